This is an optimization exercise on Yosys and OpenROAD, whose aim is small area, a short achievable clock period and few clock cycles per item, not a production implementation. The RTL was checked by simulation tests, not by an equivalence proof against the original design. The runs stand in the order in which they began. Some may have run side by side, so a run need not build on the results above it, and the first need not be the original design. Not every run is shown, and edits may drop behaviour that the tests do not exercise.

==> design.v <==
module karatsuba_multiply_32
(
    input               clk     ,
    input       [31:0]  x       , 
    input       [31:0]  y       ,   
    output reg  [63:0]  product
);
    wire [15:0] a,b,c,d;
    reg [31:0] ac,bd, ac_d1,ac_d2,ac_d3, bd_d1,bd_d2,bd_d3;
    reg [16:0] a_add_b, c_add_d;
    reg [33:0] ab_cd, ab_cd_d1; 
    reg [63:0] temp0,temp1,temp2;
      assign a = x[31:16];    
      assign b = x[15:0];     
      assign c = y[31:16];    
      assign d = y[15:0];     
      always@(posedge clk) begin
        {ac_d1,ac_d2,ac_d3}<={ac,ac_d1,ac_d2};
        {bd_d1,bd_d2,bd_d3}<={bd,bd_d1,bd_d2};
        ab_cd_d1 <= ab_cd;
      end
      always@(posedge clk ) begin
        ac <= a * c;
      end 
      always@(posedge clk ) begin 
        bd <= b * d;
      end
      always@(posedge clk ) begin
        a_add_b <= (a + b) ;
        c_add_d <= (c + d) ;
        ab_cd <= a_add_b * c_add_d;
      end
      always @(posedge clk ) begin
        temp0 <= {$signed({1'b0,ab_cd}) - $signed({1'b0,ac_d1}) - $signed({1'b0,bd_d1}), 16'b0};
        temp1 <= temp0 + bd_d2;
        product <= temp1 + {ac_d3, 32'b0};
      end
endmodule
`timescale 1ns / 1ps
module karatsuba_multiply_62
(
    input                      clk,
    input       [61:0]           x, 
    input       [61:0]           y, 
    output reg [123:0]     product
);
    wire [31:0] a,b,c,d;
    wire [32:0] ab,cd;
    wire [63:0] ac,bd, ab_cd;
    reg  [63:0] ac_d1, ac_d2, bd_d1;
    reg [123:0] temp0,temp1,temp2;
      assign a = {1'b0,x[61:31]};    
      assign b = {1'b0,x[30:0]};     
      assign c = {1'b0,y[61:31]};    
      assign d = {1'b0,y[30:0]};     
      karatsuba_multiply_32 u_karatsuba_multiply_32_0
      (
          .clk      (clk    ),
          .x        ( a     ),
          .y        ( c     ),
          .product  ( ac    )
      );
      karatsuba_multiply_32 u_karatsuba_multiply_32_1
      (
          .clk      (clk    ),
          .x        ( b     ),
          .y        ( d     ),
          .product  ( bd    )
      );
        assign ab = (a + b);
        assign cd = (c + d);
      karatsuba_multiply_32 u_karatsuba_multiply_32_2
      (
          .clk      (clk       ),
          .x        ( ab[31:0] ),
          .y        ( cd[31:0] ),
          .product  ( ab_cd    )
      );
      always@(posedge clk ) begin
        bd_d1 <= bd;
        {ac_d1,ac_d2}<={ac,ac_d1};
        temp0 <= {$signed({1'b0,ab_cd}) - $signed({1'b0,ac}) - $signed({1'b0,bd}), 31'b0};
        temp1 <= temp0 + bd_d1;
        product <= temp1 + {ac_d2[61:0], 62'b0} ;
      end
endmodule
`timescale 1ns / 1ps
module barret_sp
#(
    parameter MAX_BW = 62
)
(
    input                             clk     ,
    input                             rst_n   ,
    input                             i_valid ,
    input                             i_mode  ,
    input       [2*MAX_BW-1:0]        i_xy    ,
    input       [MAX_BW-1:0]          i_q     , 
    input       [MAX_BW:0]            i_t     ,
    output                            o_valid,
    output      [2*MAX_BW-1:0]        o_res  
);
wire                             i_hamming_sign0       ;
wire       [4:0]                 i_hamming_index0      ;
wire                             i_hamming_sign1       ;
wire       [4:0]                 i_hamming_index1      ;
wire                             i_hamming_sign0_T     ;
wire       [4:0]                 i_hamming_index0_T    ;
wire                             i_hamming_sign1_T     ;
wire       [4:0]                 i_hamming_index1_T    ;
wire                             i_hamming_sign2_T     ;
wire       [4:0]                 i_hamming_index2_T    ;
wire                             i_hamming_sign3_T     ;
wire       [4:0]                 i_hamming_index3_T    ;
assign {i_hamming_sign0    ,
        i_hamming_index0   ,
        i_hamming_sign1    ,
        i_hamming_index1   ,
        i_hamming_sign0_T  ,
        i_hamming_index0_T ,
        i_hamming_sign1_T  ,
        i_hamming_index1_T ,
        i_hamming_sign2_T  ,
        i_hamming_index2_T ,
        i_hamming_sign3_T  ,
        i_hamming_index3_T } = i_t[35:0];
assign o_res = {xy_d9[2*MAX_BW-1:MAX_BW],res} ; 
assign o_valid = valid[3];
reg [15:0] valid;
always@(posedge clk or negedge rst_n)
begin
    if(!rst_n)
        valid<=0;
    else
        valid<={valid[14:0],i_valid};
end
reg [2*MAX_BW-1:0] 
xy_d1, xy_d2, xy_d3, xy_d4, xy_d5, xy_d6, xy_d7, xy_d8, xy_d9, xy_d10; 
always@(posedge clk or negedge rst_n) 
begin
    if(!rst_n)
        {
            xy_d1, xy_d2, xy_d3, xy_d4, xy_d5, xy_d6, xy_d7, xy_d8, xy_d9, xy_d10
        }
        <=0;
    else
        {
            xy_d1, xy_d2, xy_d3, xy_d4, xy_d5, xy_d6, xy_d7, xy_d8, xy_d9, xy_d10
        }
        <=
        {
            i_xy, xy_d1, xy_d2, xy_d3, xy_d4, xy_d5, xy_d6, xy_d7, xy_d8, xy_d9
        };
end
wire    [MAX_BW:0]  ah; 
assign ah = i_mode ? 0:(i_xy[2*MAX_BW-1:MAX_BW-1]);  
reg     [MAX_BW:0]              ah_d1,   ah_d2, ah_d3, ah_d4                ;      
reg     [2*(MAX_BW+1)-1:0]      temp0,  temp1,  temp2, temp3,  temp4        ;
always@(posedge clk or negedge rst_n)
begin
    if(!rst_n)
        {ah_d1,ah_d2,ah_d3,ah_d4}<=0;
    else
        {ah_d1,ah_d2,ah_d3,ah_d4}<={ah,ah_d1,ah_d2,ah_d3};
end
always@(*)
begin
    if(!rst_n)
        temp0=0;
    else    
        temp0=( ah << (MAX_BW+1) );
end
always@(*) 
begin
    if(i_hamming_sign0_T)
        temp1=temp0-( ah << i_hamming_index0_T );       
    else
        temp1=temp0+( ah << i_hamming_index0_T );
end
always@(*) 
begin
    if(i_hamming_sign1_T)
        temp2=temp1-( ah << i_hamming_index1_T );    
    else
        temp2=temp1+( ah << i_hamming_index1_T );
end
always@(*) 
begin
    if(i_hamming_sign2_T)
        temp3=temp2-( ah << i_hamming_index2_T );       
    else
        temp3=temp2+( ah << i_hamming_index2_T );
end
always@(posedge clk or negedge rst_n) 
begin
    if(!rst_n)
        temp4<=0;
    else if(i_hamming_sign3_T)
        temp4<=temp3-( ah << i_hamming_index3_T );    
    else
        temp4<=temp3+( ah << i_hamming_index3_T );
end
wire    [MAX_BW:0]  uh_out_high ;  
assign uh_out_high = temp4[2*MAX_BW+2-1:MAX_BW+1];  
wire    [MAX_BW:0]  al; 
assign al = uh_out_high;
wire    [MAX_BW:0]      lh_out_low;  
reg     [MAX_BW:0]              al_d1,   al_d2                ;  
reg     [2*(MAX_BW+1)-1:0]      temp5,  temp6,  temp7         ;
always@(posedge clk or negedge rst_n)
begin
    if(!rst_n)
        {al_d1,al_d2}<=0;
    else
        {al_d1,al_d2}<={al,al_d1};
end
always@(*)
begin   
        temp5=al+( al << (MAX_BW-1) );
end
always@(*) 
begin
    if(i_hamming_sign0)
        temp6=temp5-( al << i_hamming_index0 );       
    else
        temp6=temp5+( al << i_hamming_index0 );
end
always@(posedge clk or negedge rst_n) 
begin
    if(!rst_n)
        temp7 <= 0;
    else if(i_hamming_sign1)
        temp7<=temp6-( al << i_hamming_index1 );    
    else
        temp7<=temp6+( al << i_hamming_index1 );
end
assign lh_out_low = temp7[MAX_BW:0];
reg    [MAX_BW:0]   sub1    ;
reg    [MAX_BW:0]   sub1_d1 ; 
always@(posedge clk or negedge rst_n)
begin
    if(!rst_n)  
        sub1<=0;
    else
        sub1<=xy_d2[MAX_BW:0]-lh_out_low; 
end
reg  signed  [MAX_BW+1:0]   sub2    ; 
always@(*)
begin
     sub2=$signed({1'b0,sub1})-$signed({2'b0,i_q});
end
reg     [MAX_BW-1:0]      res;
always@(posedge clk or negedge rst_n)
begin
    if(!rst_n)
        res<=0;
    else if(sub2[MAX_BW+1] || i_mode)  
        res<=sub1;
    else
        res<=sub2;
end
endmodule
module tfg_modmul
(
    input                 clk     ,
    input                 rst_n   ,
    input                 i_valid ,
    input       [61:0]    i_a     ,
    input       [61:0]    i_b     ,
    input       [61:0]    i_q     ,
    input       [62:0]    i_t     ,
    output                o_valid ,
    output      [61:0]    o_res
);
localparam MUL_CC = 8;
reg  [MUL_CC-1:0] mul_valid;
wire [123:0]      mul_p;
wire [123:0]      barret_res;
always@(posedge clk or negedge rst_n)
begin
    if(!rst_n)
        mul_valid <= 0;
    else
        mul_valid <= {mul_valid[MUL_CC-2:0], i_valid};
end
karatsuba_multiply_62 u_mul
(
    .clk        ( clk      ),
    .x          ( i_a      ),
    .y          ( i_b      ),
    .product    ( mul_p    )
);
barret_sp#(
    .MAX_BW     ( 62       )
)u_barret_sp(
    .clk        ( clk                  ),
    .rst_n      ( rst_n                ),
    .i_valid    ( mul_valid[MUL_CC-1]  ),
    .i_mode     ( 1'b0                 ),
    .i_xy       ( mul_p                ),
    .i_q        ( i_q                  ),
    .i_t        ( i_t                  ),
    .o_valid    ( o_valid              ),
    .o_res      ( barret_res           )
);
assign o_res = barret_res[61:0];
endmodule
==> run.sh <==
#!/bin/bash
# synth_recipe.tcl (not shown) runs the flow's synth.tcl, then flattens the netlist and writes it again
# the make line also repeats each setting of config.mk as NAME=value (left out here)
make -C /OpenROAD-flow-scripts/flow DESIGN_CONFIG=/design/flow/config.mk WORK_HOME=/design/flow/orfs CLKGATE_MAP_FILE= SYNTH_SCRIPT=/design/flow/synth_recipe.tcl finish
==> config.mk <==
export PLATFORM = sky130hd
export DESIGN_NAME = tfg_modmul
export DESIGN_NICKNAME = tfg_modmul
export VERILOG_FILES = /design/flow/design.v
export SDC_FILE = /design/flow/constraint.sdc
export NUM_CORES = 4
export LEC_CHECK = 0
export CAP_MARGIN = 20
export CORE_MARGIN = 2
export CORE_UTILIZATION = 40
export SLEW_MARGIN = 20
==> constraint.sdc <==
create_clock -name core_clock -period 18.0 [get_ports {clk}]
set_input_delay 3.6000 -clock core_clock [delete_from_list [all_inputs] [get_ports {clk}]]
set_output_delay 3.6000 -clock core_clock [all_outputs]
set_load 0.01 [all_outputs]
==> results by group, run 1 <==
Run status
  • Status: timing/DRC/antenna clean

Detailed routing
  • DR WL/cell: 20.7 µm
  • Via count: 179k
  • First-pass DRT Iterations: 10
  • Final antenna-violating net count: 0
  • Via/cell ratio: 5.34
  • # DRC: 0
  • Initial DRC count: 13.9k
  • Drt total wl: 694 mm

GRT
  • Met3 Use GR: 3.91%
  • Antenna violations before repair: 83
  • Global route total overflow: 0
  • Pin count of the biggest net entering global routing: 174
  • First-pass GRT wire length: 1050 mm
  • Met1 Use GR: 33.4%
  • Global Route Usage Sum: 24.5%
  • Busiest grt layer: met2
  • Met2 Usage GRT: 38.9%
  • Vias in the first global route: 178k

STA
  • Slew headroom: 18.0%
  • Setup TNS: 0 ns
  • Minimum hold slack: 0.211 ns
  • Tmin final: 17.23 ns
  • Slew @ Worst Pin: 1.23 ns
  • Post-route clock period utilization: 95.7%
  • Max-slew violation count: 0
  • Final Hold Fails: 0
  • Setup violators final: 0
  • Clock Skew: 0.164 ns
  • Fmax: 58.0 MHz

Cells and area
  • Share of layout cells above drive strength 1: 10.3%
  • Reg area: 45,500 µm²
  • Most common cell after layout, fill and taps aside: inv_1
  • Final Util: 45.3%
  • Layout area overhead: 12.7%
  • Multi-input logic area: 158,000 µm²
  • Filler Cells Inserted: 53.3k
  • Most frequent cells in the layout: inv_1, nand2_1, ha_1
  • Nets: 30.4k

CTS
  • CTS Root Cell: clkbuf_16
  • Clk sinks: 2,173
  • Num CTS Buffers: 218
  • Skew-Pair Late Insertion Delay: 0.99 ns
  • Post-CTS Hold Buffers: 0
  • CTS tree: yes
  • Htree depth: 4
  • Clock tree buffer depth: 4
  • CTS clk-pin slew, worst paths: 0.07 ns

Die
  • Die width: 744 µm
  • Cell Rows: 271
  • Core area: 545,000 µm²
  • Total die area: 553,000 µm²
  • Die Ht: 744 µm
  • Starting Density: 40.2%
  • I/O pins: 315

Critical path
  • Crit path max-delay cell type: mux4_2
  • WP buf/inv: 4
  • Crit path DAT: 17.95 ns
  • Slowest stage delay, CP: 0.57 ns
  • Endpoint required time on the critical path: 18.72 ns
  • Crit Path Max Fanout: 17
  • CP top delay family: compound AO/OA/AOI/OAI gates
  • CP dominant cell by count: a21o_1
  • Crit Path Category: primary input to flop
  • Startpoint types: primary input
  • Crit. End Element: flop

Placement
  • Placer Congestion: 0.962
  • Hpwl dp: 561 mm
  • IO Port Bufs: 287

Worst hold path
  • HP Class: flop to flop

Yosys
  • Netlist Area Pre-Place: 219,000 µm²
  • Async S/R FF share, synth: 17.9%
  • Simple-gate area share of the yosys netlist: 15.8%
  • Synthesized instance count: 25.1k
  • Synth unique cells: 124
  • Synth Area in Compound Gates: 12.8%
  • Mux cell area share after synthesis: 6.17%
  • Combinational family with the most area after synthesis: adder cells
  • Adder-Cell Fraction of Synth Area: 30.1%
  • Synthesized flop and latch total: 2,173
  • Dominant synthesized flop cell: dfxtp_1
  • Avg Cell Area, Syn: 8.73 µm²
  • Register area share after synthesis: 20.8%
  • Synth warnings: 4
  • EDFF count, synth: 0
  • Synth Area in XOR/XNOR: 7.23%

Flow run
  • Number of max-cap violations: 0
per-layer routing:
| metal | vias to the layer above | routed length, µm |
|---|---|---|
| met1 | 87000 | 308000 |
| li1 | 84900 | - |
| met3 | 1400 | 50000 |
| met4 | 30 | 30800 |
| met5 | - | 196 |
| met2 | 5999 | 305000 |
kinds of logic after synthesis:
family | Yosys count
flip-flops | 2173
multiplexers | 921
XOR/XNOR | 1804
adder cells (fa/ha/maj) | 4083
AO/OA/AOI/OAI | 4467
AND/OR/NAND/NOR | 7480
buffers and inverters | 4128
registers in the layout, summed over array words and instances (netlist names), 63 cells and up:
register                                 count
u_mul.u_karatsuba_multiply_32_0.product     63
u_mul.product                              124
u_mul.u_karatsuba_multiply_32_1.product     63
u_mul.bd_d1                                 63
u_barret_sp.xy_d1                           63
u_mul.temp0                                 65
u_barret_sp.temp7                           63
u_barret_sp.xy_d2                           63
u_mul.temp1                                 97
u_barret_sp.temp4                           63
u_mul.u_karatsuba_multiply_32_2.product     64
u_barret_sp.sub1                            63
layout make-up:
class	instances	share of cell area, %
Tap cell	7234	3.67
Clock inverter	130	0.713
Inverter	3143	4.78
Timing Repair Buffer	1823	5.86
Clock buffer	275	2.45
Multi-Input combinational cell	18800	64.1
Sequential cell	2173	18.4
Antenna cell	23	0.0233
synthesized netlist by cell type (all sizes together), types with 50 or more instances:
library cell | number | area [µm²]
o211ai | 56 | 420
clkbuf | 798 | 3000
nor2 | 1676 | 6300
nand4 | 121 | 757
o31ai | 50 | 389
o21ai | 917 | 4590
a31oi | 226 | 1410
or3 | 84 | 526
nand3 | 313 | 1580
fa | 1959 | 39200
and2 | 940 | 5880
a21o | 492 | 3690
ha | 2124 | 26600
nor3 | 276 | 1390
nor2b | 248 | 1550
nand2 | 3087 | 11600
nor4 | 54 | 393
buf | 187 | 845
xor2 | 667 | 5840
xnor2 | 1136 | 9960
nand2b | 198 | 1240
and3 | 247 | 1550
inv | 3132 | 11800
a21boi | 116 | 875
o21a | 161 | 1210
mux2 | 192 | 2170
a21oi | 1508 | 7550
or2 | 81 | 507
o21bai | 325 | 2440
a41oi | 51 | 447
mux4 | 323 | 7270
mux2i | 406 | 4070
a211oi | 94 | 726
dfrtp | 389 | 9730
dfxtp | 1784 | 35700
worst register-to-register path, delay by kind of cell (launching register included):
family	cells	cell delay (ns)
AOI/OAI and AO/OA	47	8.55
xor gates and xnor gates	6	0.88
adders and majority gates	3	0.80
buffers and inverters	4	0.79
DFF	1	0.52
muxes	2	1.09
and+or+nand+nor	13	2.29
through the flow:
stage | cell area, µm² | worst slack, ns | std cells
after floorplan | 219000 | 0.0515 | 25100
after global placement | 238000 | -0.935 | 33100
after detailed placement | 238000 | -0.836 | 33100
after CTS | 246000 | 0.0623 | 33500
after global routing | 247000 | -0.109 | 33500
final | 247000 | 0.768 | 33600
path summary, 6_finish.rpt:
check / start / endpoint / slack (ns) / cells after the start
max in group asynchronous: rst_n / u_barret_sp.xy_d1[42]$_DFF_PN0_ / 12.13 / 5
hold / removal: u_mul.u_karatsuba_multiply_32_2.ac_d2[7]$_DFF_P_ / u_mul.u_karatsuba_multiply_32_2.ac_d3[7]$_DFF_P_ / 0.21 / 0
min in group asynchronous: rst_n / u_barret_sp.temp4[80]$_DFF_PN0_ / 2.65 / 1
setup / recovery: i_t[18] / u_barret_sp.temp4[125]$_DFF_PN0_ / 0.77 / 75
hold reg to reg: u_mul.u_karatsuba_multiply_32_2.ac_d2[7]$_DFF_P_ / u_mul.u_karatsuba_multiply_32_2.ac_d3[7]$_DFF_P_ / 0.21 / 0
setup reg to reg: u_mul.product[76]$_DFF_P_ / u_barret_sp.temp4[125]$_DFF_PN0_ / 2.78 / 75
timing repair:
action / in CTS / in global routing
cloned: 0 / 1
setup endpoints to repair: 1 / 13
pin swaps: 0 / 13
gates resized for setup: 1 / 62
setup buffers: 0 / 5
Testbench counts, summed over its fixed seeds: cycles 12,096, items 12,000.
Power of run 1 is left out: the tool's default activity adds up to more than one toggle a clock period on the data nets, which glitch-free logic cannot reach.
## Run 2: large edit since run 1, in outline
design.v: 307 -> 9151 lines; modules unchanged: 0
  tfg_fa: new, 4 lines
  tfg_ha: new, 4 lines
  tfg_bpp: new, 3 lines
  tfg_mul_pp: new, 7724 lines, shown in part
  tfg_mul_fin: new, 252 lines
  tfg_red_t: new, 690 lines, not shown
  tfg_red_l: new, 405 lines, not shown
  tfg_red_f: new, 10 lines
  tfg_modmul: edited, 45 -> 59 lines
  removed: karatsuba_multiply_32, karatsuba_multiply_62, barret_sp
  code outside the modules changed too, not shown
==> module tfg_fa as of run 2 <==
module tfg_fa (input a, input b, input c, output s, output co);
assign s = a ^ b ^ c;
assign co = (a & b) | (a & c) | (b & c);
endmodule
==> module tfg_ha as of run 2 <==
module tfg_ha (input a, input b, output s, output co);
assign s = a ^ b;
assign co = a & b;
endmodule
==> module tfg_bpp as of run 2 <==
module tfg_bpp (input a1, input a0, input one, input two, input neg, output pp);
assign pp = ((one & a1) | (two & a0)) ^ neg;
endmodule
==> module tfg_mul_pp as of run 2, first 42 of 7724 lines <==
module tfg_mul_pp (
    input [61:0] a,
    input [61:0] b,
    output [367:0] cut
);
wire one0 = b[0] ^ 1'b0;
wire two0 = (b[1] & ~b[0] & ~1'b0) | (~b[1] & b[0] & 1'b0);
wire neg0 = b[1];
wire n1 = (a[0] & one0) ^ neg0;
wire n2;
tfg_bpp u_n2 (.a1(a[1]), .a0(a[0]), .one(one0), .two(two0), .neg(neg0), .pp(n2));
wire n3;
tfg_bpp u_n3 (.a1(a[2]), .a0(a[1]), .one(one0), .two(two0), .neg(neg0), .pp(n3));
wire n4;
tfg_bpp u_n4 (.a1(a[3]), .a0(a[2]), .one(one0), .two(two0), .neg(neg0), .pp(n4));
wire n5;
tfg_bpp u_n5 (.a1(a[4]), .a0(a[3]), .one(one0), .two(two0), .neg(neg0), .pp(n5));
wire n6;
tfg_bpp u_n6 (.a1(a[5]), .a0(a[4]), .one(one0), .two(two0), .neg(neg0), .pp(n6));
wire n7;
tfg_bpp u_n7 (.a1(a[6]), .a0(a[5]), .one(one0), .two(two0), .neg(neg0), .pp(n7));
wire n8;
tfg_bpp u_n8 (.a1(a[7]), .a0(a[6]), .one(one0), .two(two0), .neg(neg0), .pp(n8));
wire n9;
tfg_bpp u_n9 (.a1(a[8]), .a0(a[7]), .one(one0), .two(two0), .neg(neg0), .pp(n9));
wire n10;
tfg_bpp u_n10 (.a1(a[9]), .a0(a[8]), .one(one0), .two(two0), .neg(neg0), .pp(n10));
wire n11;
tfg_bpp u_n11 (.a1(a[10]), .a0(a[9]), .one(one0), .two(two0), .neg(neg0), .pp(n11));
wire n12;
tfg_bpp u_n12 (.a1(a[11]), .a0(a[10]), .one(one0), .two(two0), .neg(neg0), .pp(n12));
wire n13;
tfg_bpp u_n13 (.a1(a[12]), .a0(a[11]), .one(one0), .two(two0), .neg(neg0), .pp(n13));
wire n14;
tfg_bpp u_n14 (.a1(a[13]), .a0(a[12]), .one(one0), .two(two0), .neg(neg0), .pp(n14));
wire n15;
tfg_bpp u_n15 (.a1(a[14]), .a0(a[13]), .one(one0), .two(two0), .neg(neg0), .pp(n15));
wire n16;
tfg_bpp u_n16 (.a1(a[15]), .a0(a[14]), .one(one0), .two(two0), .neg(neg0), .pp(n16));
wire n17;
tfg_bpp u_n17 (.a1(a[16]), .a0(a[15]), .one(one0), .two(two0), .neg(neg0), .pp(n17));
wire n18;
==> module tfg_mul_fin as of run 2 <==
module tfg_mul_fin (
    input [367:0] cut,
    output [123:0] p
);
wire n1, n2;
tfg_ha u_n1 (.a(cut[3]), .b(cut[4]), .s(n1), .co(n2));
wire n3, n4;
tfg_ha u_n3 (.a(cut[6]), .b(cut[7]), .s(n3), .co(n4));
wire n5, n6;
tfg_fa u_n5 (.a(cut[8]), .b(cut[9]), .c(cut[10]), .s(n5), .co(n6));
wire n7, n8;
tfg_fa u_n7 (.a(cut[11]), .b(cut[12]), .c(cut[13]), .s(n7), .co(n8));
wire n9, n10;
tfg_fa u_n9 (.a(cut[14]), .b(cut[15]), .c(cut[16]), .s(n9), .co(n10));
wire n11, n12;
tfg_fa u_n11 (.a(cut[17]), .b(cut[18]), .c(cut[19]), .s(n11), .co(n12));
wire n13, n14;
tfg_fa u_n13 (.a(cut[20]), .b(cut[21]), .c(cut[22]), .s(n13), .co(n14));
wire n15, n16;
tfg_fa u_n15 (.a(cut[23]), .b(cut[24]), .c(cut[25]), .s(n15), .co(n16));
wire n17, n18;
tfg_fa u_n17 (.a(cut[26]), .b(cut[27]), .c(cut[28]), .s(n17), .co(n18));
wire n19, n20;
tfg_fa u_n19 (.a(cut[29]), .b(cut[30]), .c(cut[31]), .s(n19), .co(n20));
wire n21, n22;
tfg_fa u_n21 (.a(cut[32]), .b(cut[33]), .c(cut[34]), .s(n21), .co(n22));
wire n23, n24;
tfg_fa u_n23 (.a(cut[35]), .b(cut[36]), .c(cut[37]), .s(n23), .co(n24));
wire n25, n26;
tfg_fa u_n25 (.a(cut[38]), .b(cut[39]), .c(cut[40]), .s(n25), .co(n26));
wire n27, n28;
tfg_fa u_n27 (.a(cut[41]), .b(cut[42]), .c(cut[43]), .s(n27), .co(n28));
wire n29, n30;
tfg_fa u_n29 (.a(cut[44]), .b(cut[45]), .c(cut[46]), .s(n29), .co(n30));
wire n31, n32;
tfg_fa u_n31 (.a(cut[47]), .b(cut[48]), .c(cut[49]), .s(n31), .co(n32));
wire n33, n34;
tfg_fa u_n33 (.a(cut[50]), .b(cut[51]), .c(cut[52]), .s(n33), .co(n34));
wire n35, n36;
tfg_fa u_n35 (.a(cut[53]), .b(cut[54]), .c(cut[55]), .s(n35), .co(n36));
wire n37, n38;
tfg_fa u_n37 (.a(cut[56]), .b(cut[57]), .c(cut[58]), .s(n37), .co(n38));
wire n39, n40;
tfg_fa u_n39 (.a(cut[59]), .b(cut[60]), .c(cut[61]), .s(n39), .co(n40));
wire n41, n42;
tfg_fa u_n41 (.a(cut[62]), .b(cut[63]), .c(cut[64]), .s(n41), .co(n42));
wire n43, n44;
tfg_fa u_n43 (.a(cut[65]), .b(cut[66]), .c(cut[67]), .s(n43), .co(n44));
wire n45, n46;
tfg_fa u_n45 (.a(cut[68]), .b(cut[69]), .c(cut[70]), .s(n45), .co(n46));
wire n47, n48;
tfg_fa u_n47 (.a(cut[71]), .b(cut[72]), .c(cut[73]), .s(n47), .co(n48));
wire n49, n50;
tfg_fa u_n49 (.a(cut[74]), .b(cut[75]), .c(cut[76]), .s(n49), .co(n50));
wire n51, n52;
tfg_fa u_n51 (.a(cut[77]), .b(cut[78]), .c(cut[79]), .s(n51), .co(n52));
wire n53, n54;
tfg_fa u_n53 (.a(cut[80]), .b(cut[81]), .c(cut[82]), .s(n53), .co(n54));
wire n55, n56;
tfg_fa u_n55 (.a(cut[83]), .b(cut[84]), .c(cut[85]), .s(n55), .co(n56));
wire n57, n58;
tfg_fa u_n57 (.a(cut[86]), .b(cut[87]), .c(cut[88]), .s(n57), .co(n58));
wire n59, n60;
tfg_fa u_n59 (.a(cut[89]), .b(cut[90]), .c(cut[91]), .s(n59), .co(n60));
wire n61, n62;
tfg_fa u_n61 (.a(cut[92]), .b(cut[93]), .c(cut[94]), .s(n61), .co(n62));
wire n63, n64;
tfg_fa u_n63 (.a(cut[95]), .b(cut[96]), .c(cut[97]), .s(n63), .co(n64));
wire n65, n66;
tfg_fa u_n65 (.a(cut[98]), .b(cut[99]), .c(cut[100]), .s(n65), .co(n66));
wire n67, n68;
tfg_fa u_n67 (.a(cut[101]), .b(cut[102]), .c(cut[103]), .s(n67), .co(n68));
wire n69, n70;
tfg_fa u_n69 (.a(cut[104]), .b(cut[105]), .c(cut[106]), .s(n69), .co(n70));
wire n71, n72;
tfg_fa u_n71 (.a(cut[107]), .b(cut[108]), .c(cut[109]), .s(n71), .co(n72));
wire n73, n74;
tfg_fa u_n73 (.a(cut[110]), .b(cut[111]), .c(cut[112]), .s(n73), .co(n74));
wire n75, n76;
tfg_fa u_n75 (.a(cut[113]), .b(cut[114]), .c(cut[115]), .s(n75), .co(n76));
wire n77, n78;
tfg_fa u_n77 (.a(cut[116]), .b(cut[117]), .c(cut[118]), .s(n77), .co(n78));
wire n79, n80;
tfg_fa u_n79 (.a(cut[119]), .b(cut[120]), .c(cut[121]), .s(n79), .co(n80));
wire n81, n82;
tfg_fa u_n81 (.a(cut[122]), .b(cut[123]), .c(cut[124]), .s(n81), .co(n82));
wire n83, n84;
tfg_fa u_n83 (.a(cut[125]), .b(cut[126]), .c(cut[127]), .s(n83), .co(n84));
wire n85, n86;
tfg_fa u_n85 (.a(cut[128]), .b(cut[129]), .c(cut[130]), .s(n85), .co(n86));
wire n87, n88;
tfg_fa u_n87 (.a(cut[131]), .b(cut[132]), .c(cut[133]), .s(n87), .co(n88));
wire n89, n90;
tfg_fa u_n89 (.a(cut[134]), .b(cut[135]), .c(cut[136]), .s(n89), .co(n90));
wire n91, n92;
tfg_fa u_n91 (.a(cut[137]), .b(cut[138]), .c(cut[139]), .s(n91), .co(n92));
wire n93, n94;
tfg_fa u_n93 (.a(cut[140]), .b(cut[141]), .c(cut[142]), .s(n93), .co(n94));
wire n95, n96;
tfg_fa u_n95 (.a(cut[143]), .b(cut[144]), .c(cut[145]), .s(n95), .co(n96));
wire n97, n98;
tfg_fa u_n97 (.a(cut[146]), .b(cut[147]), .c(cut[148]), .s(n97), .co(n98));
wire n99, n100;
tfg_fa u_n99 (.a(cut[149]), .b(cut[150]), .c(cut[151]), .s(n99), .co(n100));
wire n101, n102;
tfg_fa u_n101 (.a(cut[152]), .b(cut[153]), .c(cut[154]), .s(n101), .co(n102));
wire n103, n104;
tfg_fa u_n103 (.a(cut[155]), .b(cut[156]), .c(cut[157]), .s(n103), .co(n104));
wire n105, n106;
tfg_fa u_n105 (.a(cut[158]), .b(cut[159]), .c(cut[160]), .s(n105), .co(n106));
wire n107, n108;
tfg_fa u_n107 (.a(cut[161]), .b(cut[162]), .c(cut[163]), .s(n107), .co(n108));
wire n109, n110;
tfg_fa u_n109 (.a(cut[164]), .b(cut[165]), .c(cut[166]), .s(n109), .co(n110));
wire n111, n112;
tfg_fa u_n111 (.a(cut[167]), .b(cut[168]), .c(cut[169]), .s(n111), .co(n112));
wire n113, n114;
tfg_fa u_n113 (.a(cut[170]), .b(cut[171]), .c(cut[172]), .s(n113), .co(n114));
wire n115, n116;
tfg_fa u_n115 (.a(cut[173]), .b(cut[174]), .c(cut[175]), .s(n115), .co(n116));
wire n117, n118;
tfg_fa u_n117 (.a(cut[176]), .b(cut[177]), .c(cut[178]), .s(n117), .co(n118));
wire n119, n120;
tfg_fa u_n119 (.a(cut[179]), .b(cut[180]), .c(cut[181]), .s(n119), .co(n120));
wire n121, n122;
tfg_fa u_n121 (.a(cut[182]), .b(cut[183]), .c(cut[184]), .s(n121), .co(n122));
wire n123, n124;
tfg_fa u_n123 (.a(cut[185]), .b(cut[186]), .c(cut[187]), .s(n123), .co(n124));
wire n125, n126;
tfg_fa u_n125 (.a(cut[188]), .b(cut[189]), .c(cut[190]), .s(n125), .co(n126));
wire n127, n128;
tfg_fa u_n127 (.a(cut[191]), .b(cut[192]), .c(cut[193]), .s(n127), .co(n128));
wire n129, n130;
tfg_fa u_n129 (.a(cut[194]), .b(cut[195]), .c(cut[196]), .s(n129), .co(n130));
wire n131, n132;
tfg_fa u_n131 (.a(cut[197]), .b(cut[198]), .c(cut[199]), .s(n131), .co(n132));
wire n133, n134;
tfg_fa u_n133 (.a(cut[200]), .b(cut[201]), .c(cut[202]), .s(n133), .co(n134));
wire n135, n136;
tfg_fa u_n135 (.a(cut[203]), .b(cut[204]), .c(cut[205]), .s(n135), .co(n136));
wire n137, n138;
tfg_fa u_n137 (.a(cut[206]), .b(cut[207]), .c(cut[208]), .s(n137), .co(n138));
wire n139, n140;
tfg_fa u_n139 (.a(cut[209]), .b(cut[210]), .c(cut[211]), .s(n139), .co(n140));
wire n141, n142;
tfg_fa u_n141 (.a(cut[212]), .b(cut[213]), .c(cut[214]), .s(n141), .co(n142));
wire n143, n144;
tfg_fa u_n143 (.a(cut[215]), .b(cut[216]), .c(cut[217]), .s(n143), .co(n144));
wire n145, n146;
tfg_fa u_n145 (.a(cut[218]), .b(cut[219]), .c(cut[220]), .s(n145), .co(n146));
wire n147, n148;
tfg_fa u_n147 (.a(cut[221]), .b(cut[222]), .c(cut[223]), .s(n147), .co(n148));
wire n149, n150;
tfg_fa u_n149 (.a(cut[224]), .b(cut[225]), .c(cut[226]), .s(n149), .co(n150));
wire n151, n152;
tfg_fa u_n151 (.a(cut[227]), .b(cut[228]), .c(cut[229]), .s(n151), .co(n152));
wire n153, n154;
tfg_fa u_n153 (.a(cut[230]), .b(cut[231]), .c(cut[232]), .s(n153), .co(n154));
wire n155, n156;
tfg_fa u_n155 (.a(cut[233]), .b(cut[234]), .c(cut[235]), .s(n155), .co(n156));
wire n157, n158;
tfg_fa u_n157 (.a(cut[236]), .b(cut[237]), .c(cut[238]), .s(n157), .co(n158));
wire n159, n160;
tfg_fa u_n159 (.a(cut[239]), .b(cut[240]), .c(cut[241]), .s(n159), .co(n160));
wire n161, n162;
tfg_fa u_n161 (.a(cut[242]), .b(cut[243]), .c(cut[244]), .s(n161), .co(n162));
wire n163, n164;
tfg_fa u_n163 (.a(cut[245]), .b(cut[246]), .c(cut[247]), .s(n163), .co(n164));
wire n165, n166;
tfg_fa u_n165 (.a(cut[248]), .b(cut[249]), .c(cut[250]), .s(n165), .co(n166));
wire n167, n168;
tfg_fa u_n167 (.a(cut[251]), .b(cut[252]), .c(cut[253]), .s(n167), .co(n168));
wire n169, n170;
tfg_fa u_n169 (.a(cut[254]), .b(cut[255]), .c(cut[256]), .s(n169), .co(n170));
wire n171, n172;
tfg_fa u_n171 (.a(cut[257]), .b(cut[258]), .c(cut[259]), .s(n171), .co(n172));
wire n173, n174;
tfg_fa u_n173 (.a(cut[260]), .b(cut[261]), .c(cut[262]), .s(n173), .co(n174));
wire n175, n176;
tfg_fa u_n175 (.a(cut[263]), .b(cut[264]), .c(cut[265]), .s(n175), .co(n176));
wire n177, n178;
tfg_fa u_n177 (.a(cut[266]), .b(cut[267]), .c(cut[268]), .s(n177), .co(n178));
wire n179, n180;
tfg_fa u_n179 (.a(cut[269]), .b(cut[270]), .c(cut[271]), .s(n179), .co(n180));
wire n181, n182;
tfg_fa u_n181 (.a(cut[272]), .b(cut[273]), .c(cut[274]), .s(n181), .co(n182));
wire n183, n184;
tfg_fa u_n183 (.a(cut[275]), .b(cut[276]), .c(cut[277]), .s(n183), .co(n184));
wire n185, n186;
tfg_fa u_n185 (.a(cut[278]), .b(cut[279]), .c(cut[280]), .s(n185), .co(n186));
wire n187, n188;
tfg_fa u_n187 (.a(cut[281]), .b(cut[282]), .c(cut[283]), .s(n187), .co(n188));
wire n189, n190;
tfg_fa u_n189 (.a(cut[284]), .b(cut[285]), .c(cut[286]), .s(n189), .co(n190));
wire n191, n192;
tfg_fa u_n191 (.a(cut[287]), .b(cut[288]), .c(cut[289]), .s(n191), .co(n192));
wire n193, n194;
tfg_fa u_n193 (.a(cut[290]), .b(cut[291]), .c(cut[292]), .s(n193), .co(n194));
wire n195, n196;
tfg_fa u_n195 (.a(cut[293]), .b(cut[294]), .c(cut[295]), .s(n195), .co(n196));
wire n197, n198;
tfg_fa u_n197 (.a(cut[296]), .b(cut[297]), .c(cut[298]), .s(n197), .co(n198));
wire n199, n200;
tfg_fa u_n199 (.a(cut[299]), .b(cut[300]), .c(cut[301]), .s(n199), .co(n200));
wire n201, n202;
tfg_fa u_n201 (.a(cut[302]), .b(cut[303]), .c(cut[304]), .s(n201), .co(n202));
wire n203, n204;
tfg_fa u_n203 (.a(cut[305]), .b(cut[306]), .c(cut[307]), .s(n203), .co(n204));
wire n205, n206;
tfg_fa u_n205 (.a(cut[308]), .b(cut[309]), .c(cut[310]), .s(n205), .co(n206));
wire n207, n208;
tfg_fa u_n207 (.a(cut[311]), .b(cut[312]), .c(cut[313]), .s(n207), .co(n208));
wire n209, n210;
tfg_fa u_n209 (.a(cut[314]), .b(cut[315]), .c(cut[316]), .s(n209), .co(n210));
wire n211, n212;
tfg_fa u_n211 (.a(cut[317]), .b(cut[318]), .c(cut[319]), .s(n211), .co(n212));
wire n213, n214;
tfg_fa u_n213 (.a(cut[320]), .b(cut[321]), .c(cut[322]), .s(n213), .co(n214));
wire n215, n216;
tfg_fa u_n215 (.a(cut[323]), .b(cut[324]), .c(cut[325]), .s(n215), .co(n216));
wire n217, n218;
tfg_fa u_n217 (.a(cut[326]), .b(cut[327]), .c(cut[328]), .s(n217), .co(n218));
wire n219, n220;
tfg_fa u_n219 (.a(cut[329]), .b(cut[330]), .c(cut[331]), .s(n219), .co(n220));
wire n221, n222;
tfg_fa u_n221 (.a(cut[332]), .b(cut[333]), .c(cut[334]), .s(n221), .co(n222));
wire n223, n224;
tfg_fa u_n223 (.a(cut[335]), .b(cut[336]), .c(cut[337]), .s(n223), .co(n224));
wire n225, n226;
tfg_fa u_n225 (.a(cut[338]), .b(cut[339]), .c(cut[340]), .s(n225), .co(n226));
wire n227, n228;
tfg_fa u_n227 (.a(cut[341]), .b(cut[342]), .c(cut[343]), .s(n227), .co(n228));
wire n229, n230;
tfg_fa u_n229 (.a(cut[344]), .b(cut[345]), .c(cut[346]), .s(n229), .co(n230));
wire n231, n232;
tfg_fa u_n231 (.a(cut[347]), .b(cut[348]), .c(cut[349]), .s(n231), .co(n232));
wire n233, n234;
tfg_fa u_n233 (.a(cut[350]), .b(cut[351]), .c(cut[352]), .s(n233), .co(n234));
wire n235, n236;
tfg_fa u_n235 (.a(cut[353]), .b(cut[354]), .c(cut[355]), .s(n235), .co(n236));
wire n237, n238;
tfg_fa u_n237 (.a(cut[356]), .b(cut[357]), .c(cut[358]), .s(n237), .co(n238));
wire n239, n240;
tfg_fa u_n239 (.a(cut[359]), .b(cut[360]), .c(cut[361]), .s(n239), .co(n240));
wire n241, n242;
tfg_fa u_n241 (.a(cut[362]), .b(cut[363]), .c(cut[364]), .s(n241), .co(n242));
wire n243, n244;
tfg_fa u_n243 (.a(cut[365]), .b(cut[366]), .c(cut[367]), .s(n243), .co(n244));
wire [123:0] r0 = {n242, n240, n238, n236, n234, n232, n230, n228, n226, n224, n222, n220, n218, n216, n214, n212, n210, n208, n206, n204, n202, n200, n198, n196, n194, n192, n190, n188, n186, n184, n182, n180, n178, n176, n174, n172, n170, n168, n166, n164, n162, n160, n158, n156, n154, n152, n150, n148, n146, n144, n142, n140, n138, n136, n134, n132, n130, n128, n126, n124, n122, n120, n118, n116, n114, n112, n110, n108, n106, n104, n102, n100, n98, n96, n94, n92, n90, n88, n86, n84, n82, n80, n78, n76, n74, n72, n70, n68, n66, n64, n62, n60, n58, n56, n54, n52, n50, n48, n46, n44, n42, n40, n38, n36, n34, n32, n30, n28, n26, n24, n22, n20, n18, n16, n14, n12, n10, n8, n6, n4, n2, n1, cut[2], cut[0]};
wire [123:0] r1 = {n243, n241, n239, n237, n235, n233, n231, n229, n227, n225, n223, n221, n219, n217, n215, n213, n211, n209, n207, n205, n203, n201, n199, n197, n195, n193, n191, n189, n187, n185, n183, n181, n179, n177, n175, n173, n171, n169, n167, n165, n163, n161, n159, n157, n155, n153, n151, n149, n147, n145, n143, n141, n139, n137, n135, n133, n131, n129, n127, n125, n123, n121, n119, n117, n115, n113, n111, n109, n107, n105, n103, n101, n99, n97, n95, n93, n91, n89, n87, n85, n83, n81, n79, n77, n75, n73, n71, n69, n67, n65, n63, n61, n59, n57, n55, n53, n51, n49, n47, n45, n43, n41, n39, n37, n35, n33, n31, n29, n27, n25, n23, n21, n19, n17, n15, n13, n11, n9, n7, n5, n3, cut[5], 1'b0, cut[1]};
assign p = r0 + r1;
endmodule
==> module tfg_red_f as of run 2 <==
module tfg_red_f (
    input [62:0] s0,
    input [62:0] s1,
    input [61:0] q,
    output [61:0] res
);
wire [62:0] s = s0 + s1;
wire [63:0] d = {1'b0, s} - {2'b0, q};
assign res = d[63] ? s[61:0] : d[61:0];
endmodule
==> module tfg_modmul as of run 2 <==
module tfg_modmul
(
    input                 clk     ,
    input                 rst_n   ,
    input                 i_valid ,
    input       [61:0]    i_a     ,
    input       [61:0]    i_b     ,
    input       [61:0]    i_q     ,
    input       [62:0]    i_t     ,
    output                o_valid ,
    output      [61:0]    o_res
);
localparam LAT = 6;
reg  [LAT-1:0]  vld;
always @(posedge clk or negedge rst_n)
begin
    if (!rst_n)
        vld <= 0;
    else
        vld <= {vld[LAT-2:0], i_valid};
end
assign o_valid = vld[LAT-1];
reg  [61:0]     cfg_q;
reg  [35:0]     cfg_t;
reg  [61:0]     r_a, r_b;
reg  [368-1:0] r_cut;
reg  [123:0]    r_p;
reg  [62:0]     r_h0, r_h1, r_plo;
reg             r_c;
reg  [62:0]     r_s0, r_s1;
reg  [61:0]     r_res;
wire [368-1:0] cut;
wire [123:0]    p;
wire [62:0]     h0, h1, s0, s1;
wire            c;
wire [61:0]     res;
tfg_mul_pp u_pp  (.a(r_a), .b(r_b), .cut(cut));
tfg_mul_fin u_fin (.cut(r_cut), .p(p));
tfg_red_t  u_t   (.ah(r_p[123:61]), .cfg(cfg_t[23:0]), .h0(h0), .h1(h1), .c(c));
tfg_red_l  u_l   (.h0(r_h0), .h1(r_h1), .c(r_c), .plo(r_plo), .cfg(cfg_t[35:24]), .s0(s0), .s1(s1));
tfg_red_f  u_f   (.s0(r_s0), .s1(r_s1), .q(cfg_q), .res(res));
always @(posedge clk)
begin
    cfg_q <= i_q;
    cfg_t <= i_t[35:0];
    r_a   <= i_a;
    r_b   <= i_b;
    r_cut <= cut;
    r_p   <= p;
    r_h0  <= h0;
    r_h1  <= h1;
    r_c   <= c;
    r_plo <= r_p[62:0];
    r_s0  <= s0;
    r_s1  <= s1;
    r_res <= res;
end
assign o_res = r_res;
endmodule
--- a/config.mk
+++ b/config.mk
@@ -8,4 +8,5 @@
 export CAP_MARGIN = 20
 export CORE_MARGIN = 2
-export CORE_UTILIZATION = 40
+export CORE_UTILIZATION = 50
 export SLEW_MARGIN = 20
+export SYNTH_HIERARCHICAL = 1
==> results by group, run 2 <==
Critical path
  • Crit path max-delay cell type: o211ai_1 (was mux4_2)
  • Crit Path Max Fanout: 42 (was 17)
  • Slowest stage delay, CP: 0.63 ns (was 0.57 ns)
  • Crit. End Element: flop (unchanged)
  • CP top delay family: compound AO/OA/AOI/OAI gates (unchanged)
  • Crit path DAT: 8.36 ns (was 17.95 ns)
  • WP buf/inv: 3 (was 4)
  • Endpoint required time on the critical path: 18.78 ns (was 18.72 ns)
  • CP cell instances: ha_1 > inv_1 > fa_1 > nor2b_1 > o211ai_1 > a21oi_1 > o21ai_0 > o211ai_1 > a21boi_0 > o31a_1 > o2111a_1 > or3_2 > ha_1 > nand2_1 > inv_1 > a221o_1 > a41oi_1 > a211oi_1 > a211oi_1 > o21a_1 > o21ai_2 > or3_4 > buf_4 > mux2_4
  • Startpoint types: flop (was primary input)
  • Crit Path Category: flop to flop (was primary input to flop)

Die
  • Cell Rows: 212 (was 271)
  • Starting Density: 50.2% (was 40.2%)
  • Core area: 333,000 µm² (was 545,000 µm²)
  • Die width: 582 µm (was 744 µm)
  • Total die area: 339,000 µm² (was 553,000 µm²)
  • Die Ht: 582 µm (was 744 µm)
  • I/O pins: 315 (unchanged)

Yosys
  • Async S/R FF share, synth: 0.546% (was 17.9%)
  • Synthesized instance count: 15.7k (was 25.1k)
  • Synth unique cells: 142 (was 124)
  • Netlist Area Pre-Place: 167,000 µm² (was 219,000 µm²)
  • EDFF count, synth: 0 (unchanged)
  • Synthesized flop and latch total: 1,098 (was 2,173)
  • Share of the synthesized area in the top cell type: 26.2% (was 17.9%)
  • Commonest cells in the netlist: xnor2_1, fa_1, a22oi_2 (was inv_1, nand2_1, ha_1)
  • Dominant synthesized flop cell: dfxtp_1 (unchanged)
  • Most frequent cell after synthesis: xnor2_1 (was inv_1)
  • Register area share after synthesis: 13.2% (was 20.8%)
  • Area contributors post-synth: fa_1, a22oi_2, xnor2_1, dfxtp_1, ha_1 (was fa_1, dfxtp_1, ha_1, inv_1, nand2_1)
  • Synth warnings: 7 (was 4)
  • Avg Cell Area, Syn: 10.7 µm² (was 8.73 µm²)
  • Yosys top cell by area: fa_1 (unchanged)

GRT
  • Busiest grt layer: met2 (unchanged)
  • Global Route Usage Sum: 39.6% (was 24.5%)
  • First-pass GRT wire length: 978 mm (was 1050 mm)
  • Global route total overflow: 0 (unchanged)
  • Pin count of the biggest net entering global routing: 89 (was 174)
  • Antenna violations before repair: 25 (was 83)
  • Met1 Use GR: 50.3% (was 33.4%)
  • Met2 Usage GRT: 58.7% (was 38.9%)
  • Vias in the first global route: 138k (was 178k)
  • Met3 Use GR: 14.4% (was 3.91%)

Detailed routing
  • # DRC: 0 (unchanged)
  • DR WL/cell: 35.0 µm (was 20.7 µm)
  • First-pass DRT Iterations: 8 (was 10)
  • Drt total wl: 690 mm (was 694 mm)
  • Final antenna-violating net count: 0 (unchanged)
  • Via/cell ratio: 6.87 (was 5.34)
  • Via count: 136k (was 179k)
  • Initial DRC count: 17.0k (was 13.9k)

Run status
  • Status: timing/DRC/antenna clean (unchanged)

Cells and area
  • Largest reg by FF count: r_cut (was u_mul.product)
  • Share of layout cells above drive strength 1: 20.9% (was 10.3%)
  • Most frequent cells in the layout: xnor2_1, fa_1, a22oi_2 (was inv_1, nand2_1, ha_1)
  • Layout area overhead: 6.01% (was 12.7%)
  • Max reg flops: 368 (was 124)
  • Top flop regs: r_cut: 368 flops, r_p: 124 flops (was u_mul.product: 124 flops, u_mul.temp1: 97 flops, u_mul.temp0: 65 flops)
  • Filler Cells Inserted: 30.1k (was 53.3k)
  • Most common cell after layout, fill and taps aside: xnor2_1 (was inv_1)
  • Nets: 18.3k (was 30.4k)

CTS
  • Clock tree buffer depth: 4 (unchanged)
  • Clk sinks: 1,098 (was 2,173)
  • Post-CTS Hold Buffers: 0 (unchanged)
  • Num CTS Buffers: 145 (was 218)
  • Htree depth: 4 (unchanged)
  • CTS tree: yes (unchanged)
  • # Post-CTS Setup Buffers: 0 (unchanged)
  • CTS Root Cell: clkbuf_16 (unchanged)
  • Skew-Pair Late Insertion Delay: 0.94 ns (was 0.99 ns)
  • PostCTS Resize Cnt: 0 (was 1)
  • CTS clk-pin slew, worst paths: 0.07 ns (about the same)

Worst hold path
  • HP Class: flop to flop (unchanged)

Flow run
  • Number of max-cap violations: 0 (unchanged)

STA
  • Setup violators final: 0 (unchanged)
  • RSZ-0062 raised after global routing: no
  • Max-slew violation count: 0 (unchanged)
  • Clock Skew: 0.0997 ns (was 0.164 ns)
  • Post-route clock period utilization: 42.1% (was 95.7%)
  • Slew headroom: 12.1% (was 18.0%)
  • Tmin final: 7.58 ns (was 17.23 ns)
  • Final Hold Fails: 0 (unchanged)
  • Setup TNS: 0 ns (unchanged)
  • Fmax: 132 MHz (was 58.0 MHz)
  • Slew @ Worst Pin: 1.30 ns (was 1.23 ns)

Placement
  • Placer Congestion: 1.03 (was 0.962)
  • Hpwl dp: 494 mm (was 561 mm)
  • IO Port Bufs: 287 (unchanged)
[run 2: cell types whose count changed after synthesis, sizes merged, moves of 692 or more]
| cell | delta |
|---|---|
| a22oi | +1903 |
| buf | +716 |
| and2 | -839 |
| inv | -2725 |
| nand2 | -2417 |
| a21oi | -904 |
| ha | -1510 |
| dfxtp | -692 |
| xnor2 | +1456 |
| nor2 | -1023 |
[run 2: final cells by class]
cell class / instances / area (µm²) / area share, %
antenna: 11 / 27.5 / 0.0155
clock inverter: 78 / 1020 / 0.573
sequential: 1098 / 22400 / 12.6
timing repair buffer: 679 / 6030 / 3.40
multi-input combinational: 12900 / 137000 / 77.2
inverter: 412 / 1560 / 0.877
tap: 4387 / 5490 / 3.09
clock buffer: 175 / 3960 / 2.23
[run 2: metrics by stage]
step,std cells,area (µm²),util (%),hold WS [ns],setup WS [ns]
detailed placement,19500,172000,51.7,0.312,10.63
global route,19700,177000,53.2,0.294,10.04
CTS,19700,177000,53.2,0.291,10.56
finish,19700,177000,53.2,0.294,10.42
global placement,19500,172000,51.7,0.311,10.64
floorplan,15700,167000,-,0.310,5.50
[run 2: logic make-up after synthesis]
logic type	Yosys count	share of synthesized area (%)
DFF	1098	13.2
other	2	0.00449
and+or+nand+nor	2162	6.01
AOI/OAI and AO/OA	4228	23.2
muxes	973	6.98
buffers and inverters	1666	5.59
xor gates and xnor gates	2730	14.3
adders and majority gates	2802	30.8
[run 2: path summary, 6_finish.rpt]
path | start | endpoint | slack (ns) | depth (start not counted)
setup / recovery | r_s0[0]$_DFF_P_ | r_res[24]$_DFF_P_ | 10.42 | 24
min in group asynchronous | rst_n | vld[5]$_DFF_PN0_ | 2.95 | 1
setup reg to reg | r_s0[0]$_DFF_P_ | r_res[24]$_DFF_P_ | 10.42 | 24
hold / removal | r_p[53]$_DFF_P_ | r_plo[53]$_DFF_P_ | 0.29 | 0
hold reg to reg | r_p[53]$_DFF_P_ | r_plo[53]$_DFF_P_ | 0.29 | 0
max in group asynchronous | rst_n | vld[1]$_DFF_PN0_ | 14.84 | 1
[run 2: per-module statistics from Yosys, one instance, submodules excluded]
module | cells inside | cell area, µm² | flip-flops and latches | times used
tfg_bpp | 2 | 21.3 | 0 | 1891
tfg_ha | 1 | 12.5 | 0 | 216
tfg_red_t | 2736 | 20700 | 0 | 1
tfg_fa | 1 | 20.0 | 0 | 2184
tfg_red_f | 1263 | 9050 | 0 | 1
tfg_red_l | 2205 | 14800 | 0 | 1
tfg_mul_fin | 1263 | 8210 | 0 | 1
tfg_modmul | 1098 | 22000 | 1098 | 1
tfg_mul_pp | 914 | 5940 | 0 | 1
[run 2: layer usage]
| metal | part of all wire [%] | vias to the layer above |
|---|---|---|
| met4 | 6.1 | 38 |
| li1 | - | 54800 |
| met2 | 42 | 9804 |
| met5 | 0.13 | - |
| met1 | 38 | 68500 |
| met3 | 13 | 2414 |
[run 2: worst reg2reg max path: stages (launching register included)]
cell and delay [ns]:
dfxtp_1 0.31, ha_1 0.16, inv_1 0.06, fa_1 0.40, nor2b_1 0.17, o211ai_1 0.13
a21oi_1 0.21, o21ai_0 0.14, o211ai_1 0.63, a21boi_0 0.42, o31a_1 0.44, o2111a_1 0.25
or3_2 0.52, ha_1 0.38, nand2_1 0.17, inv_1 0.06, a221o_1 0.35, a41oi_1 0.36
a211oi_1 0.15, a211oi_1 0.23, o21a_1 0.35, o21ai_2 0.12, or3_4 0.52, buf_4 0.43
mux2_4 0.48
Testbench counts for the RTL of run 2, summed over its fixed seeds: cycles 12,048, items 12,000.
Power of run 2 is left out for the same reason.
## Run 3: large edit since run 2, in outline
design.v: 9151 -> 9505 lines; modules unchanged: 2
  tfg_bpp2: new, 4 lines
  tfg_add124_sk: new, 977 lines, not shown
  tfg_add63_sk: new, 440 lines
  tfg_add63_skc: new, 441 lines, not shown
  tfg_add64_sk: new, 453 lines, not shown
  tfg_mul_pp: edited, 7724 -> 5742 lines, shown in part
  tfg_mul_fin: edited, 252 -> 253 lines
  tfg_red_t: edited, 690 -> 690 lines
  tfg_red_l: edited, 405 -> 407 lines
  tfg_red_f: edited, 10 -> 17 lines
  tfg_modmul: edited, 59 -> 73 lines
  removed: tfg_bpp
==> module tfg_bpp2 as of run 3 <==
module tfg_bpp2 (input a2, input a1, input a0, input one, input two, input neg, output pp1, output pp0);
assign pp1 = ((one & a2) | (two & a1)) ^ neg;
assign pp0 = ((one & a1) | (two & a0)) ^ neg;
endmodule
==> module tfg_add63_sk as of run 3 <==
module tfg_add63_sk (input [62:0] a, input [62:0] b, output [62:0] s, output co);
wire [62:0] p0 = a ^ b;
wire [62:0] g0 = a & b;
wire g1 = g0[1] | (p0[1] & g0[0]);
wire p1 = p0[1] & p0[0];
wire g2 = g0[3] | (p0[3] & g0[2]);
wire p2 = p0[3] & p0[2];
wire g3 = g0[5] | (p0[5] & g0[4]);
wire p3 = p0[5] & p0[4];
wire g4 = g0[7] | (p0[7] & g0[6]);
wire p4 = p0[7] & p0[6];
wire g5 = g0[9] | (p0[9] & g0[8]);
wire p5 = p0[9] & p0[8];
wire g6 = g0[11] | (p0[11] & g0[10]);
wire p6 = p0[11] & p0[10];
wire g7 = g0[13] | (p0[13] & g0[12]);
wire p7 = p0[13] & p0[12];
wire g8 = g0[15] | (p0[15] & g0[14]);
wire p8 = p0[15] & p0[14];
wire g9 = g0[17] | (p0[17] & g0[16]);
wire p9 = p0[17] & p0[16];
wire g10 = g0[19] | (p0[19] & g0[18]);
wire p10 = p0[19] & p0[18];
wire g11 = g0[21] | (p0[21] & g0[20]);
wire p11 = p0[21] & p0[20];
wire g12 = g0[23] | (p0[23] & g0[22]);
wire p12 = p0[23] & p0[22];
wire g13 = g0[25] | (p0[25] & g0[24]);
wire p13 = p0[25] & p0[24];
wire g14 = g0[27] | (p0[27] & g0[26]);
wire p14 = p0[27] & p0[26];
wire g15 = g0[29] | (p0[29] & g0[28]);
wire p15 = p0[29] & p0[28];
wire g16 = g0[31] | (p0[31] & g0[30]);
wire p16 = p0[31] & p0[30];
wire g17 = g0[33] | (p0[33] & g0[32]);
wire p17 = p0[33] & p0[32];
wire g18 = g0[35] | (p0[35] & g0[34]);
wire p18 = p0[35] & p0[34];
wire g19 = g0[37] | (p0[37] & g0[36]);
wire p19 = p0[37] & p0[36];
wire g20 = g0[39] | (p0[39] & g0[38]);
wire p20 = p0[39] & p0[38];
wire g21 = g0[41] | (p0[41] & g0[40]);
wire p21 = p0[41] & p0[40];
wire g22 = g0[43] | (p0[43] & g0[42]);
wire p22 = p0[43] & p0[42];
wire g23 = g0[45] | (p0[45] & g0[44]);
wire p23 = p0[45] & p0[44];
wire g24 = g0[47] | (p0[47] & g0[46]);
wire p24 = p0[47] & p0[46];
wire g25 = g0[49] | (p0[49] & g0[48]);
wire p25 = p0[49] & p0[48];
wire g26 = g0[51] | (p0[51] & g0[50]);
wire p26 = p0[51] & p0[50];
wire g27 = g0[53] | (p0[53] & g0[52]);
wire p27 = p0[53] & p0[52];
wire g28 = g0[55] | (p0[55] & g0[54]);
wire p28 = p0[55] & p0[54];
wire g29 = g0[57] | (p0[57] & g0[56]);
wire p29 = p0[57] & p0[56];
wire g30 = g0[59] | (p0[59] & g0[58]);
wire p30 = p0[59] & p0[58];
wire g31 = g0[61] | (p0[61] & g0[60]);
wire p31 = p0[61] & p0[60];
wire g32 = g0[2] | (p0[2] & g1);
wire p32 = p0[2] & p1;
wire g33 = g2 | (p2 & g1);
wire p33 = p2 & p1;
wire g34 = g0[6] | (p0[6] & g3);
wire p34 = p0[6] & p3;
wire g35 = g4 | (p4 & g3);
wire p35 = p4 & p3;
wire g36 = g0[10] | (p0[10] & g5);
wire p36 = p0[10] & p5;
wire g37 = g6 | (p6 & g5);
wire p37 = p6 & p5;
wire g38 = g0[14] | (p0[14] & g7);
wire p38 = p0[14] & p7;
wire g39 = g8 | (p8 & g7);
wire p39 = p8 & p7;
wire g40 = g0[18] | (p0[18] & g9);
wire p40 = p0[18] & p9;
wire g41 = g10 | (p10 & g9);
wire p41 = p10 & p9;
wire g42 = g0[22] | (p0[22] & g11);
wire p42 = p0[22] & p11;
wire g43 = g12 | (p12 & g11);
wire p43 = p12 & p11;
wire g44 = g0[26] | (p0[26] & g13);
wire p44 = p0[26] & p13;
wire g45 = g14 | (p14 & g13);
wire p45 = p14 & p13;
wire g46 = g0[30] | (p0[30] & g15);
wire p46 = p0[30] & p15;
wire g47 = g16 | (p16 & g15);
wire p47 = p16 & p15;
wire g48 = g0[34] | (p0[34] & g17);
wire p48 = p0[34] & p17;
wire g49 = g18 | (p18 & g17);
wire p49 = p18 & p17;
wire g50 = g0[38] | (p0[38] & g19);
wire p50 = p0[38] & p19;
wire g51 = g20 | (p20 & g19);
wire p51 = p20 & p19;
wire g52 = g0[42] | (p0[42] & g21);
wire p52 = p0[42] & p21;
wire g53 = g22 | (p22 & g21);
wire p53 = p22 & p21;
wire g54 = g0[46] | (p0[46] & g23);
wire p54 = p0[46] & p23;
wire g55 = g24 | (p24 & g23);
wire p55 = p24 & p23;
wire g56 = g0[50] | (p0[50] & g25);
wire p56 = p0[50] & p25;
wire g57 = g26 | (p26 & g25);
wire p57 = p26 & p25;
wire g58 = g0[54] | (p0[54] & g27);
wire p58 = p0[54] & p27;
wire g59 = g28 | (p28 & g27);
wire p59 = p28 & p27;
wire g60 = g0[58] | (p0[58] & g29);
wire p60 = p0[58] & p29;
wire g61 = g30 | (p30 & g29);
wire p61 = p30 & p29;
wire g62 = g0[62] | (p0[62] & g31);
wire p62 = p0[62] & p31;
wire g63 = g0[4] | (p0[4] & g33);
wire p63 = p0[4] & p33;
wire g64 = g3 | (p3 & g33);
wire p64 = p3 & p33;
wire g65 = g34 | (p34 & g33);
wire p65 = p34 & p33;
wire g66 = g35 | (p35 & g33);
wire p66 = p35 & p33;
wire g67 = g0[12] | (p0[12] & g37);
wire p67 = p0[12] & p37;
wire g68 = g7 | (p7 & g37);
wire p68 = p7 & p37;
wire g69 = g38 | (p38 & g37);
wire p69 = p38 & p37;
wire g70 = g39 | (p39 & g37);
wire p70 = p39 & p37;
wire g71 = g0[20] | (p0[20] & g41);
wire p71 = p0[20] & p41;
wire g72 = g11 | (p11 & g41);
wire p72 = p11 & p41;
wire g73 = g42 | (p42 & g41);
wire p73 = p42 & p41;
wire g74 = g43 | (p43 & g41);
wire p74 = p43 & p41;
wire g75 = g0[28] | (p0[28] & g45);
wire p75 = p0[28] & p45;
wire g76 = g15 | (p15 & g45);
wire p76 = p15 & p45;
wire g77 = g46 | (p46 & g45);
wire p77 = p46 & p45;
wire g78 = g47 | (p47 & g45);
wire p78 = p47 & p45;
wire g79 = g0[36] | (p0[36] & g49);
wire p79 = p0[36] & p49;
wire g80 = g19 | (p19 & g49);
wire p80 = p19 & p49;
wire g81 = g50 | (p50 & g49);
wire p81 = p50 & p49;
wire g82 = g51 | (p51 & g49);
wire p82 = p51 & p49;
wire g83 = g0[44] | (p0[44] & g53);
wire p83 = p0[44] & p53;
wire g84 = g23 | (p23 & g53);
wire p84 = p23 & p53;
wire g85 = g54 | (p54 & g53);
wire p85 = p54 & p53;
wire g86 = g55 | (p55 & g53);
wire p86 = p55 & p53;
wire g87 = g0[52] | (p0[52] & g57);
wire p87 = p0[52] & p57;
wire g88 = g27 | (p27 & g57);
wire p88 = p27 & p57;
wire g89 = g58 | (p58 & g57);
wire p89 = p58 & p57;
wire g90 = g59 | (p59 & g57);
wire p90 = p59 & p57;
wire g91 = g0[60] | (p0[60] & g61);
wire p91 = p0[60] & p61;
wire g92 = g31 | (p31 & g61);
wire p92 = p31 & p61;
wire g93 = g62 | (p62 & g61);
wire p93 = p62 & p61;
wire g94 = g0[8] | (p0[8] & g66);
wire p94 = p0[8] & p66;
wire g95 = g5 | (p5 & g66);
wire p95 = p5 & p66;
wire g96 = g36 | (p36 & g66);
wire p96 = p36 & p66;
wire g97 = g37 | (p37 & g66);
wire p97 = p37 & p66;
wire g98 = g67 | (p67 & g66);
wire p98 = p67 & p66;
wire g99 = g68 | (p68 & g66);
wire p99 = p68 & p66;
wire g100 = g69 | (p69 & g66);
wire p100 = p69 & p66;
wire g101 = g70 | (p70 & g66);
wire p101 = p70 & p66;
wire g102 = g0[24] | (p0[24] & g74);
wire p102 = p0[24] & p74;
wire g103 = g13 | (p13 & g74);
wire p103 = p13 & p74;
wire g104 = g44 | (p44 & g74);
wire p104 = p44 & p74;
wire g105 = g45 | (p45 & g74);
wire p105 = p45 & p74;
wire g106 = g75 | (p75 & g74);
wire p106 = p75 & p74;
wire g107 = g76 | (p76 & g74);
wire p107 = p76 & p74;
wire g108 = g77 | (p77 & g74);
wire p108 = p77 & p74;
wire g109 = g78 | (p78 & g74);
wire p109 = p78 & p74;
wire g110 = g0[40] | (p0[40] & g82);
wire p110 = p0[40] & p82;
wire g111 = g21 | (p21 & g82);
wire p111 = p21 & p82;
wire g112 = g52 | (p52 & g82);
wire p112 = p52 & p82;
wire g113 = g53 | (p53 & g82);
wire p113 = p53 & p82;
wire g114 = g83 | (p83 & g82);
wire p114 = p83 & p82;
wire g115 = g84 | (p84 & g82);
wire p115 = p84 & p82;
wire g116 = g85 | (p85 & g82);
wire p116 = p85 & p82;
wire g117 = g86 | (p86 & g82);
wire p117 = p86 & p82;
wire g118 = g0[56] | (p0[56] & g90);
wire p118 = p0[56] & p90;
wire g119 = g29 | (p29 & g90);
wire p119 = p29 & p90;
wire g120 = g60 | (p60 & g90);
wire p120 = p60 & p90;
wire g121 = g61 | (p61 & g90);
wire p121 = p61 & p90;
wire g122 = g91 | (p91 & g90);
wire p122 = p91 & p90;
wire g123 = g92 | (p92 & g90);
wire p123 = p92 & p90;
wire g124 = g93 | (p93 & g90);
wire p124 = p93 & p90;
wire g125 = g0[16] | (p0[16] & g101);
wire p125 = p0[16] & p101;
wire g126 = g9 | (p9 & g101);
wire p126 = p9 & p101;
wire g127 = g40 | (p40 & g101);
wire p127 = p40 & p101;
wire g128 = g41 | (p41 & g101);
wire p128 = p41 & p101;
wire g129 = g71 | (p71 & g101);
wire p129 = p71 & p101;
wire g130 = g72 | (p72 & g101);
wire p130 = p72 & p101;
wire g131 = g73 | (p73 & g101);
wire p131 = p73 & p101;
wire g132 = g74 | (p74 & g101);
wire p132 = p74 & p101;
wire g133 = g102 | (p102 & g101);
wire p133 = p102 & p101;
wire g134 = g103 | (p103 & g101);
wire p134 = p103 & p101;
wire g135 = g104 | (p104 & g101);
wire p135 = p104 & p101;
wire g136 = g105 | (p105 & g101);
wire p136 = p105 & p101;
wire g137 = g106 | (p106 & g101);
wire p137 = p106 & p101;
wire g138 = g107 | (p107 & g101);
wire p138 = p107 & p101;
wire g139 = g108 | (p108 & g101);
wire p139 = p108 & p101;
wire g140 = g109 | (p109 & g101);
wire p140 = p109 & p101;
wire g141 = g0[48] | (p0[48] & g117);
wire p141 = p0[48] & p117;
wire g142 = g25 | (p25 & g117);
wire p142 = p25 & p117;
wire g143 = g56 | (p56 & g117);
wire p143 = p56 & p117;
wire g144 = g57 | (p57 & g117);
wire p144 = p57 & p117;
wire g145 = g87 | (p87 & g117);
wire p145 = p87 & p117;
wire g146 = g88 | (p88 & g117);
wire p146 = p88 & p117;
wire g147 = g89 | (p89 & g117);
wire p147 = p89 & p117;
wire g148 = g90 | (p90 & g117);
wire p148 = p90 & p117;
wire g149 = g118 | (p118 & g117);
wire p149 = p118 & p117;
wire g150 = g119 | (p119 & g117);
wire p150 = p119 & p117;
wire g151 = g120 | (p120 & g117);
wire p151 = p120 & p117;
wire g152 = g121 | (p121 & g117);
wire p152 = p121 & p117;
wire g153 = g122 | (p122 & g117);
wire p153 = p122 & p117;
wire g154 = g123 | (p123 & g117);
wire p154 = p123 & p117;
wire g155 = g124 | (p124 & g117);
wire p155 = p124 & p117;
wire g156 = g0[32] | (p0[32] & g140);
wire p156 = p0[32] & p140;
wire g157 = g17 | (p17 & g140);
wire p157 = p17 & p140;
wire g158 = g48 | (p48 & g140);
wire p158 = p48 & p140;
wire g159 = g49 | (p49 & g140);
wire p159 = p49 & p140;
wire g160 = g79 | (p79 & g140);
wire p160 = p79 & p140;
wire g161 = g80 | (p80 & g140);
wire p161 = p80 & p140;
wire g162 = g81 | (p81 & g140);
wire p162 = p81 & p140;
wire g163 = g82 | (p82 & g140);
wire p163 = p82 & p140;
wire g164 = g110 | (p110 & g140);
wire p164 = p110 & p140;
wire g165 = g111 | (p111 & g140);
wire p165 = p111 & p140;
wire g166 = g112 | (p112 & g140);
wire p166 = p112 & p140;
wire g167 = g113 | (p113 & g140);
wire p167 = p113 & p140;
wire g168 = g114 | (p114 & g140);
wire p168 = p114 & p140;
wire g169 = g115 | (p115 & g140);
wire p169 = p115 & p140;
wire g170 = g116 | (p116 & g140);
wire p170 = p116 & p140;
wire g171 = g117 | (p117 & g140);
wire p171 = p117 & p140;
wire g172 = g141 | (p141 & g140);
wire p172 = p141 & p140;
wire g173 = g142 | (p142 & g140);
wire p173 = p142 & p140;
wire g174 = g143 | (p143 & g140);
wire p174 = p143 & p140;
wire g175 = g144 | (p144 & g140);
wire p175 = p144 & p140;
wire g176 = g145 | (p145 & g140);
wire p176 = p145 & p140;
wire g177 = g146 | (p146 & g140);
wire p177 = p146 & p140;
wire g178 = g147 | (p147 & g140);
wire p178 = p147 & p140;
wire g179 = g148 | (p148 & g140);
wire p179 = p148 & p140;
wire g180 = g149 | (p149 & g140);
wire p180 = p149 & p140;
wire g181 = g150 | (p150 & g140);
wire p181 = p150 & p140;
wire g182 = g151 | (p151 & g140);
wire p182 = p151 & p140;
wire g183 = g152 | (p152 & g140);
wire p183 = p152 & p140;
wire g184 = g153 | (p153 & g140);
wire p184 = p153 & p140;
wire g185 = g154 | (p154 & g140);
wire p185 = p154 & p140;
wire g186 = g155 | (p155 & g140);
wire p186 = p155 & p140;
assign s[0] = p0[0] ^ 1'b0;
assign s[1] = p0[1] ^ g0[0];
assign s[2] = p0[2] ^ g1;
assign s[3] = p0[3] ^ g32;
assign s[4] = p0[4] ^ g33;
assign s[5] = p0[5] ^ g63;
assign s[6] = p0[6] ^ g64;
assign s[7] = p0[7] ^ g65;
assign s[8] = p0[8] ^ g66;
assign s[9] = p0[9] ^ g94;
assign s[10] = p0[10] ^ g95;
assign s[11] = p0[11] ^ g96;
assign s[12] = p0[12] ^ g97;
assign s[13] = p0[13] ^ g98;
assign s[14] = p0[14] ^ g99;
assign s[15] = p0[15] ^ g100;
assign s[16] = p0[16] ^ g101;
assign s[17] = p0[17] ^ g125;
assign s[18] = p0[18] ^ g126;
assign s[19] = p0[19] ^ g127;
assign s[20] = p0[20] ^ g128;
assign s[21] = p0[21] ^ g129;
assign s[22] = p0[22] ^ g130;
assign s[23] = p0[23] ^ g131;
assign s[24] = p0[24] ^ g132;
assign s[25] = p0[25] ^ g133;
assign s[26] = p0[26] ^ g134;
assign s[27] = p0[27] ^ g135;
assign s[28] = p0[28] ^ g136;
assign s[29] = p0[29] ^ g137;
assign s[30] = p0[30] ^ g138;
assign s[31] = p0[31] ^ g139;
assign s[32] = p0[32] ^ g140;
assign s[33] = p0[33] ^ g156;
assign s[34] = p0[34] ^ g157;
assign s[35] = p0[35] ^ g158;
assign s[36] = p0[36] ^ g159;
assign s[37] = p0[37] ^ g160;
assign s[38] = p0[38] ^ g161;
assign s[39] = p0[39] ^ g162;
assign s[40] = p0[40] ^ g163;
assign s[41] = p0[41] ^ g164;
assign s[42] = p0[42] ^ g165;
assign s[43] = p0[43] ^ g166;
assign s[44] = p0[44] ^ g167;
assign s[45] = p0[45] ^ g168;
assign s[46] = p0[46] ^ g169;
assign s[47] = p0[47] ^ g170;
assign s[48] = p0[48] ^ g171;
assign s[49] = p0[49] ^ g172;
assign s[50] = p0[50] ^ g173;
assign s[51] = p0[51] ^ g174;
assign s[52] = p0[52] ^ g175;
assign s[53] = p0[53] ^ g176;
assign s[54] = p0[54] ^ g177;
assign s[55] = p0[55] ^ g178;
assign s[56] = p0[56] ^ g179;
assign s[57] = p0[57] ^ g180;
assign s[58] = p0[58] ^ g181;
assign s[59] = p0[59] ^ g182;
assign s[60] = p0[60] ^ g183;
assign s[61] = p0[61] ^ g184;
assign s[62] = p0[62] ^ g185;
assign co = g186;
endmodule
==> module tfg_mul_pp as of run 3, first 33 of 5742 lines <==
module tfg_mul_pp (
    input [61:0] a_in,
    input [92:0] enc,
    input b61,
    output [367:0] cut
);
wire [62:0] a = {1'b0, a_in};
wire n1 = (a[0] & enc[0]) ^ enc[2];
wire n2, n3;
tfg_bpp2 u_n2 (.a2(a[2]), .a1(a[1]), .a0(a[0]), .one(enc[0]), .two(enc[1]), .neg(enc[2]), .pp1(n3), .pp0(n2));
wire n4, n5;
tfg_bpp2 u_n4 (.a2(a[4]), .a1(a[3]), .a0(a[2]), .one(enc[0]), .two(enc[1]), .neg(enc[2]), .pp1(n5), .pp0(n4));
wire n6, n7;
tfg_bpp2 u_n6 (.a2(a[6]), .a1(a[5]), .a0(a[4]), .one(enc[0]), .two(enc[1]), .neg(enc[2]), .pp1(n7), .pp0(n6));
wire n8, n9;
tfg_bpp2 u_n8 (.a2(a[8]), .a1(a[7]), .a0(a[6]), .one(enc[0]), .two(enc[1]), .neg(enc[2]), .pp1(n9), .pp0(n8));
wire n10, n11;
tfg_bpp2 u_n10 (.a2(a[10]), .a1(a[9]), .a0(a[8]), .one(enc[0]), .two(enc[1]), .neg(enc[2]), .pp1(n11), .pp0(n10));
wire n12, n13;
tfg_bpp2 u_n12 (.a2(a[12]), .a1(a[11]), .a0(a[10]), .one(enc[0]), .two(enc[1]), .neg(enc[2]), .pp1(n13), .pp0(n12));
wire n14, n15;
tfg_bpp2 u_n14 (.a2(a[14]), .a1(a[13]), .a0(a[12]), .one(enc[0]), .two(enc[1]), .neg(enc[2]), .pp1(n15), .pp0(n14));
wire n16, n17;
tfg_bpp2 u_n16 (.a2(a[16]), .a1(a[15]), .a0(a[14]), .one(enc[0]), .two(enc[1]), .neg(enc[2]), .pp1(n17), .pp0(n16));
wire n18, n19;
tfg_bpp2 u_n18 (.a2(a[18]), .a1(a[17]), .a0(a[16]), .one(enc[0]), .two(enc[1]), .neg(enc[2]), .pp1(n19), .pp0(n18));
wire n20, n21;
tfg_bpp2 u_n20 (.a2(a[20]), .a1(a[19]), .a0(a[18]), .one(enc[0]), .two(enc[1]), .neg(enc[2]), .pp1(n21), .pp0(n20));
wire n22, n23;
tfg_bpp2 u_n22 (.a2(a[22]), .a1(a[21]), .a0(a[20]), .one(enc[0]), .two(enc[1]), .neg(enc[2]), .pp1(n23), .pp0(n22));
wire n24, n25;
tfg_bpp2 u_n24 (.a2(a[24]), .a1(a[23]), .a0(a[22]), .one(enc[0]), .two(enc[1]), .neg(enc[2]), .pp1(n25), .pp0(n24));
wire n26, n27;
==> module tfg_mul_fin, changes in run 3 <==
@@ -249,4 +249,5 @@
 wire [123:0] r0 = {n242, n240, n238, n236, n234, n232, n230, n228, n226, n224, n222, n220, n218, n216, n214, n212, n210, n208, n206, n204, n202, n200, n198, n196, n194, n192, n190, n188, n186, n184, n182, n180, n178, n176, n174, n172, n170, n168, n166, n164, n162, n160, n158, n156, n154, n152, n150, n148, n146, n144, n142, n140, n138, n136, n134, n132, n130, n128, n126, n124, n122, n120, n118, n116, n114, n112, n110, n108, n106, n104, n102, n100, n98, n96, n94, n92, n90, n88, n86, n84, n82, n80, n78, n76, n74, n72, n70, n68, n66, n64, n62, n60, n58, n56, n54, n52, n50, n48, n46, n44, n42, n40, n38, n36, n34, n32, n30, n28, n26, n24, n22, n20, n18, n16, n14, n12, n10, n8, n6, n4, n2, n1, cut[2], cut[0]};
 wire [123:0] r1 = {n243, n241, n239, n237, n235, n233, n231, n229, n227, n225, n223, n221, n219, n217, n215, n213, n211, n209, n207, n205, n203, n201, n199, n197, n195, n193, n191, n189, n187, n185, n183, n181, n179, n177, n175, n173, n171, n169, n167, n165, n163, n161, n159, n157, n155, n153, n151, n149, n147, n145, n143, n141, n139, n137, n135, n133, n131, n129, n127, n125, n123, n121, n119, n117, n115, n113, n111, n109, n107, n105, n103, n101, n99, n97, n95, n93, n91, n89, n87, n85, n83, n81, n79, n77, n75, n73, n71, n69, n67, n65, n63, n61, n59, n57, n55, n53, n51, n49, n47, n45, n43, n41, n39, n37, n35, n33, n31, n29, n27, n25, n23, n21, n19, n17, n15, n13, n11, n9, n7, n5, n3, cut[5], 1'b0, cut[1]};
-assign p = r0 + r1;
+wire pco;
+tfg_add124_sk u_add (.a(r0), .b(r1), .s(p), .co(pco));
 endmodule
==> module tfg_red_t, changes in run 3 <==
@@ -684,6 +684,6 @@
 wire [125:0] r0 = {n636, n634, n632, n630, n628, n626, n624, n622, n620, n618, n616, n614, n612, n610, n608, n606, n604, n602, n600, n598, n596, n594, n592, n590, n588, n586, n584, n582, n580, n578, n576, n574, n572, n570, n568, n566, n564, n562, n560, n558, n556, n554, n552, n550, n548, n546, n544, n542, n540, n538, n536, n534, n532, n530, n528, n526, n524, n522, n520, n518, n516, n514, n512, n510, n508, n506, n504, n502, n500, n498, n496, n494, n492, n490, n488, n486, n484, n482, n480, n478, n476, n474, n472, n470, n468, n466, n464, n462, n460, n458, n456, n454, n452, n450, n448, n446, n444, n442, n440, n438, n436, n434, n432, n430, n428, n426, n424, n422, n420, n418, n416, n414, n412, n410, n408, n406, n404, n402, n400, n398, n396, n394, n392, n390, n388, n387};
 wire [125:0] r1 = {n637, n635, n633, n631, n629, n627, n625, n623, n621, n619, n617, n615, n613, n611, n609, n607, n605, n603, n601, n599, n597, n595, n593, n591, n589, n587, n585, n583, n581, n579, n577, n575, n573, n571, n569, n567, n565, n563, n561, n559, n557, n555, n553, n551, n549, n547, n545, n543, n541, n539, n537, n535, n533, n531, n529, n527, n525, n523, n521, n519, n517, n515, n513, n511, n509, n507, n505, n503, n501, n499, n497, n495, n493, n491, n489, n487, n485, n483, n481, n479, n477, n475, n473, n471, n469, n467, n465, n463, n461, n459, n457, n455, n453, n451, n449, n447, n445, n443, n441, n439, n437, n435, n433, n431, n429, n427, n425, n423, n421, n419, n417, n415, n413, n411, n409, n407, n405, n403, n401, n399, n397, n395, n393, n391, n389, cfg[5]};
-wire [63:0] lo = {1'b0, r0[62:0]} + {1'b0, r1[62:0]};
-assign c = lo[63];
+wire [62:0] lo;
+tfg_add63_sk u_lo (.a(r0[62:0]), .b(r1[62:0]), .s(lo), .co(c));
 assign h0 = r0[125:63];
 assign h1 = r1[125:63];
==> module tfg_red_l, changes in run 3 <==
@@ -8,5 +8,7 @@
     output [62:0] s1
 );
-wire [62:0] al = h0 + h1 + {62'b0, c};
+wire [62:0] al;
+wire alco;
+tfg_add63_skc u_al (.a(h0), .b(h1), .ci(c), .s(al), .co(alco));
 wire [62:0] nal = ~al;
 wire [62:0] u0 = al << cfg[10:6];
==> module tfg_red_f as of run 3 <==
module tfg_red_f (
    input [62:0] s0,
    input [62:0] s1,
    input [61:0] q,
    output [61:0] res
);
wire [63:0] x;
tfg_add63_sk u_x (.a(s0), .b(s1), .s(x[62:0]), .co(x[63]));
wire [63:0] nq = {1'b1, 1'b1, ~q};
wire [63:0] ca = {1'b0, s0} ^ {1'b0, s1} ^ nq;
wire [63:0] cb = {(s0 & s1) | (s0 & nq[62:0]) | (s1 & nq[62:0]), 1'b1};
wire [63:0] z;
wire zco;
tfg_add64_sk u_z (.a(ca), .b(cb), .s(z), .co(zco));
wire ge = ~z[63] ^ x[63];
assign res = ge ? z[61:0] : x[61:0];
endmodule
==> module tfg_modmul, changes in run 3 <==
@@ -23,5 +23,18 @@
 reg  [61:0]     cfg_q;
 reg  [35:0]     cfg_t;
-reg  [61:0]     r_a, r_b;
+reg  [61:0]     r_a;
+reg  [92:0]     r_enc;
+reg             r_b61;
+wire [63:0]     bx = {2'b0, i_b};
+wire [92:0]     enc;
+genvar gi;
+generate for (gi = 0; gi < 31; gi = gi + 1) begin : g_enc
+    wire b1 = bx[2*gi+1];
+    wire b0 = bx[2*gi];
+    wire bm = (gi == 0) ? 1'b0 : bx[2*gi-1];
+    assign enc[3*gi]   = b0 ^ bm;
+    assign enc[3*gi+1] = (b1 & ~b0 & ~bm) | (~b1 & b0 & bm);
+    assign enc[3*gi+2] = b1;
+end endgenerate
 reg  [368-1:0] r_cut;
 reg  [123:0]    r_p;
@@ -35,5 +48,5 @@
 wire            c;
 wire [61:0]     res;
-tfg_mul_pp u_pp  (.a(r_a), .b(r_b), .cut(cut));
+tfg_mul_pp u_pp  (.a_in(r_a), .enc(r_enc), .b61(r_b61), .cut(cut));
 tfg_mul_fin u_fin (.cut(r_cut), .p(p));
 tfg_red_t  u_t   (.ah(r_p[123:61]), .cfg(cfg_t[23:0]), .h0(h0), .h1(h1), .c(c));
@@ -45,5 +58,6 @@
     cfg_t <= i_t[35:0];
     r_a   <= i_a;
-    r_b   <= i_b;
+    r_enc <= enc;
+    r_b61 <= i_b[61];
     r_cut <= cut;
     r_p   <= p;
removed: run.sh
==> flow/run.sh (new file) <==
#!/bin/bash
set -euo pipefail
bash standard.sh SETUP_SLACK_MARGIN=12.5 finish > orfs_make.log 2>&1
==> standard.sh (new file) <==
#!/bin/bash
# synth_recipe.tcl (not shown) runs the flow's synth.tcl, then flattens the netlist and writes it again
# the make line also repeats each setting of config.mk as NAME=value (left out here)
make -C /OpenROAD-flow-scripts/flow DESIGN_CONFIG=/design/flow/config.mk WORK_HOME=/design/flow/orfs CLKGATE_MAP_FILE= SYNTH_SCRIPT=/design/flow/synth_recipe.tcl "${@:-finish}"
==> results by group, run 3 <==
Cells and area
  • Top flop regs: r_cut: 368 flops, r_p: 124 flops, r_enc: 93 flops (was r_cut: 368 flops, r_p: 124 flops)
  • Cell Count, Final, Fillers Out: 18.4k (was 19.7k)
  • Most frequent cells in the layout: xnor2_1, fa_1, a22oi_1 (was xnor2_1, fa_1, a22oi_2)
  • Largest reg by FF count: r_cut (unchanged)
  • Max reg flops: 368 (unchanged)
  • Share of layout cells above drive strength 1: 14.8% (was 20.9%)
  • Nets: 17.3k (was 18.3k)
  • Layout area overhead: 8.49% (was 6.01%)
  • Most common cell after layout, fill and taps aside: xnor2_1 (unchanged)

Placement
  • Placer Congestion: 1.00 (was 1.03)
  • Placed cells: 18.0k (was 19.5k)
  • DP Worst Slack: 10.62 ns (was 10.63 ns)
  • IO Port Bufs: 287 (unchanged)
  • Hpwl dp: 464 mm (was 494 mm)

Yosys
  • Avg Cell Area, Syn: 11.0 µm² (was 10.7 µm²)
  • Synthesized instance count: 14.2k (was 15.7k)
  • Synth warnings: 7 (unchanged)
  • Netlist Area Pre-Place: 157,000 µm² (was 167,000 µm²)

STA
  • Setup violators final: 0 (unchanged)
  • RSZ-0062 raised after global routing: yes (was no)
  • Slew headroom: 15.5% (was 12.1%)
  • Setup slack after layout: 12.20 ns (was 10.42 ns)
  • Final Hold Fails: 0 (unchanged)
  • Tmin final: 5.80 ns (was 7.58 ns)
  • Setup TNS: 0 ns (unchanged)
  • Post-route clock period utilization: 32.2% (was 42.1%)
  • Slew @ Worst Pin: 1.27 ns (was 1.30 ns)
  • Clock Skew: 0.116 ns (was 0.0997 ns)
  • Fmax: 172 MHz (was 132 MHz)
  • Max-slew violation count: 0 (unchanged)

Critical path
  • Worst R2R Start: cfg_t[19]$_DFF_P_ (was r_s0[0]$_DFF_P_)
  • Crit Path Max Fanout: 6 (was 42)
  • R2R depth: 21 (was 24)
  • Endpoint required time on the critical path: 18.73 ns (was 18.78 ns)
  • Crit path max-delay cell type: fa_1 (was o211ai_1)
  • R2R Setup Slk: 12.20 ns (was 10.42 ns)
  • CP cell instances: buf_12 > buf_8 > buf_12 > mux4_2 > mux2_4 > buf_4 > o22ai_1 > a21oi_1 > xnor2_1 > ha_1 > fa_1 > fa_1 > ha_1 > a21oi_1 > o21ai_1 > nor2_1 > nand4_1 > nand3_2 > a21oi_2 > a221o_1 > a21o_1 (was ha_1 > inv_1 > fa_1 > nor2b_1 > o211ai_1 > a21oi_1 > o21ai_0 > o211ai_1 > a21boi_0 > o31a_1 > o2111a_1 > or3_2 > ha_1 > nand2_1 > inv_1 > a221o_1 > a41oi_1 > a211oi_1 > a211oi_1 > o21a_1 > o21ai_2 > or3_4 > buf_4 > mux2_4)
  • Slowest stage delay, CP: 0.54 ns (was 0.63 ns)
  • Worst R2R End: r_c$_DFF_P_ (was r_res[24]$_DFF_P_)
  • Crit. End Element: flop (unchanged)
  • CP top delay family: adder cells (was compound AO/OA/AOI/OAI gates)
  • Crit Path Category: flop to flop (unchanged)
  • Crit path DAT: 6.52 ns (was 8.36 ns)
  • Startpoint types: flop (unchanged)
  • WP buf/inv: 4 (was 3)

Detailed routing
  • First-pass DRT Iterations: 10 (was 8)
  • DR WL/cell: 38.4 µm (was 35.0 µm)
  • WL met3: 102 mm (was 92.3 mm)
  • Final antenna-violating net count: 0 (unchanged)
  • # DRC: 0 (unchanged)
  • Initial DRC count: 20.3k (was 17.0k)
  • Met2 WL: 296 mm (was 292 mm)
  • Via/cell ratio: 7.22 (was 6.87)
  • Via count: 133k (was 136k)
  • Highest routed layer: met5 (unchanged)
  • Met1 wire length: 253 mm (was 263 mm)
  • Drt total wl: 705 mm (was 690 mm)

CTS
  • CTS tree: yes (unchanged)
  • CTS clk-pin slew, worst paths: 0.06 ns (was 0.07 ns)
  • Htree depth: 4 (unchanged)
  • Clk sinks: 1,129 (was 1,098)
  • Skew-Pair Late Insertion Delay: 0.91 ns (was 0.94 ns)
  • CTS Root Cell: clkbuf_16 (unchanged)
  • Post-CTS Hold Buffers: 0 (unchanged)
  • Num CTS Buffers: 143 (was 145)
  • Clock tree buffer depth: 4 (unchanged)

Worst hold path
  • Origin of the worst min-delay path: r_p[56]$_DFF_P_ (was r_p[53]$_DFF_P_)
  • HP Class: flop to flop (unchanged)
  • Hold EP: r_plo[56]$_DFF_P_ (was r_plo[53]$_DFF_P_)
  • Hold Path Depth: 0 (unchanged)

Die
  • Die width: 564 µm (was 582 µm)
  • Total die area: 318,000 µm² (was 339,000 µm²)
  • Core area: 312,000 µm² (was 333,000 µm²)
  • Starting Density: 50.3% (was 50.2%)
  • Die Ht: 564 µm (was 582 µm)
  • I/O pins: 315 (unchanged)
  • Cell Rows: 205 (was 212)

Run status
  • Status: timing/DRC/antenna clean (unchanged)

GRT
  • Global route total overflow: 0 (unchanged)
  • Global Route Usage Sum: 43.4% (was 39.6%)
  • First-pass GRT wire length: 992 mm (was 978 mm)
  • Pin count of the biggest net entering global routing: 74 (was 89)
  • Antenna violations before repair: 33 (was 25)
  • Vias in the first global route: 139k (was 138k)

Flow run
  • Number of max-cap violations: 0 (unchanged)
==> run 3: area by class of cell <==
cell class	instances	area [µm²]
Antenna cell	26	65.1
Multi-Input combinational cell	11400	127000
Clock buffer	193	4080
Clock inverter	60	812
Timing Repair inverter	1	5.00
Tap cell	4140	5180
Fill cell	27200	142000
Sequential cell	1129	23100
Timing Repair Buffer	850	8050
Inverter	628	2380
==> run 3: worst reg2reg max path, stage by stage, from the launching register on <==
cell	delay, ns
dfxtp_4	0.36
buf_12	0.15
buf_8	0.14
buf_12	0.12
mux4_2	0.51
mux2_4	0.32
buf_4	0.16
o22ai_1	0.22
a21oi_1	0.10
xnor2_1	0.50
ha_1	0.35
fa_1	0.54
fa_1	0.43
ha_1	0.31
a21oi_1	0.14
o21ai_1	0.10
nor2_1	0.17
nand4_1	0.28
nand3_2	0.21
a21oi_2	0.09
a221o_1	0.36
a21o_1	0.17
==> run 3: repair_timing <==
action | 4_1_cts | 5_1_grt
gates cloned | 7 | 1
pin swaps | 77 | 65
gates resized for setup | 291 | 228
endpoints found under the setup margin | 193 | 200
setup buffers | 86 | 36
==> run 3: worst max path at each step <==
stage,start,end,slack [ns],depth (start not counted)
after global routing,r_c$_DFF_P_,r_s1[61]$_DFF_P_,12.14,23
after floorplan,r_enc[0]$_DFF_P_,r_cut[177]$_DFF_P_,12.59,10
after CTS,cfg_t[19]$_DFF_P_,r_c$_DFF_P_,12.32,21
after global placement,cfg_t[19]$_DFF_P_,r_c$_DFF_P_,10.64,16
final,cfg_t[19]$_DFF_P_,r_c$_DFF_P_,12.20,21
after detailed placement,cfg_t[19]$_DFF_P_,r_c$_DFF_P_,10.62,16
==> run 3: per-layer routing <==
metal / GRT usage [%] / vias up
met5: 0.565 / -
met4: 27.0 / 26
met3: 17.7 / 3742
met2: 63.4 / 12100
met1: 53.0 / 66600
li1: - / 50200
==> run 3: per-stage QoR <==
stage | hold WS (ns) | instance area, µm² | util, %
detailed placement | 0.312 | 161000 | 51.7
floorplan | 0.310 | 157000 | -
global route | 0.291 | 170000 | 54.5
global placement | 0.314 | 161000 | 51.7
finish | 0.292 | 170000 | 54.6
CTS | 0.287 | 169000 | 54.1
Testbench counts for the RTL of run 3, summed over its fixed seeds: cycles 12,048, items 12,000.
Power of run 3 is left out for the same reason.
==> run 4: changes to the inputs <==
--- a/design.v
+++ b/design.v
@@ -9007,8 +9007,15 @@
 assign h1 = r1[125:63];
 endmodule
-module tfg_red_l (
+module tfg_red_al (
     input [62:0] h0,
     input [62:0] h1,
     input c,
+    output [62:0] al
+);
+wire alco;
+tfg_add63_skc u_al (.a(h0), .b(h1), .ci(c), .s(al), .co(alco));
+endmodule
+module tfg_red_l (
+    input [62:0] al,
     input [62:0] plo,
     input [11:0] cfg,
@@ -9016,7 +9023,4 @@
     output [62:0] s1
 );
-wire [62:0] al;
-wire alco;
-tfg_add63_skc u_al (.a(h0), .b(h1), .ci(c), .s(al), .co(alco));
 wire [62:0] nal = ~al;
 wire [62:0] u0 = al << cfg[10:6];
@@ -9443,5 +9447,5 @@
     output      [61:0]    o_res
 );
-localparam LAT = 6;
+localparam LAT = 7;
 reg  [LAT-1:0]  vld;
 always @(posedge clk or negedge rst_n)
@@ -9473,9 +9477,10 @@
 reg  [62:0]     r_h0, r_h1, r_plo;
 reg             r_c;
+reg  [62:0]     r_al, r_plo2;
 reg  [62:0]     r_s0, r_s1;
 reg  [61:0]     r_res;
 wire [368-1:0] cut;
 wire [123:0]    p;
-wire [62:0]     h0, h1, s0, s1;
+wire [62:0]     h0, h1, al, s0, s1;
 wire            c;
 wire [61:0]     res;
@@ -9483,5 +9488,6 @@
 tfg_mul_fin u_fin (.cut(r_cut), .p(p));
 tfg_red_t  u_t   (.ah(r_p[123:61]), .cfg(cfg_t[23:0]), .h0(h0), .h1(h1), .c(c));
-tfg_red_l  u_l   (.h0(r_h0), .h1(r_h1), .c(r_c), .plo(r_plo), .cfg(cfg_t[35:24]), .s0(s0), .s1(s1));
+tfg_red_al u_al  (.h0(r_h0), .h1(r_h1), .c(r_c), .al(al));
+tfg_red_l  u_l   (.al(r_al), .plo(r_plo2), .cfg(cfg_t[35:24]), .s0(s0), .s1(s1));
 tfg_red_f  u_f   (.s0(r_s0), .s1(r_s1), .q(cfg_q), .res(res));
 always @(posedge clk)
@@ -9498,4 +9504,6 @@
     r_c   <= c;
     r_plo <= r_p[62:0];
+    r_al  <= al;
+    r_plo2 <= r_plo;
     r_s0  <= s0;
     r_s1  <= s1;
==> flow/run.sh (replaced) <==
#!/bin/bash
set -euo pipefail
bash standard.sh SETUP_SLACK_MARGIN=13 finish > orfs_make.log 2>&1
==> results by group, run 4 <==
CTS
  • Clock tree buffer depth: 4 (unchanged)
  • Htree depth: 4 (unchanged)
  • CTS clk-pin slew, worst paths: 0.07 ns (was 0.06 ns)
  • Clk sinks: 1,256 (was 1,129)
  • Skew-Pair Late Insertion Delay: 0.91 ns (about the same)
  • Num CTS Buffers: 156 (was 143)
  • CTS Root Cell: clkbuf_16 (unchanged)
  • CTS tree: yes (unchanged)

Cells and area
  • Most common cell after layout, fill and taps aside: xnor2_1 (unchanged)
  • Reg area: 25,700 µm² (was 23,100 µm²)
  • Filler Cells Inserted: 27.2k (about the same)
  • Top flop regs: r_cut: 368 flops, r_p: 124 flops, r_enc: 93 flops (unchanged)
  • Layout area overhead: 9.77% (was 8.49%)
  • Share of layout cells above drive strength 1: 14.8% (about the same)
  • Largest reg by FF count: r_cut (unchanged)
  • Max reg flops: 368 (unchanged)
  • Multi-input logic area: 125,000 µm² (was 127,000 µm²)
  • Nets: 17.5k (was 17.3k)
  • Most frequent cells in the layout: xnor2_1, fa_1, a22oi_1 (unchanged)

GRT
  • Antenna violations before repair: 31 (was 33)
  • Pin count of the biggest net entering global routing: 73 (was 74)
  • Vias in the first global route: 140k (was 139k)
  • Global Route Usage Sum: 43.2% (was 43.4%)
  • First-pass GRT wire length: 1010 mm (was 992 mm)
  • Global route total overflow: 0 (unchanged)

Critical path
  • Endpoint required time on the critical path: 18.79 ns (was 18.73 ns)
  • Worst R2R End: r_c$_DFF_P_ (unchanged)
  • Crit Path Category: flop to flop (unchanged)
  • Crit Path Max Fanout: 41 (was 6)
  • Startpoint types: flop (unchanged)
  • Crit. End Element: flop (unchanged)
  • R2R Setup Slk: 12.32 ns (was 12.20 ns)
  • Crit path DAT: 6.47 ns (was 6.52 ns)
  • Worst R2R Start: cfg_t[10]$_DFF_P_ (was cfg_t[19]$_DFF_P_)
  • R2R depth: 15 (was 21)

Die
  • Cell Rows: 207 (was 205)
  • Die Ht: 569 µm (was 564 µm)
  • Total die area: 323,000 µm² (was 318,000 µm²)
  • Core area: 318,000 µm² (was 312,000 µm²)
  • Die width: 569 µm (was 564 µm)
  • Starting Density: 50.2% (was 50.3%)
  • I/O pins: 315 (unchanged)

STA
  • Setup TNS: 0 ns (unchanged)
  • Post-route clock period utilization: 31.6% (was 32.2%)
  • Setup slack after layout: 12.32 ns (was 12.20 ns)
  • Clock Skew: 0.0707 ns (was 0.116 ns)
  • Fmax: 176 MHz (was 172 MHz)
  • Max-slew violation count: 0 (unchanged)
  • Slew headroom: 21.4% (was 15.5%)
  • Tmin final: 5.68 ns (was 5.80 ns)
  • RSZ-0062 raised after global routing: yes (unchanged)
  • Setup violators final: 0 (unchanged)
  • Final Hold Fails: 0 (unchanged)
  • Slew @ Worst Pin: 1.18 ns (was 1.27 ns)

Worst hold path
  • Hold EP: r_plo[25]$_DFF_P_ (was r_plo[56]$_DFF_P_)
  • HP Class: flop to flop (unchanged)
  • Origin of the worst min-delay path: r_p[25]$_DFF_P_ (was r_p[56]$_DFF_P_)
  • Hold Path Depth: 0 (unchanged)

Detailed routing
  • Final antenna-violating net count: 0 (unchanged)
  • First-pass DRT Iterations: 13 (was 10)
  • # DRC: 0 (unchanged)
  • DR WL/cell: 39.2 µm (was 38.4 µm)
  • Via count: 135k (was 133k)
  • Drt total wl: 732 mm (was 705 mm)
  • Initial DRC count: 21.0k (was 20.3k)
  • Via/cell ratio: 7.24 (was 7.22)

Yosys
  • Netlist Area Pre-Place: 159,000 µm² (was 157,000 µm²)
  • Avg Cell Area, Syn: 11.1 µm² (was 11.0 µm²)
  • Synth warnings: 7 (unchanged)
  • Synthesized instance count: 14.4k (was 14.2k)

Flow run
  • Number of max-cap violations: 0 (unchanged)

Placement
  • Hpwl dp: 465 mm (was 464 mm)
  • Placer Congestion: 1.00 (about the same)
  • IO Port Bufs: 287 (unchanged)
  • DP Worst Slack: 10.89 ns (was 10.62 ns)

Run status
  • Status: timing/DRC/antenna clean (unchanged)
[run 4: worst max-delay path, cell delays in order (launching register included)]
cell,delay (ns)
dfxtp_2,0.40
buf_4,0.55
nand2_1,0.78
o221ai_1,0.62
xnor2_1,0.19
fa_1,0.48
fa_1,0.42
ha_1,0.35
a21o_1,0.17
o21bai_1,0.18
a221oi_2,0.32
nand4_1,0.34
nand3_2,0.20
a21oi_4,0.08
a221o_1,0.31
a21o_1,0.16
[run 4: repair_timing]
action	in CTS	in global routing
gates cloned	20	27
hold buffers	0	0
gates resized for setup	716	239
pin swaps	15	30
setup endpoints to repair	296	144
setup buffers	73	110
[run 4: how the worst max path moves through the flow]
stage / endpoint / slack, ns / from
after floorplan: r_c$_DFF_P_ / 12.96 / cfg_t[13]$_DFF_P_
after global placement: r_c$_DFF_P_ / 10.89 / cfg_t[13]$_DFF_P_
after detailed placement: r_c$_DFF_P_ / 10.89 / cfg_t[13]$_DFF_P_
after CTS: r_c$_DFF_P_ / 12.38 / cfg_t[13]$_DFF_P_
after global routing: r_c$_DFF_P_ / 12.24 / cfg_t[13]$_DFF_P_
final: r_c$_DFF_P_ / 12.32 / cfg_t[10]$_DFF_P_
[run 4: per-layer routing]
layer / share of wire, % / GRT usage (%)
met1: 35 / 52.6
met2: 41 / 62.5
met3: 15 / 18.7
met4: 8.3 / 27.5
met5: 0.16 / 1.01
[run 4: final cells by class]
type / count / area share (%)
Antenna cell: 31 / 0.0443
Clock buffer: 204 / 2.50
Clock inverter: 80 / 0.565
Inverter: 628 / 1.36
Multi-Input combinational cell: 11400 / 71.7
Sequential cell: 1256 / 14.7
Tap cell: 4180 / 2.99
Timing Repair Buffer: 938 / 6.15
Timing Repair inverter: 1 / 0.00286
[run 4: per-stage QoR]
| step | instance area (µm²) | util [%] | std cells | hold slack, ns |
|---|---|---|---|---|
| 2_1_floorplan | 160000 | - | 14400 | 0.310 |
| 3_3_place_gp | 164000 | 51.6 | 18100 | 0.312 |
| 3_5_place_dp | 164000 | 51.6 | 18100 | 0.312 |
| 4_1_cts | 172000 | 54.2 | 18500 | 0.321 |
| 5_1_grt | 175000 | 55.1 | 18700 | 0.325 |
| 6_report | 175000 | 55.1 | 18700 | 0.310 |
Testbench counts for the RTL of run 4, summed over its fixed seeds: cycles 12,056, items 12,000.
Power of run 4 is not shown: the default activity estimate is doubtful for this run.
==> run 5: changes to the inputs <==
--- a/design.v
+++ b/design.v
@@ -988,5 +988,5 @@
 assign co = g424;
 endmodule
-module tfg_add63_sk (input [62:0] a, input [62:0] b, output [62:0] s, output co);
+module tfg_blkgp63_8 (input [62:0] a, input [62:0] b, output [7:0] g, output [7:0] p);
 wire [62:0] p0 = a ^ b;
 wire [62:0] g0 = a & b;
@@ -999,4 +999,135 @@
 wire g4 = g0[7] | (p0[7] & g0[6]);
 wire p4 = p0[7] & p0[6];
+wire g5 = g2 | (p2 & g1);
+wire p5 = p2 & p1;
+wire g6 = g4 | (p4 & g3);
+wire p6 = p4 & p3;
+wire g7 = g6 | (p6 & g5);
+wire p7 = p6 & p5;
+assign g[0] = g7;
+assign p[0] = p7;
+wire g8 = g0[9] | (p0[9] & g0[8]);
+wire p8 = p0[9] & p0[8];
+wire g9 = g0[11] | (p0[11] & g0[10]);
+wire p9 = p0[11] & p0[10];
+wire g10 = g0[13] | (p0[13] & g0[12]);
+wire p10 = p0[13] & p0[12];
+wire g11 = g0[15] | (p0[15] & g0[14]);
+wire p11 = p0[15] & p0[14];
+wire g12 = g9 | (p9 & g8);
+wire p12 = p9 & p8;
+wire g13 = g11 | (p11 & g10);
+wire p13 = p11 & p10;
+wire g14 = g13 | (p13 & g12);
+wire p14 = p13 & p12;
+assign g[1] = g14;
+assign p[1] = p14;
+wire g15 = g0[17] | (p0[17] & g0[16]);
+wire p15 = p0[17] & p0[16];
+wire g16 = g0[19] | (p0[19] & g0[18]);
+wire p16 = p0[19] & p0[18];
+wire g17 = g0[21] | (p0[21] & g0[20]);
+wire p17 = p0[21] & p0[20];
+wire g18 = g0[23] | (p0[23] & g0[22]);
+wire p18 = p0[23] & p0[22];
+wire g19 = g16 | (p16 & g15);
+wire p19 = p16 & p15;
+wire g20 = g18 | (p18 & g17);
+wire p20 = p18 & p17;
+wire g21 = g20 | (p20 & g19);
+wire p21 = p20 & p19;
+assign g[2] = g21;
+assign p[2] = p21;
+wire g22 = g0[25] | (p0[25] & g0[24]);
+wire p22 = p0[25] & p0[24];
+wire g23 = g0[27] | (p0[27] & g0[26]);
+wire p23 = p0[27] & p0[26];
+wire g24 = g0[29] | (p0[29] & g0[28]);
+wire p24 = p0[29] & p0[28];
+wire g25 = g0[31] | (p0[31] & g0[30]);
+wire p25 = p0[31] & p0[30];
+wire g26 = g23 | (p23 & g22);
+wire p26 = p23 & p22;
+wire g27 = g25 | (p25 & g24);
+wire p27 = p25 & p24;
+wire g28 = g27 | (p27 & g26);
+wire p28 = p27 & p26;
+assign g[3] = g28;
+assign p[3] = p28;
+wire g29 = g0[33] | (p0[33] & g0[32]);
+wire p29 = p0[33] & p0[32];
+wire g30 = g0[35] | (p0[35] & g0[34]);
+wire p30 = p0[35] & p0[34];
+wire g31 = g0[37] | (p0[37] & g0[36]);
+wire p31 = p0[37] & p0[36];
+wire g32 = g0[39] | (p0[39] & g0[38]);
+wire p32 = p0[39] & p0[38];
+wire g33 = g30 | (p30 & g29);
+wire p33 = p30 & p29;
+wire g34 = g32 | (p32 & g31);
+wire p34 = p32 & p31;
+wire g35 = g34 | (p34 & g33);
+wire p35 = p34 & p33;
+assign g[4] = g35;
+assign p[4] = p35;
+wire g36 = g0[41] | (p0[41] & g0[40]);
+wire p36 = p0[41] & p0[40];
+wire g37 = g0[43] | (p0[43] & g0[42]);
+wire p37 = p0[43] & p0[42];
+wire g38 = g0[45] | (p0[45] & g0[44]);
+wire p38 = p0[45] & p0[44];
+wire g39 = g0[47] | (p0[47] & g0[46]);
+wire p39 = p0[47] & p0[46];
+wire g40 = g37 | (p37 & g36);
+wire p40 = p37 & p36;
+wire g41 = g39 | (p39 & g38);
+wire p41 = p39 & p38;
+wire g42 = g41 | (p41 & g40);
+wire p42 = p41 & p40;
+assign g[5] = g42;
+assign p[5] = p42;
+wire g43 = g0[49] | (p0[49] & g0[48]);
+wire p43 = p0[49] & p0[48];
+wire g44 = g0[51] | (p0[51] & g0[50]);
+wire p44 = p0[51] & p0[50];
+wire g45 = g0[53] | (p0[53] & g0[52]);
+wire p45 = p0[53] & p0[52];
+wire g46 = g0[55] | (p0[55] & g0[54]);
+wire p46 = p0[55] & p0[54];
+wire g47 = g44 | (p44 & g43);
+wire p47 = p44 & p43;
+wire g48 = g46 | (p46 & g45);
+wire p48 = p46 & p45;
+wire g49 = g48 | (p48 & g47);
+wire p49 = p48 & p47;
+assign g[6] = g49;
+assign p[6] = p49;
+wire g50 = g0[57] | (p0[57] & g0[56]);
+wire p50 = p0[57] & p0[56];
+wire g51 = g0[59] | (p0[59] & g0[58]);
+wire p51 = p0[59] & p0[58];
+wire g52 = g0[61] | (p0[61] & g0[60]);
+wire p52 = p0[61] & p0[60];
+wire g53 = g51 | (p51 & g50);
+wire p53 = p51 & p50;
+wire g54 = g0[62] | (p0[62] & g52);
+wire p54 = p0[62] & p52;
+wire g55 = g54 | (p54 & g53);
+wire p55 = p54 & p53;
+assign g[7] = g55;
+assign p[7] = p55;
+endmodule
+module tfg_add63_skc (input [62:0] a, input [62:0] b, input ci, output [62:0] s, output co);
+wire [62:0] p0 = a ^ b;
+wire [62:0] g0 = a & b;
+wire gc0 = g0[0] | (p0[0] & ci);
+wire g1 = g0[1] | (p0[1] & gc0);
+wire p1 = p0[1] & p0[0];
+wire g2 = g0[3] | (p0[3] & g0[2]);
+wire p2 = p0[3] & p0[2];
+wire g3 = g0[5] | (p0[5] & g0[4]);
+wire p3 = p0[5] & p0[4];
+wire g4 = g0[7] | (p0[7] & g0[6]);
+wire p4 = p0[7] & p0[6];
 wire g5 = g0[9] | (p0[9] & g0[8]);
 wire p5 = p0[9] & p0[8];
@@ -1363,6 +1494,6 @@
 wire g186 = g155 | (p155 & g140);
 wire p186 = p155 & p140;
-assign s[0] = p0[0] ^ 1'b0;
-assign s[1] = p0[1] ^ g0[0];
+assign s[0] = p0[0] ^ ci;
+assign s[1] = p0[1] ^ gc0;
 assign s[2] = p0[2] ^ g1;
 assign s[3] = p0[3] ^ g32;
@@ -1428,9 +1559,8 @@
 assign co = g186;
 endmodule
-module tfg_add63_skc (input [62:0] a, input [62:0] b, input ci, output [62:0] s, output co);
+module tfg_add63_sk (input [62:0] a, input [62:0] b, output [62:0] s, output co);
 wire [62:0] p0 = a ^ b;
 wire [62:0] g0 = a & b;
-wire gc0 = g0[0] | (p0[0] & ci);
-wire g1 = g0[1] | (p0[1] & gc0);
+wire g1 = g0[1] | (p0[1] & g0[0]);
 wire p1 = p0[1] & p0[0];
 wire g2 = g0[3] | (p0[3] & g0[2]);
@@ -1804,6 +1934,6 @@
 wire g186 = g155 | (p155 & g140);
 wire p186 = p155 & p140;
-assign s[0] = p0[0] ^ ci;
-assign s[1] = p0[1] ^ gc0;
+assign s[0] = p0[0] ^ 1'b0;
+assign s[1] = p0[1] ^ g0[0];
 assign s[2] = p0[2] ^ g1;
 assign s[3] = p0[3] ^ g32;
@@ -8322,5 +8452,6 @@
     output [62:0] h0,
     output [62:0] h1,
-    output c
+    output [7:0] lg,
+    output [7:0] lp
 );
 wire [93:0] v0 = {31'b0, ah} << cfg[22:18];
@@ -9002,6 +9133,5 @@
 wire [125:0] r0 = {n636, n634, n632, n630, n628, n626, n624, n622, n620, n618, n616, n614, n612, n610, n608, n606, n604, n602, n600, n598, n596, n594, n592, n590, n588, n586, n584, n582, n580, n578, n576, n574, n572, n570, n568, n566, n564, n562, n560, n558, n556, n554, n552, n550, n548, n546, n544, n542, n540, n538, n536, n534, n532, n530, n528, n526, n524, n522, n520, n518, n516, n514, n512, n510, n508, n506, n504, n502, n500, n498, n496, n494, n492, n490, n488, n486, n484, n482, n480, n478, n476, n474, n472, n470, n468, n466, n464, n462, n460, n458, n456, n454, n452, n450, n448, n446, n444, n442, n440, n438, n436, n434, n432, n430, n428, n426, n424, n422, n420, n418, n416, n414, n412, n410, n408, n406, n404, n402, n400, n398, n396, n394, n392, n390, n388, n387};
 wire [125:0] r1 = {n637, n635, n633, n631, n629, n627, n625, n623, n621, n619, n617, n615, n613, n611, n609, n607, n605, n603, n601, n599, n597, n595, n593, n591, n589, n587, n585, n583, n581, n579, n577, n575, n573, n571, n569, n567, n565, n563, n561, n559, n557, n555, n553, n551, n549, n547, n545, n543, n541, n539, n537, n535, n533, n531, n529, n527, n525, n523, n521, n519, n517, n515, n513, n511, n509, n507, n505, n503, n501, n499, n497, n495, n493, n491, n489, n487, n485, n483, n481, n479, n477, n475, n473, n471, n469, n467, n465, n463, n461, n459, n457, n455, n453, n451, n449, n447, n445, n443, n441, n439, n437, n435, n433, n431, n429, n427, n425, n423, n421, n419, n417, n415, n413, n411, n409, n407, n405, n403, n401, n399, n397, n395, n393, n391, n389, cfg[5]};
-wire [62:0] lo;
-tfg_add63_sk u_lo (.a(r0[62:0]), .b(r1[62:0]), .s(lo), .co(c));
+tfg_blkgp63_8 u_lo (.a(r0[62:0]), .b(r1[62:0]), .g(lg), .p(lp));
 assign h0 = r0[125:63];
 assign h1 = r1[125:63];
@@ -9010,8 +9140,24 @@
     input [62:0] h0,
     input [62:0] h1,
-    input c,
+    input [7:0] lg,
+    input [7:0] lp,
     output [62:0] al
 );
 wire alco;
+wire cg1 = lg[1] | (lp[1] & lg[0]);
+wire cp1 = lp[1] & lp[0];
+wire cg2 = lg[3] | (lp[3] & lg[2]);
+wire cp2 = lp[3] & lp[2];
+wire cg3 = lg[5] | (lp[5] & lg[4]);
+wire cp3 = lp[5] & lp[4];
+wire cg4 = lg[7] | (lp[7] & lg[6]);
+wire cp4 = lp[7] & lp[6];
+wire cg5 = cg2 | (cp2 & cg1);
+wire cp5 = cp2 & cp1;
+wire cg6 = cg4 | (cp4 & cg3);
+wire cp6 = cp4 & cp3;
+wire cg7 = cg6 | (cp6 & cg5);
+wire cp7 = cp6 & cp5;
+wire c = cg7;
 tfg_add63_skc u_al (.a(h0), .b(h1), .ci(c), .s(al), .co(alco));
 endmodule
@@ -9476,5 +9622,5 @@
 reg  [123:0]    r_p;
 reg  [62:0]     r_h0, r_h1, r_plo;
-reg             r_c;
+reg  [8-1:0]   r_lg, r_lp;
 reg  [62:0]     r_al, r_plo2;
 reg  [62:0]     r_s0, r_s1;
@@ -9483,10 +9629,10 @@
 wire [123:0]    p;
 wire [62:0]     h0, h1, al, s0, s1;
-wire            c;
+wire [8-1:0]   lg, lp;
 wire [61:0]     res;
 tfg_mul_pp u_pp  (.a_in(r_a), .enc(r_enc), .b61(r_b61), .cut(cut));
 tfg_mul_fin u_fin (.cut(r_cut), .p(p));
-tfg_red_t  u_t   (.ah(r_p[123:61]), .cfg(cfg_t[23:0]), .h0(h0), .h1(h1), .c(c));
-tfg_red_al u_al  (.h0(r_h0), .h1(r_h1), .c(r_c), .al(al));
+tfg_red_t  u_t   (.ah(r_p[123:61]), .cfg(cfg_t[23:0]), .h0(h0), .h1(h1), .lg(lg), .lp(lp));
+tfg_red_al u_al  (.h0(r_h0), .h1(r_h1), .lg(r_lg), .lp(r_lp), .al(al));
 tfg_red_l  u_l   (.al(r_al), .plo(r_plo2), .cfg(cfg_t[35:24]), .s0(s0), .s1(s1));
 tfg_red_f  u_f   (.s0(r_s0), .s1(r_s1), .q(cfg_q), .res(res));
@@ -9502,5 +9648,6 @@
     r_h0  <= h0;
     r_h1  <= h1;
-    r_c   <= c;
+    r_lg  <= lg;
+    r_lp  <= lp;
     r_plo <= r_p[62:0];
     r_al  <= al;
==> flow/run.sh (replaced) <==
#!/bin/bash
set -euo pipefail
bash standard.sh SETUP_SLACK_MARGIN=13.3 finish > orfs_make.log 2>&1
--- a/config.mk
+++ b/config.mk
@@ -8,5 +8,5 @@
 export CAP_MARGIN = 20
 export CORE_MARGIN = 2
-export CORE_UTILIZATION = 50
+export CORE_UTILIZATION = 65
 export SLEW_MARGIN = 20
 export SYNTH_HIERARCHICAL = 1
==> results by group, run 5 <==
Yosys
  • Netlist Area Pre-Place: 160,000 µm² (was 159,000 µm²)
  • Avg Cell Area, Syn: 11.1 µm² (about the same)
  • Synth warnings: 7 (unchanged)
  • Synthesized instance count: 14.4k (about the same)

Placement
  • Hpwl dp: 429 mm (was 465 mm)
  • IO Port Bufs: 287 (unchanged)
  • Placer Congestion: 1.06 (was 1.00)

Die
  • I/O pins: 315 (unchanged)
  • Die width: 500 µm (was 569 µm)
  • Starting Density: 65.5% (was 50.2%)
  • Die Ht: 500 µm (was 569 µm)
  • Cell Rows: 181 (was 207)

Run status
  • Run Error: [ERROR GRT-0232] Routing congestion too high. Check the congestion heatmap in the GUI.
  • Exit stage: global routing (5_1_grt)
  • Status: stopped before the end (was timing/DRC/antenna clean)

CTS
  • Post-CTS Hold Buffers: 0 (unchanged)
  • CTS Root Cell: clkbuf_16 (unchanged)
  • Htree depth: 4 (unchanged)
  • Clock tree buffer depth: 4 (unchanged)
  • Num CTS Buffers: 150 (was 156)

GRT
  • Pin count of the biggest net entering global routing: 88
-- run 5: worst max-delay path by stage --
stage | from | endpoint | slack [ns] | cells after the start
CTS | vld[6]$_DFF_PN0_ | o_valid | 13.02 | 1
detailed placement | cfg_t[13]$_DFF_P_ | r_lp[3]$_DFF_P_ | 12.20 | 12
global placement | cfg_t[13]$_DFF_P_ | r_lg[3]$_DFF_P_ | 12.26 | 12
floorplan | r_enc[11]$_DFF_P_ | r_cut[192]$_DFF_P_ | 13.27 | 9
-- run 5: stage by stage --
| stage | worst slack, ns | instance area [µm²] | hold slack [ns] | std cells | util [%] |
|---|---|---|---|---|---|
| 4_1_cts | 13.02 | 172000 | 0.309 | 17500 | 70.5 |
| 3_3_place_gp | 12.26 | 162000 | 0.312 | 17100 | 66.6 |
| 3_5_place_dp | 12.20 | 162000 | 0.312 | 17100 | 66.6 |
| 2_1_floorplan | 13.27 | 160000 | 0.310 | 14400 | - |
-- run 5: timing repair --
| action | in CTS |
|---|---|
| pin swaps | 10 |
| resized for setup | 683 |
| setup endpoints to repair | 361 |
| setup buffers | 161 |
| cloned | 26 |
Testbench counts for the RTL of run 5, summed over its fixed seeds: cycles 12,056, items 12,000.
==> run 6: changes to the inputs <==
==> flow/run.sh (replaced) <==
#!/bin/bash
set -euo pipefail
bash standard.sh SETUP_SLACK_MARGIN=13 finish > orfs_make.log 2>&1
--- a/config.mk
+++ b/config.mk
@@ -8,5 +8,5 @@
 export CAP_MARGIN = 20
 export CORE_MARGIN = 2
-export CORE_UTILIZATION = 65
+export CORE_UTILIZATION = 50
 export SLEW_MARGIN = 20
 export SYNTH_HIERARCHICAL = 1
==> results by group, run 6 <==
Critical path
  • Crit path DAT: 5.89 ns
  • Crit. path cell count: 10
  • Endpoint required time on the critical path: 18.78 ns
  • CP cell instances: buf_12 > a22oi_1 > xnor2_1 > fa_1 > fa_1 > fa_1 > fa_1 > fa_1 > fa_1 > fa_1
  • Crit. End Element: flop
  • WP buf/inv: 1
  • Startpoint types: flop
  • Slowest stage delay, CP: 0.66 ns
  • Crit Path Max Fanout: 29
  • Crit path max-delay cell type: fa_1
  • CP top delay family: adder cells
  • R2R depth: 10
  • Crit Path Category: flop to flop
  • CP dominant cell by count: fa_1

Run status
  • Status: timing/DRC/antenna clean (was stopped before the end)

Die
  • I/O pins: 315 (unchanged)
  • Total die area: 324,000 µm²
  • Die width: 569 µm (was 500 µm)
  • Core area: 318,000 µm²
  • Cell Rows: 207 (was 181)
  • Starting Density: 50.2% (was 65.5%)
  • Die Ht: 569 µm (was 500 µm)

Placement
  • Placer Congestion: 1.01 (was 1.06)
  • Hpwl dp: 465 mm (was 429 mm)
  • IO Port Bufs: 287 (unchanged)

CTS
  • Htree depth: 4 (unchanged)
  • Clock tree buffer depth: 4 (unchanged)
  • Num CTS Buffers: 157 (was 150)
  • Skew-Pair Late Insertion Delay: 0.93 ns
  • CTS Root Cell: clkbuf_16 (unchanged)
  • Clk sinks: 1,270
  • CTS tree: yes
  • CTS clk-pin slew, worst paths: 0.07 ns

Detailed routing
  • Via count: 134k
  • # DRC: 0
  • Via/cell ratio: 7.22
  • WL met3: 102 mm
  • DR WL/cell: 39.0 µm
  • Initial DRC count: 20.5k
  • Met2 WL: 301 mm
  • Met1 wire length: 260 mm
  • Final antenna-violating net count: 0
  • First-pass DRT Iterations: 12
  • Highest routed layer: met5
  • Drt total wl: 723 mm

Cells and area
  • Max reg flops: 368
  • Largest reg by FF count: r_cut
  • Layout area overhead: 7.98%
  • Filler Cells Inserted: 27.3k
  • Share of layout cells above drive strength 1: 13.4%
  • Top flop regs: r_cut: 368 flops, r_p: 124 flops, r_enc: 93 flops
  • Most common cell after layout, fill and taps aside: xnor2_1
  • Nets: 17.4k
  • Most frequent cells in the layout: xnor2_1, fa_1, a22oi_1

Yosys
  • Netlist Area Pre-Place: 160,000 µm² (unchanged)
  • Synthesized instance count: 14.4k (unchanged)
  • Synth warnings: 7 (unchanged)
  • Avg Cell Area, Syn: 11.1 µm² (unchanged)

Flow run
  • Number of max-cap violations: 0

GRT
  • First-pass GRT wire length: 1000 mm
  • Global Route Usage Sum: 43.1%
  • Vias in the first global route: 139k
  • Antenna violations before repair: 32
  • Pin count of the biggest net entering global routing: 79
  • Global route total overflow: 0

STA
  • Final Hold Fails: 0
  • RSZ-0062 raised after global routing: yes
  • Tmin final: 5.11 ns
  • Max-slew violation count: 0
  • Clock Skew: 0.0754 ns
  • Post-route clock period utilization: 28.4%
  • Setup TNS: 0 ns
  • Slew @ Worst Pin: 1.14 ns
  • Fmax: 196 MHz
  • Setup violators final: 0
  • Slew headroom: 23.7%

Worst hold path
  • HP Class: flop to flop
  • Hold Path Depth: 0
run 6: final timing paths:
check / startpoint / endpoint / slack (ns)
max: r_a[43]$_DFF_P_ / r_cut[195]$_DFF_P_ / 12.89
min: r_plo[61]$_DFF_P_ / r_plo2[61]$_DFF_P_ / 0.30
max reg2reg: r_a[43]$_DFF_P_ / r_cut[195]$_DFF_P_ / 12.89
min reg2reg: r_plo[61]$_DFF_P_ / r_plo2[61]$_DFF_P_ / 0.30
max in group asynchronous: rst_n / vld[3]$_DFF_PN0_ / 14.82
min in group asynchronous: rst_n / vld[0]$_DFF_PN0_ / 2.96
run 6: cell type report:
cell class / count / area (µm²) / area share [%]
Multi-Input combinational cell: 11400 / 125000 / 72.3
Sequential cell: 1270 / 25900 / 15.0
Timing Repair Buffer: 802 / 8680 / 5.03
Tap cell: 4180 / 5230 / 3.03
Clock buffer: 201 / 4400 / 2.55
Inverter: 624 / 2340 / 1.36
Clock inverter: 75 / 1080 / 0.625
Antenna cell: 24 / 60.1 / 0.0348
run 6: layer usage:
layer / up-vias / track usage, %
met4: 31 / 27.8
met3: 3853 / 16.6
met5: - / 0.997
met2: 12400 / 62.7
li1: 50600 / -
met1: 67000 / 53.1
run 6: repair_timing:
| item | in CTS | in global routing |
|---|---|---|
| pin swaps | 1 | 12 |
| gates resized for setup | 539 | 216 |
| hold buffers | 0 | 0 |
| setup buffers | 36 | 57 |
| endpoints found under the setup margin | 321 | 211 |
| gates cloned | 7 | 13 |
run 6: stage by stage:
step	area (µm²)	hold WS, ns	cells	setup slack, ns	utilization, %
finish	173000	0.305	18500	12.89	54.2
detailed placement	164000	0.312	18100	12.06	51.5
floorplan	160000	0.310	14400	13.10	-
CTS	171000	0.304	18400	12.96	53.7
global placement	164000	0.312	18100	12.13	51.5
global route	172000	0.311	18500	12.93	54.2
Power of run 6 is not shown: the default activity estimate is doubtful for this run.

-- port drivers added, routing unchanged --
How much do the figures lean on ideal ports? The routed layouts below were timed once more, with nothing changed but the port constraints. Step 1 sets driving cells, clkbuf_16 on the clock port and buf_2 on the other inputs (assumed; they add their load-dependent delay and slew). Step 2, shift: input delay + t, output delay - t, t = (earliest + latest rising clock arrival at the registers) / 2. This alone moves slack from input paths to output paths. Three values: ideal ports, drivers, drivers and shift; two values: the first two.
| run | t (ns) | slack for setup (ns) | clock arrival spread, ns |
|---|---|---|---|
| run 1 | 0.997 | 0.768 / 0.778 / -0.219 | 0.165 / 0.166 |
| run 2 | 0.996 | 10.421 / 10.421 / 10.421 | 0.105 / 0.106 |
| run 3 | 0.949 | 12.203 / 12.203 / 12.203 | 0.116 / 0.116 |
| run 4 | 0.980 | 12.318 / 12.318 / 12.318 | 0.073 / 0.074 |
| run 6 | 0.995 | 12.888 / 12.888 / 12.888 | 0.075 / 0.075 |
Met with ideal ports but missed after step 2: setup timing in run 1. For run 1, which loses most, drivers alone change the setup slack by +0.010 ns; drivers and shift together by -0.987 ns.
